Context: an optimization exercise on an open-source flow, tuned for small area. The choices shown serve that exercise and are no tape-out recipe.
Function was checked by simulation only, so behaviour that the tests miss may differ from the original.
Runs are listed by start time; runs that overlapped did not see each other's results, and the first one shown may already differ from the original design.
Some runs may be left out. An edit can pass the tests and still lose a function that they never use.
The clock port is modelled as an ideal driver, which makes a skipped or thinned clock tree look cheaper than it is; a real chip needs a root buffer or a tree.

===== flow/config.mk =====
export PLATFORM = sky130hd
export DESIGN_NAME = test
export DESIGN_NICKNAME = test
export VERILOG_FILES = /design/flow/design.v
export SDC_FILE = /design/flow/constraint.sdc
export NUM_CORES = 4
export LEC_CHECK = 0
export CAP_MARGIN = 20
export CORE_MARGIN = 2
export CORE_UTILIZATION = 40
export SLEW_MARGIN = 20

===== flow/run.sh =====
#!/bin/bash
# synth_recipe.tcl (not shown) runs the flow's synth.tcl, then flattens the netlist and writes it again
# the make line also repeats each setting of config.mk as NAME=value (left out here)
make -C /OpenROAD-flow-scripts/flow DESIGN_CONFIG=/design/flow/config.mk WORK_HOME=/design/flow/orfs CLKGATE_MAP_FILE= SYNTH_SCRIPT=/design/flow/synth_recipe.tcl finish

===== flow/design.v =====
module Custom_font_ROM(addr, out_data);
	input 	[5:0] addr; 
	output 	[7:0] out_data;
	wire 	[7:0] data[63:0];
	assign out_data = data[addr];
	assign data[00] = 8'b000_01100;
	assign data[01] = 8'b000_01100;
	assign data[02] = 8'b000_00000;
	assign data[03] = 8'b000_00001;
	assign data[04] = 8'b000_10000;
	assign data[05] = 8'b000_11000;
	assign data[06] = 8'b000_00110;
	assign data[07] = 8'b000_00011;
	assign data[08] = 8'b000_00110;
	assign data[09] = 8'b000_00110;
	assign data[10] = 8'b000_00000;
	assign data[11] = 8'b000_10000;
	assign data[12] = 8'b000_0001;
	assign data[13] = 8'b000_00011;
	assign data[14] = 8'b000_01100;
	assign data[15] = 8'b000_11000;
	assign data[16] = 8'b000_10000;
	assign data[17] = 8'b000_11000;
	assign data[18] = 8'b000_00110;
	assign data[19] = 8'b000_00001;
	assign data[20] = 8'b000_00000;
	assign data[21] = 8'b000_00000;
	assign data[22] = 8'b000_00000;
	assign data[23] = 8'b000_00000;
	assign data[24] = 8'b000_00001;
	assign data[25] = 8'b000_00011;
	assign data[26] = 8'b000_01100;
	assign data[27] = 8'b000_10000;
	assign data[28] = 8'b000_00000;
	assign data[29] = 8'b000_00000;
	assign data[30] = 8'b000_00000;
	assign data[31] = 8'b000_00000;
	assign data[32] = 8'b000_00000;
	assign data[33] = 8'b000_00000;
	assign data[34] = 8'b000_00000;
	assign data[35] = 8'b000_00000;
	assign data[36] = 8'b000_00000;
	assign data[37] = 8'b000_00000;
	assign data[38] = 8'b000_00000;
	assign data[39] = 8'b000_00000;
	assign data[40] = 8'b000_00000;
	assign data[41] = 8'b000_00000;
	assign data[42] = 8'b000_00000;
	assign data[43] = 8'b000_00000;
	assign data[44] = 8'b000_00000;
	assign data[45] = 8'b000_00000;
	assign data[46] = 8'b000_00000;
	assign data[47] = 8'b000_00000;
	assign data[48] = 8'b000_00000;
	assign data[49] = 8'b000_00000;
	assign data[50] = 8'b000_00000;
	assign data[51] = 8'b000_00000;
	assign data[52] = 8'b000_00000;
	assign data[53] = 8'b000_00000;
	assign data[54] = 8'b000_00000;
	assign data[55] = 8'b000_00000;
	assign data[56] = 8'b000_00000;
	assign data[57] = 8'b000_00000;
	assign data[58] = 8'b000_00000;
	assign data[59] = 8'b000_00000;
	assign data[60] = 8'b000_00000;
	assign data[61] = 8'b000_00000;
	assign data[62] = 8'b000_00000;
	assign data[63] = 8'b000_00000;
endmodule
module LCD_display_string(clk, rst, ID_data, index, out);
	input 			  	clk, rst;
	input 		[4:0]	index;
	input 		[255:0] ID_data;
	output reg 	[7:0]	out;	
	reg [7:0] displayreg [31:0];
	always@(posedge clk)begin
		displayreg[0] 	<= ID_data[127:120];
		displayreg[1] 	<= ID_data[119:112];
		displayreg[2] 	<= ID_data[111:104]; 
		displayreg[3] 	<= ID_data[103: 96];
		displayreg[4] 	<= ID_data[ 95: 88];
		displayreg[5] 	<= ID_data[ 87: 80];
		displayreg[6] 	<= ID_data[ 79: 72];
		displayreg[7] 	<= ID_data[ 71: 64];
		displayreg[8] 	<= ID_data[ 63: 56];
		displayreg[9] 	<= ID_data[ 55: 48];
		displayreg[10] 	<= ID_data[ 47: 40];
		displayreg[11] 	<= ID_data[ 39: 32]; 
		displayreg[12] 	<= ID_data[ 31: 24];
		displayreg[13] 	<= ID_data[ 23: 16];
		displayreg[14] 	<= ID_data[ 15:  8];
		displayreg[15] 	<= ID_data[  7:  0];
		displayreg[16] 	<= ID_data[255:248];	
		displayreg[17] 	<= ID_data[247:240];
		displayreg[18] 	<= ID_data[239:232]; 
		displayreg[19] 	<= ID_data[231:224];
		displayreg[20] 	<= ID_data[223:216];
		displayreg[21] 	<= ID_data[215:208];
		displayreg[22] 	<= ID_data[207:200];
		displayreg[23] 	<= ID_data[199:192];
		displayreg[24] 	<= ID_data[191:184];
		displayreg[25] 	<= ID_data[183:176];
		displayreg[26] 	<= ID_data[175:168];
		displayreg[27] 	<= ID_data[167:160]; 
		displayreg[28] 	<= ID_data[159:152];
		displayreg[29] 	<= ID_data[151:144];
		displayreg[30] 	<= ID_data[143:136];
		displayreg[31] 	<= ID_data[135:128];			
	end
	always@(*)begin
		out = displayreg[index];
	end
endmodule
module IR_RECEIVE(iCLK,iRST_n,iIRDA,oDATA_READY,oDATA);
input 				iCLK;         
input 				iRST_n;       
input 				iIRDA;        
output 				oDATA_READY;  
output	reg	[31:0]	oDATA;  
parameter IDLE = 2'b00;    
parameter GUIDANCE = 2'b01;    
parameter DATAREAD = 2'b10;    
parameter IDLE_DUR = 230000;   
parameter GUIDANCE_DUR = 210000;   
parameter DATAREAD_DUR = 262143;   
parameter DATA_HIGH_DUR = 41500;	  
parameter BIT_AVAILABLE_DUR = 20000;    
reg [17:0] 	idle_count;           
reg 		idle_count_flag;       
reg [17:0] 	guidance_count;           
reg			guidance_count_flag;      
reg [17:0] 	data_count;            
reg 		data_count_flag;    
reg [5:0] 	bitcount;  
reg [1:0] 	state;    
reg [31:0] 	data;    
reg [31:0] 	data_buf;  
reg 		data_ready;  
assign oDATA_READY = data_ready;
always @(posedge iCLK or negedge iRST_n)begin 
	if (!iRST_n) begin	     
	    state <= IDLE;
	end
	else begin
		case (state)
 		    IDLE     	: if (idle_count > IDLE_DUR)  
		  	              	state <= GUIDANCE; 
		    GUIDANCE 	: if (guidance_count > GUIDANCE_DUR)
		  	              	state <= DATAREAD;
		    DATAREAD 	: if ((data_count >= DATAREAD_DUR) || (bitcount >= 33))
		  					state <= IDLE;
	    default  		: state <= IDLE; 
		endcase
	end
end
always @(posedge iCLK or negedge iRST_n)begin	
	if (!iRST_n)
		idle_count_flag <= 1'b0;
	else if ((state == IDLE) && !iIRDA)
		idle_count_flag <= 1'b1;
	else                           
		idle_count_flag <= 1'b0;		     		 	
 end  		  
always @(posedge iCLK or negedge iRST_n)begin	
	if (!iRST_n)
		idle_count <= 0;
	else if (idle_count_flag)     
		idle_count <= idle_count + 1'b1;
	else  
		idle_count <= 0;	          
end
always @(posedge iCLK or negedge iRST_n)	begin
	if (!iRST_n)
		guidance_count_flag <= 1'b0;
	else if ((state == GUIDANCE) && iIRDA)
		guidance_count_flag <= 1'b1;
	else  
		guidance_count_flag <= 1'b0;     		 	
end
always @(posedge iCLK or negedge iRST_n)	begin
	if (!iRST_n)
		guidance_count <= 0;
	else if (guidance_count_flag)     
		guidance_count <= guidance_count + 1'b1;
	else  
		guidance_count <= 0;	         
end
always @(posedge iCLK or negedge iRST_n)begin
	if (!iRST_n) 
		data_count_flag <= 0;	
	else if ((state == DATAREAD) && iIRDA)
		data_count_flag <= 1'b1;  
	else
		data_count_flag <= 1'b0; 
end
always @(posedge iCLK or negedge iRST_n)begin
	if (!iRST_n)
		data_count <= 1'b0;
	else if(data_count_flag)       
		data_count <= data_count + 1'b1;
	else 
		data_count <= 1'b0;         
end
always @(posedge iCLK or negedge iRST_n) begin
    if (!iRST_n)
       	bitcount <= 6'b0;
	else if (state == DATAREAD) begin
		if (data_count == BIT_AVAILABLE_DUR)
			bitcount <= bitcount + 1'b1;  
	end   
	else
	    bitcount <= 6'b0;
end	  
always @(posedge iCLK or negedge iRST_n)begin
	if (!iRST_n) begin
		data <= 0;
	end
	else if (state == DATAREAD) begin
		if (data_count >= DATA_HIGH_DUR)  
			data[bitcount-1'b1] <= 1'b1;   
	end
	else begin
		data <= 0;	
	end
end		 
always @(posedge iCLK or negedge iRST_n) begin 
	if (!iRST_n) begin
	    data_ready <= 1'b0;
	end
    else if (bitcount == 32) begin
		if (data[31:24] == ~data[23:16]) begin		
			data_buf <= data;      
			data_ready <= 1'b1;    
		end	
		else begin
			data_ready <= 1'b0 ;   
		end
	end
	else begin
		data_ready <= 1'b0 ;
	end
end
always @(posedge iCLK or negedge iRST_n) begin
	  if (!iRST_n)
		   oDATA <= 32'b0000;
	else if (data_ready)
	    oDATA <= data_buf;   
end	  
endmodule
module div400(clk50M, rst, clk400, en400);
    input               clk50M, rst;
    output  reg         clk400;
    output              en400;
    parameter   [22:0]  DIV = 23'd62_500;
    reg         [22:0]  count;
    assign en400 = (count == DIV) & ~clk400;
    always @(posedge clk50M or negedge rst)begin
        if (!rst) begin
            count <= 23'd0;
            clk400 <= 1'd0;
        end
        else begin
            if (count == DIV)begin
                count <= 23'd0;
                clk400 <= ~clk400;
            end
            else begin
                count <= count + 1'd1;
            end
        end
    end
endmodule
module test(clk, rst, IRDA_RXD, LCD_DATA, LCD_EN, LCD_RW, LCD_RS, LED,KEY,SW);
    input               clk, rst;
    input               IRDA_RXD;
    output      [7:0]   LCD_DATA;
	 input 	     [2:0] KEY;
	 input [17:0]SW;
	 output  reg         LCD_EN, LCD_RS, LCD_RW;
    output  reg [17:0]   LED;
    wire            clk400;
    wire            en400;
    div400 	#(.DIV(23'd1953)) div_400HZ(.clk50M(clk), .rst(rst), .clk400(clk400), .en400(en400));
    wire            IR_READY;
    wire    [31:0]  IR_DATA;
    IR_RECEIVE #(.IDLE_DUR(7187), .GUIDANCE_DUR(6562), .DATAREAD_DUR(8191),
                 .DATA_HIGH_DUR(1297), .BIT_AVAILABLE_DUR(625))
               IR(  .iCLK(clk), .iRST_n(rst),
                    .iIRDA(IRDA_RXD), .oDATA_READY(IR_READY), .oDATA(IR_DATA));
    reg             IR_READY_q;
    wire            IR_FALL = IR_READY_q & ~IR_READY;
    always @(posedge clk or negedge rst)begin
        if (!rst)
            IR_READY_q <= 1'b0;
        else
            IR_READY_q <= IR_READY;
    end
    always @(posedge clk or negedge rst)begin
        if (!rst)begin
            LED <= 8'd1;
        end
        else if (IR_FALL) begin
            case(IR_DATA[23:16])
                8'h14 : LED <= (LED[7] == 1'd1) ? {{7{1'd0}}, 1'd1} : LED << 1;
                8'h18 : LED <= (LED[0] == 1'd1) ? {1'd1, {7{1'd0}}} : LED >> 1;
            endcase
        end
    end
    reg     [3:0]   	state, next_command;
    reg     [4:0]   	CHAR_COUNT;
    reg 		[7:0] 	DATA_BUS_VALUE;
    reg     [255:0] 	ID_data;
    reg     [127:0] 	num_Data;
    wire    [127:0] 	org_num;
    reg     [127:0] 	crypto_num;
    reg 		[5:0] 	font_addr;
    wire 	[7:0]		font_data;
    wire    [7:0]   	Next_Char;
    assign LCD_DATA = DATA_BUS_VALUE;
    Custom_font_ROM cr(.addr(font_addr), .out_data(font_data));
    LCD_display_string LCD( .clk(clk), .rst(rst), 
                            .index(CHAR_COUNT), .ID_data(ID_data), .out(Next_Char));
	parameter   space   =   8'h20,
					N       =   8'h4e,
					C       =   8'h43,
					L       =   8'h4c,
					A       =   8'h41,
					B       =   8'h42,
					zero    =   8'h30,
					one     =   8'h31,
					two     =   8'h32,
					three   =   8'h33,
					four    =   8'h34,
					eight   =   8'h38;
	always @(posedge clk or negedge rst)begin
		 if (!rst)begin
				ID_data[127:0] <= {16{space}}; 	  	
				ID_data[255:128] <= {16{space}};   	
 		 end														
		 else if (IR_FALL) begin
			  case (IR_DATA[23:16])
					8'h01 : begin
						 ID_data[127:0] <= {{5{space}}, N, C, L, A, B, space, 8'h00, 8'h01, {3{space}}};
						 ID_data[255:128] <= {16{space}};
					end
					8'h02 : begin
						 ID_data[127:0] <= {16{space}};
						 ID_data[255:128] <= {two, zero, two, four, space, one, one, space, two, eight, {6{space}}};
					end 
			  endcase
		 end
	end
    parameter  RESET 			= 4'd0,
	            DROP_LCD_E 		= 4'd1,
	            HOLD 				= 4'd2,
	            DISPLAY_CLEAR 	= 4'd3,
	            MODE_SET 		= 4'd4,
	            Print_String 	= 4'd5,
	            LINE2 			= 4'd6,
	            RETURN_HOME 	= 4'd7,
	            CG_RAM_HOME 	= 4'd8,
	            write_CG 		= 4'd9;
    reg     [3:0]   	state_nx;
    always @(posedge clk or negedge rst)begin
		if (!rst)
			state <= RESET;
		else if (en400)
			state <= state_nx;
	end
    always @(*)begin
		state_nx = state;
		case (state)
			RESET, DISPLAY_CLEAR, MODE_SET, Print_String,
			LINE2, RETURN_HOME, CG_RAM_HOME, write_CG : state_nx = DROP_LCD_E;
			DROP_LCD_E : state_nx = HOLD;
			HOLD       : state_nx = next_command;
			default    : state_nx = state;
		endcase
	end
    always @(posedge clk)begin
		if (en400) begin
			case (state)
				RESET : begin   
					LCD_EN 			<= 1'b1;
					LCD_RS 			<= 1'b0;
					LCD_RW 			<= 1'b0;
					DATA_BUS_VALUE 	<= 8'h38;
					next_command 	<= DISPLAY_CLEAR;
					CHAR_COUNT 		<= 5'b00000;
				end
				DISPLAY_CLEAR : begin
					LCD_EN 			<= 1'b1;
					LCD_RS 			<= 1'b0;
					LCD_RW 			<= 1'b0;
					DATA_BUS_VALUE 	<= 8'h01;
					next_command 	<= MODE_SET;
				end
				MODE_SET : begin
					LCD_EN 			<= 1'b1;
					LCD_RS 			<= 1'b0;
					LCD_RW 			<= 1'b0;
					DATA_BUS_VALUE 	<= 8'h06;
					next_command 	<= CG_RAM_HOME;
				end
				Print_String : begin
					LCD_EN 			<= 1'b1;
					LCD_RS 			<= 1'b1;
					LCD_RW 			<= 1'b0;
					DATA_BUS_VALUE 	<= Next_Char;
					if (CHAR_COUNT < 31)
						CHAR_COUNT <= CHAR_COUNT + 1'b1;
					else
						CHAR_COUNT <= 5'b00000; 
					if (CHAR_COUNT == 15)
						next_command <= LINE2;
					else if (CHAR_COUNT == 31)
						next_command <= RETURN_HOME;
					else
						next_command <= Print_String;
				end
				LINE2 : begin
					LCD_EN 			<= 1'b1;
					LCD_RS 			<= 1'b0;
					LCD_RW 			<= 1'b0;
					DATA_BUS_VALUE 	<= 8'hC0;  
					next_command 	<= Print_String;
				end
				RETURN_HOME : begin
					LCD_EN 			<= 1'b1;
					LCD_RS 			<= 1'b0;
					LCD_RW 			<= 1'b0;
					DATA_BUS_VALUE 	<= 8'h80;  
					next_command 	<= Print_String;
				end
				CG_RAM_HOME : begin
					LCD_EN 			<= 1'b1;
					LCD_RS 			<= 1'b0;
					LCD_RW 			<= 1'b0;
					DATA_BUS_VALUE 	<= 8'h40;  
					font_addr		<= 6'd0;
					next_command 	<= write_CG;
				end
				write_CG : begin
					LCD_EN 			<= 1'b1;
					LCD_RS 			<= 1'b1;
					LCD_RW 			<= 1'b0;
					DATA_BUS_VALUE 	<= font_data;
					if(font_addr == 6'b111111)begin
						next_command 	<= RETURN_HOME;
					end else begin
						font_addr		<= font_addr + 6'b1;
						next_command 	<= write_CG;
					end
				end
				DROP_LCD_E : begin
					LCD_EN 	<= 1'b0;
				end
				HOLD : begin
				end
			endcase
		end
	end
endmodule

===== flow/constraint.sdc =====
create_clock -name core_clock -period 10.0 [get_ports {clk}]
set_input_delay 2.0000 -clock core_clock [delete_from_list [all_inputs] [get_ports {clk}]]
set_output_delay 2.0000 -clock core_clock [all_outputs]
set_load 0.01 [all_outputs]

==> results.cfg, run 1 <==
[run_status]
status = complete, no violations

[critical_path]
slowest_delay_ps = 590
path_cells = clkdlybuf4s50_1
critPathRequiredTime_ps = 8000
crit_path_top_delay_cell = dfstp_2
start_kind = register
path_delay_family = flip-flops
path_buf_inv = 1
critPathKind = reg -> out
critPathMaxFanout = 6
r2r_slack_ps = 7190
cp-end-kind = output pin
worstPathArrival_ps = 1570

[die]
ioPinCount = 53
die_h_um = 154
dieArea_mm2 = 0.0238
initial_core_util_pct = 41.1
std_cell_rows = 54
core_area_mm2 = 0.0220
dieWidth_um = 154

[route]
wl_mm = 16.9
drtPass1Iterations = 5
drt_iter0_markers = 422
drcViolationCount = 0
vias = 6266
wire_per_inst_um = 14.2
via_per_inst = 5.26
ant_nets = 0

[timing]
hold_violations = 0
setup_ws_ps = 6430
finalSetupViolCount = 0
slew_viol_final = 0
timing.setup.tns_ps = 0
rsz0062_at_grt = no
period_share_pct = 35.7
worst_pin_slew_ps = 931
max_freq_ghz = 0.280
relSlewSlack_pct = 37.3
period_needed_ps = 3570
fin_skew_ps = 10.8

[clocking]
clock_latency_ps = 430
cts.path.max_buffers = 2
cts_made_buffers = 17
cts-resized-gates = 0
cts_root_buf = clkbuf_16
cts_tree = built
cts_setup_buffers = 0
cts.sinks = 176
cts_hold_buffers = 0
cts.clk_slew.worst_paths_ps = 70
htree_levels = 4

[global_routing]
grt_usage_pct = 15.3
grt_pass1_wl_mm = 30.2
overflow = 0
antenna_found_initial = 0
grt_pass1_vias = 6213
grt_max_degree = 73

[synthesis]
synth_edf_count = 33
ys_warn_count = 6
synth_largest_area_cell = dfrtp_1
ys_ff_latch = 176
syn_inst = 880
ys_seq_area_share_pct = 50.5
ys_types = 76
async_flop_share_pct = 79.5
avgSynthCellArea_um2 = 10.3
ys.flop_type = dfrtp_1
synthDominantCellAreaShare_pct = 38.3
ys_top_cells_by_area = dfrtp_1 (38%), edfxtp_1 (11%), xnor2_1 (4.9%)
syn_area_mm2 = 0.00903

[final_layout]
drive_gt1_share_pct = 6.03
multi_input_area_mm2 = 0.00422
nets = 947
area_delta_synth_final_pct = 12.3
register_area_mm2 = 0.00456
n_fill_cell = 2021
diodes = 0
fin_area_mm2 = 0.0101

[min_path]
hold_path_class = reg -> reg

[place]
dp_slack_ps = 6530
port_buffers = 30
hpwl_mm = 11.0
placed_area_mm2 = 0.00956
gp_congestion = 0.791

[job]
cap_viol_max_count = 0
## Yosys cell counts (5+ instances only)
library cell,n
or3_1,11
nor3_1,16
a21boi_1,5
nor4_1,12
o21ai_0,26
ha_1,24
nor2_1,76
nand3b_1,5
and4_1,5
and3_1,12
clkbuf_1,22
mux2_2,8
edfxtp_1,33
nand3_1,47
a21oi_1,23
o41ai_1,16
dfrtp_1,138
nand4_1,19
xnor2_1,50
buf_2,7
nor2b_1,36
nand2_1,64
nand2b_1,15
and2_1,45
a221o_1,13
inv_1,27
xor2_1,40
## layer usage
metal / track usage, % / wire (µm)
met1: 21.4 / 8430
met2: 24.2 / 7820
met3: 3.53 / 481
met4: 3.74 / 140
met5: 0 / 0
## layout by cell type, fill, tap and decap left out, drive strengths merged, types with 6 or more instances in the layout
cell	netlist	routed
a21oi	23	23
clkdlybuf4s50	0	29
edfxtp	33	33
nor4	13	13
xnor2	51	51
clkbuf	22	19
o21ai	29	29
nor3	16	16
o41ai	16	16
xor2	40	40
and3	12	12
a221o	13	13
a21boi	7	7
nand2	64	64
or3	11	11
nor2b	36	36
nand4	19	19
nand3	47	47
clkinv	0	6
dfrtp	138	138
and2	45	45
or2	8	8
nor2	76	76
nand2b	15	15
ha	24	24
mux2	9	9
inv	27	32
## cell families after synthesis
family	after synthesis	synth area share, %
simple gates	385	22.7
flops	176	50.5
compound gates	130	10.3
xor+xnor	91	8.91
buf+inv	61	2.80
fa+ha+maj	24	3.33
mux	12	1.46
other cells	1	0.0415
## metrics by stage
stage / hold slack, ps / cells / utilization [%]
2_1_floorplan: 347 / 880 / -
3_3_place_gp: 367 / 1160 / 43.5
3_5_place_dp: 366 / 1160 / 43.5
4_1_cts: 392 / 1192 / 46.2
5_1_grt: 405 / 1192 / 46.2
6_report: 388 / 1192 / 46.2
## registers in the layout, indices dropped and copies added (netlist names), 2 cells and up
name               flops
IR.bitcount            6
IR.idle_count         18
IR.oDATA               8
IR.data_count         18
font_addr              6
CHAR_COUNT             5
DATA_BUS_VALUE         8
div_400HZ.count       23
LCD.displayreg         3
IR.data_buf            8
ID_data                3
IR.guidance_count     18
next_command           4
state                  4
IR.data               16
IR.state               2
LED                   18
## final timing paths
path / startpoint / endpoint / cells past startpoint
max: LED[0]$_DFFE_PN1P_ / LED[0] / 1
min: ID_data[249]$_DFFE_PN0P_ / LCD.displayreg[16][1]$_DFF_P_ / 0
max reg2reg: div_400HZ.count[1]$_DFF_PN0_ / CHAR_COUNT[2]$_SDFFCE_PP0P_ / 6
min reg2reg: ID_data[249]$_DFFE_PN0P_ / LCD.displayreg[16][1]$_DFF_P_ / 0
max in group asynchronous: rst / IR.guidance_count[3]$_DFF_PN0_ / 2
min in group asynchronous: rst / IR.guidance_count[16]$_DFF_PN0_ / 1
## layout make-up
class | instances | share of cell area [%]
Multi-Input combinational cell | 643 | 41.6
Inverter | 27 | 0.999
Clock buffer | 19 | 4.49
Sequential cell | 176 | 44.9
Clock inverter | 13 | 1.25
Tap cell | 280 | 3.45
Timing Repair Buffer | 34 | 3.27
Power of run 1 is not shown: the default activity estimate is doubtful for this run.
==> inputs of run 2 (changes only) <==
==> flow/design.v (replaced) <==
module Custom_font_ROM(addr, out_data);
	input 	[5:0] addr;
	output reg [4:0] out_data;
	always @(*) begin
		case (addr)
			6'd0: out_data = 5'b01100;
			6'd1: out_data = 5'b01100;
			6'd3: out_data = 5'b00001;
			6'd4: out_data = 5'b10000;
			6'd5: out_data = 5'b11000;
			6'd6: out_data = 5'b00110;
			6'd7: out_data = 5'b00011;
			6'd8: out_data = 5'b00110;
			6'd9: out_data = 5'b00110;
			6'd11: out_data = 5'b10000;
			6'd12: out_data = 5'b00001;
			6'd13: out_data = 5'b00011;
			6'd14: out_data = 5'b01100;
			6'd15: out_data = 5'b11000;
			6'd16: out_data = 5'b10000;
			6'd17: out_data = 5'b11000;
			6'd18: out_data = 5'b00110;
			6'd19: out_data = 5'b00001;
			6'd24: out_data = 5'b00001;
			6'd25: out_data = 5'b00011;
			6'd26: out_data = 5'b01100;
			6'd27: out_data = 5'b10000;
			default: out_data = 5'b00000;
		endcase
	end
endmodule
module LCD_display_string(txt, index, out);
	input 		[1:0]	txt;
	input 		[4:0]	index;
	output reg 	[7:0]	out;
	always @(*) begin
		out = 8'h20;
		if (txt[0]) begin
			case (index)
				5'd5:  out = 8'h4e;
				5'd6:  out = 8'h43;
				5'd7:  out = 8'h4c;
				5'd8:  out = 8'h41;
				5'd9:  out = 8'h42;
				5'd11: out = 8'h00;
				5'd12: out = 8'h01;
				default: out = 8'h20;
			endcase
		end
		else if (txt[1]) begin
			case (index)
				5'd16: out = 8'h32;
				5'd17: out = 8'h30;
				5'd18: out = 8'h32;
				5'd19: out = 8'h34;
				5'd21: out = 8'h31;
				5'd22: out = 8'h31;
				5'd24: out = 8'h32;
				5'd25: out = 8'h38;
				default: out = 8'h20;
			endcase
		end
	end
endmodule
module IR_RECEIVE(iCLK, iRST_n, iIRDA, oDATA_READY, oCMD);
input               iCLK;
input               iRST_n;
input               iIRDA;
output              oDATA_READY;
output      [7:0]   oCMD;
localparam IDLE = 2'b00, GUIDANCE = 2'b01, DATAREAD = 2'b10;
reg     [1:0]   state, state_nx;
reg     [12:0]  cnt;
reg             flag;
reg     [5:0]   bitcount;
reg             T;           
reg     [7:0]   R;           
reg             M;           
reg             data_ready;
always @(*) begin
    case (state)
        IDLE:     state_nx = (cnt == 13'd7188) ? GUIDANCE : IDLE;
        GUIDANCE: state_nx = (cnt == 13'd6563) ? DATAREAD : GUIDANCE;
        DATAREAD: state_nx = ((cnt == 13'd8191) || (bitcount == 6'd33)) ? IDLE : DATAREAD;
        default:  state_nx = IDLE;
    endcase
end
wire chg  = (state_nx != state);
wire cond = (state == IDLE) ? ~iIRDA : iIRDA;
wire rd   = (state == DATAREAD);
wire sh   = rd && (cnt == 13'd625);
wire st1  = rd && (cnt == 13'd1297);
wire push = (bitcount <= 6'd24);
wire rot  = (bitcount >= 6'd25) && (bitcount <= 6'd31);
wire neq  = T ^ R[0];
always @(posedge iCLK or negedge iRST_n)
    if (!iRST_n) begin
        state    <= IDLE;
        flag     <= 1'b0;
        cnt      <= 13'd0;
        bitcount <= 6'd0;
        data_ready <= 1'b0;
    end
    else begin
        state <= state_nx;
        flag  <= cond & ~chg;
        cnt   <= (flag & ~chg) ? cnt + 13'd1 : 13'd0;
        if (rd) begin
            if (cnt == 13'd625) bitcount <= bitcount + 6'd1;
        end
        else
            bitcount <= 6'd0;
        data_ready <= (bitcount == 6'd32) && M && neq;
    end
always @(posedge iCLK) begin
    if (sh)       T <= 1'b0;
    else if (st1) T <= 1'b1;
    if (sh) begin
        if (push)     R <= {T, R[7:1]};
        else if (rot) R <= {R[0], R[7:1]};
    end
    if (!rd)
        M <= 1'b1;
    else if (sh && rot)
        M <= M & neq;
end
assign oDATA_READY = data_ready;
assign oCMD = {R[0], R[7:1]};
endmodule
module div400(clk, rst, en400);
    input               clk, rst;
    output              en400;
    parameter   [10:0]  DIV = 11'd1953;
    reg         [10:0]  count;
    reg                 half;
    wire        tc = (count == DIV);
    assign en400 = tc & ~half;
    always @(posedge clk or negedge rst)
        if (!rst) begin
            count <= 11'd0;
            half  <= 1'b0;
        end
        else if (tc) begin
            count <= 11'd0;
            half  <= ~half;
        end
        else
            count <= count + 11'd1;
endmodule
module test(clk, rst, IRDA_RXD, LCD_DATA, LCD_EN, LCD_RW, LCD_RS, LED, KEY, SW);
    input               clk, rst;
    input               IRDA_RXD;
    output      [7:0]   LCD_DATA;
    input       [2:0]   KEY;
    input       [17:0]  SW;
    output              LCD_EN, LCD_RS, LCD_RW;
    output      [17:0]  LED;
    wire            en400;
    div400 div_400HZ(.clk(clk), .rst(rst), .en400(en400));
    wire            IR_READY;
    wire    [7:0]   IR_CMD;
    IR_RECEIVE IR(.iCLK(clk), .iRST_n(rst), .iIRDA(IRDA_RXD),
                  .oDATA_READY(IR_READY), .oCMD(IR_CMD));
    reg             IR_READY_q;
    wire            IR_FALL = IR_READY_q & ~IR_READY;
    always @(posedge clk or negedge rst)
        if (!rst) IR_READY_q <= 1'b0;
        else      IR_READY_q <= IR_READY;
    reg     [2:0]   led_pos;
    always @(posedge clk or negedge rst)
        if (!rst)
            led_pos <= 3'd0;
        else if (IR_FALL) begin
            if (IR_CMD == 8'h14) led_pos <= led_pos + 3'd1;
            else if (IR_CMD == 8'h18) led_pos <= led_pos - 3'd1;
        end
    assign LED = {10'd0, 8'd1 << led_pos};
    reg     [1:0]   txt;
    always @(posedge clk or negedge rst)
        if (!rst)
            txt <= 2'b00;
        else if (IR_FALL) begin
            if (IR_CMD == 8'h01) txt <= 2'b01;
            else if (IR_CMD == 8'h02) txt <= 2'b10;
        end
    reg     [1:0]   txt_d, txt_w;
    always @(posedge clk) txt_d <= txt;
    localparam INIT = 3'b000, FONT = 3'b001, HOME = 3'b010, CHAR = 3'b011, L2 = 3'b100;
    reg     [1:0]   ph;
    reg     [2:0]   t;
    reg     [5:0]   k;
    always @(posedge clk or negedge rst)
        if (!rst) begin
            ph <= 2'd0;
            t  <= INIT;
            k  <= 6'd59;
        end
        else if (en400) begin
            case (ph)
                2'd0:    ph <= 2'd1;
                2'd1:    ph <= 2'd2;
                default: ph <= 2'd0;
            endcase
            if (ph == 2'd0) begin
                case (t)
                    INIT: begin
                        k <= k + 6'd1;
                        if (k == 6'd63) t <= FONT;
                    end
                    FONT: begin
                        if (k == 6'd63) t <= HOME;
                        else k <= k + 6'd1;
                    end
                    CHAR: begin
                        if (k[3:0] == 4'd15) t <= k[4] ? HOME : L2;
                        else k <= k + 6'd1;
                    end
                    default: begin  
                        t <= CHAR;
                        k <= k + 6'd1;
                    end
                endcase
            end
        end
    always @(posedge clk)
        if (en400 && ph == 2'd0) txt_w <= txt_d;
    wire    [4:0]   font_data;
    wire    [7:0]   char_data;
    Custom_font_ROM cr(.addr(k), .out_data(font_data));
    LCD_display_string LCD(.txt(txt_w), .index(k[4:0]), .out(char_data));
    reg     [7:0]   data;
    always @(*) begin
        case (t)
            INIT:    case (k[1:0])
                         2'd0: data = 8'h38;
                         2'd1: data = 8'h01;
                         2'd2: data = 8'h06;
                         default: data = 8'h40;
                     endcase
            FONT:    data = {3'b000, font_data};
            HOME:    data = 8'h80;
            CHAR:    data = char_data;
            default: data = 8'hC0;
        endcase
    end
    assign LCD_DATA = data;
    assign LCD_EN   = (ph == 2'd1);
    assign LCD_RS   = t[0];
    assign LCD_RW   = 1'b0;
endmodule
==> run 2 against run 1 <==
Against the previous run: routed wire length decreased by 54%; via count shrank 53%; register-to-register slack improved by 410 ps; still clean on timing, DRC and antenna; first-iteration DRC count decreased by 69%; worst setup slack worse by 1300 ps; global-route usage is 0.73 points higher; design area is 57% lower; utilization up 0.54 points; maximum frequency shrank 27%; synthesized cell count shrank 54%; sequential share of layout area is 6.2 points lower.
==> results.cfg, run 2 <==
[synthesis]
ys.flop_type = dfrtp_1
ys_seq_area_share_pct = 43.5
synth_edf_count = 10
syn_inst = 406
syn_area_mm2 = 0.00388
ys_warn_count = 5
ys_types = 61
avgSynthCellArea_um2 = 9.57
ys_top_cells_by_area = dfrtp_1 (30%), edfxtp_1 (7.7%), ha_1 (4.5%)
ys_ff_latch = 66
synth_common_cells = dfrtp_1 (47), nor3_1 (31), nor2_1 (29), nand2_1 (28)
synth_largest_area_cell = dfrtp_1
async_flop_share_pct = 78.8
synth_most_common_cell = dfrtp_1
synthDominantCellAreaShare_pct = 30.3

[final_layout]
final_common_cell = dfrtp_1
area_delta_synth_final_pct = 12.2
drive_gt1_share_pct = 8.00
largest-register = IR.cnt
nets = 459
diodes = 0
largest_reg_flops = 13
stdcell_count = 554
largest_registers = IR.cnt (13), div_400HZ.count (11), IR.R (8)
final_cell_mix = dfrtp_1 (47), nor3_1 (31), nor2_1 (29)

[clocking]
cts-resized-gates = 0
cts.clk_slew.worst_paths_ps = 70
cts.path.max_buffers = 2
cts_root_buf = clkbuf_8
htree_levels = 3
cts_made_buffers = 9
cts_setup_buffers = 0
cts.sinks = 66
clock_latency_ps = 340
cts_tree = built
cts_hold_buffers = 0

[global_routing]
met3_usage_pct = 2.24
grt_max_degree = 53
grt_usage_pct = 16.0
grt_use_met1_pct = 20.7
overflow = 0
antenna_found_initial = 0
grt_pass1_wl_mm = 13.6
top_usage_layer = met2
use_met2_pct = 27.5
grt_pass1_vias = 2923

[critical_path]
crit_top_cell = o21ai_0
slowest_delay_ps = 660
path_delay_family = compound AO/OA/AOI/OAI gates
path_cells = ha_1 > nor2_1 > o21ai_0 > o21ai_0 > o311ai_1 > clkdlybuf4s50_1
start_kind = register
worstPathArrival_ps = 2920
critPathKind = reg -> out
crit_path_top_delay_cell = dfstp_2
critPathMaxFanout = 12
path_buf_inv = 1
critPathRequiredTime_ps = 8000
cp-end-kind = output pin

[timing]
setup_ws_ps = 5080
relSlewSlack_pct = 44.3
rsz0062_at_grt = no
hold_violations = 0
period_share_pct = 49.2
max_freq_ghz = 0.203
period_needed_ps = 4920
worst_pin_slew_ps = 829
slew_viol_final = 0
fin_skew_ps = 5.74
timing.setup.tns_ps = 0
finalSetupViolCount = 0

[place]
hpwl_mm = 5.42
dp_cells = 538
port_buffers = 20
dp_slack_ps = 5460
gp_congestion = 0.867

[die]
initial_core_util_pct = 41.6
die_h_um = 103
dieArea_mm2 = 0.0105
dieWidth_um = 103
core_area_mm2 = 0.00933
ioPinCount = 53
std_cell_rows = 35

[route]
wire_per_inst_um = 13.9
ant_nets = 0
drcViolationCount = 0
drtPass1Iterations = 4
via_per_inst = 5.35
vias = 2965
wl_mm = 7.68
drt_iter0_markers = 131

[job]
cap_viol_max_count = 0

[min_path]
hold_path_class = reg -> reg

[run_status]
status = complete, no violations
run 2: cell count changes after synthesis, moves of 33 or more:
cell	previous run	this run
and2_1	45	3
dfrtp_1	138	47
nand2_1	64	28
nor2_1	76	29
nor2b_1	36	3
xnor2_1	50	12
run 2: final timing paths:
check	from	endpoint	slack [ps]	cells after the start
worst max-delay path	k[1]$_DFFE_PN1P_	LCD_DATA[0]	5080	6
worst min-delay path	txt[1]$_DFFE_PN0P_	txt_d[1]$_DFF_P_	380	0
worst max register to register	IR.cnt[11]$_DFF_PN0_	IR.R[5]$_DFFE_PP_	7600	3
worst min register to register	txt[1]$_DFFE_PN0P_	txt_d[1]$_DFF_P_	380	0
max in group asynchronous	rst	IR.cnt[8]$_DFF_PN0_	7800	2
min in group asynchronous	rst	IR.cnt[2]$_DFF_PN0_	1770	2
run 2: per-layer routing:
metal  up-vias  wire length [µm]
li1       1474                 -
met1      1437              3590
met2        47              3760
met3         7               225
met4         0                97
met5         -                 0
run 2: layout make-up:
type	instances	area, µm²
multi-input combinational	302	2010
clock inverter	4	47.5
clock buffer	12	166
sequential	66	1690
inverter	19	71.3
timing repair buffer	22	210
fill	915	4970
tap	129	161
run 2: kinds of logic after synthesis:
| group | synth area share (%) |
|---|---|
| AOI/OAI and AO/OA | 10.1 |
| DFF | 43.5 |
| xor gates and xnor gates | 6.99 |
| adders and majority gates | 5.03 |
| and+or+nand+nor | 24.9 |
| other | 0.0966 |
| muxes | 3.58 |
| buffers and inverters | 5.80 |
run 2: stage by stage:
stage	utilization, %	cell area (µm²)	hold WS (ps)
global placement	44.3	4130	349
floorplan	-	3920	344
CTS	46.7	4350	378
finish	46.7	4360	377
global route	46.7	4360	386
detailed placement	44.4	4140	363
Power of run 2 is not shown: the default activity estimate is doubtful for this run.
==> inputs of run 3 (changes only) <==
--- a/flow/design.v
+++ b/flow/design.v
@@ -71,2 +71,6 @@
 localparam IDLE = 2'b00, GUIDANCE = 2'b01, DATAREAD = 2'b10;
+localparam [12:0] B_IDLE = 13'b0100100000100,
+                  B_GUID = 13'b0101101100100,
+                  C625   = 13'b0101010010000,
+                  C1297  = 13'b0000110001011;
 reg     [1:0]   state, state_nx;
@@ -79,8 +83,20 @@
 reg             data_ready;
+wire        z      = (cnt[11:0] == 12'd0);
+wire        tc     = cnt[12] & z;
+wire        fb     = cnt[12] ^ cnt[7] ^ cnt[6] ^ cnt[5] ^ z;
+wire [12:0] cnt_nx = {cnt[11:0], fb};
 always @(*) begin
     case (state)
-        IDLE:     state_nx = (cnt == 13'd7188) ? GUIDANCE : IDLE;
-        GUIDANCE: state_nx = (cnt == 13'd6563) ? DATAREAD : GUIDANCE;
-        DATAREAD: state_nx = ((cnt == 13'd8191) || (bitcount == 6'd33)) ? IDLE : DATAREAD;
+        IDLE:     state_nx = tc ? GUIDANCE : IDLE;
+        GUIDANCE: state_nx = tc ? DATAREAD : GUIDANCE;
+        DATAREAD: state_nx = (tc || (bitcount == 6'd33)) ? IDLE : DATAREAD;
         default:  state_nx = IDLE;
+    endcase
+end
+reg [12:0] base;
+always @(*) begin
+    case (state)
+        IDLE:     base = B_IDLE;
+        GUIDANCE: base = B_GUID;
+        default:  base = 13'd0;
     endcase
@@ -90,4 +106,4 @@
 wire rd   = (state == DATAREAD);
-wire sh   = rd && (cnt == 13'd625);
-wire st1  = rd && (cnt == 13'd1297);
+wire sh   = rd && (cnt == C625);
+wire st1  = rd && (cnt == C1297);
 wire push = (bitcount <= 6'd24);
@@ -106,5 +122,5 @@
         flag  <= cond & ~chg;
-        cnt   <= (flag & ~chg) ? cnt + 13'd1 : 13'd0;
+        cnt   <= flag ? cnt_nx : base;
         if (rd) begin
-            if (cnt == 13'd625) bitcount <= bitcount + 6'd1;
+            if (sh) bitcount <= bitcount + 6'd1;
         end
@@ -132,6 +148,6 @@
     output              en400;
-    parameter   [10:0]  DIV = 11'd1953;
+    localparam  [10:0]  S0 = 11'd1547, TC = 11'd1797;
     reg         [10:0]  count;
     reg                 half;
-    wire        tc = (count == DIV);
+    wire        tc = (count == TC);
     assign en400 = tc & ~half;
@@ -139,11 +155,9 @@
         if (!rst) begin
-            count <= 11'd0;
+            count <= S0;
             half  <= 1'b0;
         end
-        else if (tc) begin
-            count <= 11'd0;
-            half  <= ~half;
-        end
-        else
-            count <= count + 11'd1;
+        else begin
+            count <= {count[9:0], count[10] ^ count[8] ^ tc};
+            if (tc) half <= ~half;
+        end
 endmodule
@@ -163,7 +177,14 @@
                   .oDATA_READY(IR_READY), .oCMD(IR_CMD));
-    reg             IR_READY_q;
-    wire            IR_FALL = IR_READY_q & ~IR_READY;
-    always @(posedge clk or negedge rst)
-        if (!rst) IR_READY_q <= 1'b0;
-        else      IR_READY_q <= IR_READY;
+    reg             IR_READY_q, IR_READY_q2;
+    wire            IR_FALL  = IR_READY_q & ~IR_READY;
+    wire            TXT_FALL = IR_READY_q2 & ~IR_READY_q;
+    always @(posedge clk or negedge rst)
+        if (!rst) begin
+            IR_READY_q  <= 1'b0;
+            IR_READY_q2 <= 1'b0;
+        end
+        else begin
+            IR_READY_q  <= IR_READY;
+            IR_READY_q2 <= IR_READY_q;
+        end
     reg     [2:0]   led_pos;
@@ -181,3 +202,3 @@
             txt <= 2'b00;
-        else if (IR_FALL) begin
+        else if (TXT_FALL) begin
             if (IR_CMD == 8'h01) txt <= 2'b01;
@@ -185,4 +206,3 @@
         end
-    reg     [1:0]   txt_d, txt_w;
-    always @(posedge clk) txt_d <= txt;
+    reg     [1:0]   txt_w;
     localparam INIT = 3'b000, FONT = 3'b001, HOME = 3'b010, CHAR = 3'b011, L2 = 3'b100;
@@ -225,3 +245,3 @@
     always @(posedge clk)
-        if (en400 && ph == 2'd0) txt_w <= txt_d;
+        if (en400 && ph == 2'd0) txt_w <= txt;
     wire    [4:0]   font_data;
==> run 3 against run 2 <==
Against the previous run: worst hold slack worse by 10 ps; synthesized cell count shrank 15%; still clean on timing, DRC and antenna; via count shrank 13%; die area is 9.2% lower; largest cell class is now flip-flops and latches; sequential cell count decreased by 1; register-to-register slack improved by 20 ps; clock-buffer cell count decreased by 1; non-clock buffer count is the same; area after synthesis decreased by 9.5%; global-route usage decreased by 0.71 points; highest routed layer unchanged; critical path depth grew 1; worst setup slack improved by 180 ps.
==> results.cfg, run 3 <==
[synthesis]
ys_types = 60
ys_ff_latch = 65
ys.flop_type = dfrtp_1
ys_top_cells_by_area = dfrtp_1 (31%), edfxtp_1 (8.5%), dfstp_2 (7.5%)
synthDominantCellAreaShare_pct = 30.6
syn_area_mm2 = 0.00351
synth_largest_area_cell = dfrtp_1
syn_inst = 346
ys_seq_area_share_pct = 47.8
async_flop_share_pct = 81.5
synth_most_common_cell = dfrtp_1
avgSynthCellArea_um2 = 10.2
ys_warn_count = 5
synth_common_cells = dfrtp_1 (43), a21oi_1 (22), inv_1 (19), clkbuf_1 (15), nor3_1 (15)
synth_edf_count = 10

[die]
dieArea_mm2 = 0.00955
dieWidth_um = 97.7
core_area_mm2 = 0.00864
ioPinCount = 53
initial_core_util_pct = 40.7
die_h_um = 97.7
std_cell_rows = 34

[clocking]
cts_hold_buffers = 0
cts.sinks = 65
cts-resized-gates = 0
cts_root_buf = clkbuf_8
cts_setup_buffers = 0
htree_levels = 3
cts.clk_slew.worst_paths_ps = 70
cts_tree = built
cts.path.max_buffers = 2
clock_latency_ps = 340
cts_made_buffers = 9

[global_routing]
grt_usage_pct = 15.3
antenna_found_initial = 0
use_met2_pct = 24.1
grt_use_met1_pct = 20.9
grt_pass1_wl_mm = 12.1
grt_max_degree = 54
overflow = 0
met3_usage_pct = 3.02
grt_pass1_vias = 2559
top_usage_layer = met2

[timing]
finalSetupViolCount = 0
hold_ws_ps = 367
worst_pin_slew_ps = 714
rsz0062_at_grt = no
period_share_pct = 47.4
hold_violations = 0
timing.setup.tns_ps = 0
fin_skew_ps = 12.8
relSlewSlack_pct = 52.1
max_freq_ghz = 0.211
period_needed_ps = 4740
slew_viol_final = 0

[route]
wire_per_inst_um = 14.8
drt_iter0_markers = 115
ant_nets = 0
drtPass1Iterations = 4
vias = 2592
drcViolationCount = 0
via_per_inst = 5.46
wl_mm = 7.01

[critical_path]
start_kind = register
slowest_delay_ps = 640
crit_path_top_delay_cell = dfstp_2
critPathMaxFanout = 10
worstPathArrival_ps = 2740
cp-end-kind = output pin
critPathKind = reg -> out
crit_top_cell = a22o_1
path_cells = inv_1 > ha_1 > or2_2 > a22o_1 > o21ai_0 > a22o_1 > clkdlybuf4s50_1
critPathRequiredTime_ps = 8000

[final_layout]
nets = 397
final_common_cell = dfrtp_1
largest_registers = IR.cnt (13), div_400HZ.count (11), IR.R (8)
n_fill_cell = 847
stdcell_count = 475
drive_gt1_share_pct = 11.2
diodes = 0
largest-register = IR.cnt
fin_area_mm2 = 0.00397
largest_reg_flops = 13
area_delta_synth_final_pct = 12.9
final_cell_mix = dfrtp_1 (43), a21oi_1 (22), inv_1 (19), clkdlybuf4s50_1 (19), nor3_1 (15)

[place]
dp_cells = 459
port_buffers = 20
hpwl_mm = 4.91
placed_area_mm2 = 0.00375
gp_congestion = 0.830

[run_status]
status = complete, no violations

[min_path]
hold_path_class = reg -> reg

[job]
cap_viol_max_count = 0
[run 3: cell types whose count changed after synthesis, sizes merged, moves of 6 or more]
cell,before,now
a21oi,14,22
nand2,28,12
nor2b,3,13
nor3,32,15
xor2,19,8
a21o,1,7
o21ai,15,6
nor2,30,13
[run 3: path summary, 6_finish.rpt]
kind	cells after the start	startpoint	slack, ps	end
setup / recovery	7	k[1]$_DFFE_PN1P_	5260	LCD_DATA[5]
hold / removal	0	div_400HZ.count[9]$_DFF_PN1_	370	div_400HZ.count[10]$_DFF_PN1_
setup reg to reg	5	k[1]$_DFFE_PN1P_	7620	k[1]$_DFFE_PN1P_
hold reg to reg	0	div_400HZ.count[9]$_DFF_PN1_	370	div_400HZ.count[10]$_DFF_PN1_
max in group asynchronous	2	rst	7780	IR.cnt[5]$_DFF_PN0_
min in group asynchronous	2	rst	1780	ph[1]$_DFFE_PN0N_
[run 3: layout make-up]
type | instances | area, µm² | share of cell area [%]
multi-input cells | 244 | 1650 | 41.7
flip-flops and latches | 65 | 1680 | 42.3
inverters | 20 | 75.1 | 1.89
clock inverters | 5 | 61.3 | 1.55
clock buffers | 11 | 153 | 3.85
repair buffers | 22 | 210 | 5.30
well taps | 108 | 135 | 3.41
[run 3: kinds of logic (layout without fill, tap and decap cells)]
kind of cell	count (synthesis)	in the layout	synth area share, %
and+or+nand+nor	126	126	21.4
other	1	11	0.107
AOI/OAI and AO/OA	72	72	13.9
buffers and inverters	47	58	6.23
muxes	7	7	2.14
adders and majority gates	11	11	4.13
DFF	65	65	47.8
xor gates and xnor gates	17	17	4.24
[run 3: layer usage]
layer	routed length, µm	vias to the layer above
met5	0	-
met4	180	0
met3	223	19
met2	3340	52
met1	3270	1245
li1	-	1276
[run 3: critical path, delay by kind of cell (launching register included)]
family                   cells  cell delay, ps
adder cells (fa/ha/maj)      1             300
AND/OR/NAND/NOR              1             310
AO/OA/AOI/OAI                3             540
buffers and inverters        2             620
flip-flops                   1             640
[run 3: per-stage QoR]
stage,setup WS (ps),util (%)
floorplan,6030,-
global placement,5690,43.5
detailed placement,5640,43.5
CTS,5260,45.9
global route,5090,45.9
finish,5260,45.9
Power of run 3 is not shown: the default activity estimate is doubtful for this run.
==> inputs of run 4 (changes only) <==
==> flow/flow/run.sh (new file) <==
#!/bin/bash
# The standard layout (standard.sh) with two changes:
#  - synthesis runs ABC with an area-oriented script (flow/abc_area.script);
#  - the port buffers are sky130_fd_sc_hd__buf_1.
set -euo pipefail
W=$PWD
sed "s#SYNTH_SCRIPT=[^ ]*#SYNTH_SCRIPT=$W/flow/my_synth.tcl#" standard.sh > my_standard.sh
echo 'export BUFFER_PORTS_ARGS = -buffer_cell sky130_fd_sc_hd__buf_1' >> config.mk
export MY_ABC_SCRIPT=$W/flow/abc_area.script
export FLOW_SYNTH=$W/synth_recipe.tcl
bash my_standard.sh > flow.log 2>&1
==> flow/flow/abc_area.script (new file) <==
&get -n
&st
&deepsyn -T 20 -S 1
&st
&dch -f
&nf -R 1000 -a
&put
==> flow/flow/my_synth.tcl (new file) <==
# The standard synthesis (synth_recipe.tcl), with ABC's mapping script
# replaced by abc_area.script; registers are mapped before ABC and are untouched.
proc abc {args} {
  set i [lsearch -exact $args -script]
  if {$i >= 0} { lset args [expr {$i + 1}] $::env(MY_ABC_SCRIPT) }
  yosys abc {*}$args
}
source $::env(FLOW_SYNTH)
==> flow/standard.sh (new file) <==
#!/bin/bash
# synth_recipe.tcl (not shown) runs the flow's synth.tcl, then flattens the netlist and writes it again
# the make line also repeats each setting of config.mk as NAME=value (left out here)
make -C /OpenROAD-flow-scripts/flow DESIGN_CONFIG=/design/flow/config.mk WORK_HOME=/design/flow/orfs CLKGATE_MAP_FILE= SYNTH_SCRIPT=/design/flow/synth_recipe.tcl "${@:-finish}"
--- a/flow/config.mk
+++ b/flow/config.mk
@@ -11 +11,2 @@
 export SLEW_MARGIN = 20
+export BUFFER_PORTS_ARGS = -buffer_cell sky130_fd_sc_hd__buf_1
removed: flow/run.sh
==> run 4 against run 3 <==
Against the previous run: maximum frequency increased by 12%; synthesized cell count fell by 13%; clock-buffer cell count grew 1; critical path depth unchanged; register-to-register slack got worse by 520 ps; cell count fell by 7.4%; die area shrank 10%; clock skew is 0.99 ps lower; sequential share of layout area increased by 6.0 points; critical path type unchanged; non-clock buffer count fell by 1; via count decreased by 14%; highest routed layer unchanged; worst hold slack got worse by 14 ps.
==> results.cfg, run 4 <==
[clocking]
cts_tree = built
cts_root_buf = clkbuf_8
htree_levels = 3
cts_hold_buffers = 0
cts.sinks = 65
cts-resized-gates = 0
cts.path.max_buffers = 2
cts_made_buffers = 9
cts.clk_slew.worst_paths_ps = 70
clock_latency_ps = 340
cts_setup_buffers = 0

[final_layout]
area_delta_synth_final_pct = 10.3
largest_reg_flops = 13
fin_area_mm2 = 0.00347
nets = 368
largest_registers = IR.cnt (13), div_400HZ.count (11), IR.R (8)
largest-register = IR.cnt
final_cell_mix = dfrtp_1 (43), nor2_1 (25), nand2_1 (25)
diodes = 0
drive_gt1_share_pct = 7.10
final_common_cell = dfrtp_1
n_fill_cell = 770

[route]
ant_nets = 0
vias = 2222
via_per_inst = 5.05
drcViolationCount = 0
drt_iter0_markers = 143
wl_mm = 5.46
drtPass1Iterations = 4
wire_per_inst_um = 12.4

[global_routing]
grt_usage_pct = 14.1
grt_max_degree = 54
grt_pass1_vias = 2054
antenna_found_initial = 0
grt_pass1_wl_mm = 9.57
overflow = 0

[synthesis]
synth_largest_area_cell = dfrtp_1
ys_top_cells_by_area = dfrtp_1 (34%), edfxtp_1 (9.5%), dfstp_2 (8.3%)
async_flop_share_pct = 81.5
synthDominantCellAreaShare_pct = 34.2
syn_area_mm2 = 0.00315
synth_common_cells = dfrtp_1 (43), nand2_1 (25), nor2_1 (25), a21oi_1 (22), clkinv_1 (15)
ys_types = 48
ys_warn_count = 5
avgSynthCellArea_um2 = 10.4
synth_edf_count = 10
ys_seq_area_share_pct = 53.3
ys.flop_type = dfrtp_1
syn_inst = 302
ys_ff_latch = 65
synth_most_common_cell = dfrtp_1

[timing]
worst_pin_slew_ps = 921
max_freq_ghz = 0.237
finalSetupViolCount = 0
relSlewSlack_pct = 38.0
setup_ws_ps = 5790
rsz0062_at_grt = no
hold_violations = 0
period_share_pct = 42.1
timing.setup.tns_ps = 0
slew_viol_final = 0
period_needed_ps = 4210
fin_skew_ps = 11.8
hold_ws_ps = 353

[place]
dp_slack_ps = 6180
gp_congestion = 0.836
placed_area_mm2 = 0.00332
hpwl_mm = 3.85
port_buffers = 20

[critical_path]
critPathRequiredTime_ps = 8000
critPathKind = reg -> out
cp-end-kind = output pin
start_kind = register
worstPathArrival_ps = 2210
critPathMaxFanout = 5

[die]
die_h_um = 92.7
ioPinCount = 53
dieArea_mm2 = 0.00860
dieWidth_um = 92.7
initial_core_util_pct = 41.0
std_cell_rows = 32
core_area_mm2 = 0.00769

[min_path]
hold_path_class = reg -> reg

[run_status]
status = complete, no violations

[job]
cap_viol_max_count = 0
## run 4: critical path, cell delays in order (launching register included)
cell	delay, ps
dfstp_2	560
clkinv_1	120
ha_1	280
nor2b_1	160
a21o_1	190
a221oi_1	290
o211ai_1	140
buf_1	150
## run 4: worst paths after layout
path / from / endpoint / slack (ps) / cells past startpoint
worst max register to register: div_400HZ.count[9]$_DFF_PN1_ / t[1]$_DFFE_PN0P_ / 7100 / 9
worst min-delay path: div_400HZ.count[9]$_DFF_PN1_ / div_400HZ.count[10]$_DFF_PN1_ / 350 / 0
min in group asynchronous: rst / IR_READY_q$_DFF_PN0_ / 1770 / 2
max in group asynchronous: rst / IR.cnt[8]$_DFF_PN0_ / 7790 / 2
worst min register to register: div_400HZ.count[9]$_DFF_PN1_ / div_400HZ.count[10]$_DFF_PN1_ / 350 / 0
worst max-delay path: k[0]$_DFFE_PN1P_ / LCD_DATA[0] / 5790 / 7
## run 4: cells by family after synthesis
group	count (synthesis)	synth area share [%]
DFF	65	53.3
xor gates and xnor gates	13	3.62
adders and majority gates	11	4.61
other	1	0.119
AOI/OAI and AO/OA	47	8.86
and+or+nand+nor	132	22.6
buffers and inverters	26	4.41
muxes	7	2.42
## run 4: final cells by class
cell class	count	area [µm²]	area share (%)
flip-flops and latches	65	1680	48.4
multi-input cells	221	1370	39.4
clock buffers	12	135	3.89
well taps	102	128	3.68
repair buffers	21	83.8	2.41
inverters	15	56.3	1.62
clock inverters	4	21.3	0.613
## run 4: routing by layer
layer | share of wire [%] | global-route usage (%) | vias to the layer above
met1 | 47 | 19.1 | 1038
met4 | 1.4 | 4.04 | 0
met2 | 45 | 21.4 | 64
li1 | - | - | 1113
met5 | 0 | 0 | -
met3 | 5.8 | 5.13 | 7
## run 4: stage by stage
step | util (%) | cells
after floorplan | - | 312
after global placement | 43.1 | 424
after detailed placement | 43.1 | 424
after CTS | 45.2 | 440
after global routing | 45.2 | 440
final | 45.2 | 440
Power of run 4 is not shown: the default activity estimate is doubtful for this run.
==> inputs of run 5 (changes only) <==
--- a/flow/flow/run.sh
+++ b/flow/flow/run.sh
@@ -3,3 +3,4 @@
 #  - synthesis runs ABC with an area-oriented script (flow/abc_area.script);
-#  - the port buffers are sky130_fd_sc_hd__buf_1.
+#  - the port buffers are sky130_fd_sc_hd__buf_1;
+#  - CTS adds no dummy loads to the clock tree.
 set -euo pipefail
@@ -8,2 +9,3 @@
 echo 'export BUFFER_PORTS_ARGS = -buffer_cell sky130_fd_sc_hd__buf_1' >> config.mk
+echo 'export CTS_ARGS = -sink_clustering_enable -repair_clock_nets -dont_use_dummy_load' >> config.mk
 export MY_ABC_SCRIPT=$W/flow/abc_area.script
--- a/flow/config.mk
+++ b/flow/config.mk
@@ -12 +12,2 @@
 export BUFFER_PORTS_ARGS = -buffer_cell sky130_fd_sc_hd__buf_1
+export CTS_ARGS = -sink_clustering_enable -repair_clock_nets -dont_use_dummy_load
==> run 5 against run 4 <==
Against the previous run: still clean on timing, DRC and antenna; first-iteration DRC count decreased by 48%; clock skew increased by 12 ps; register-to-register slack got worse by 70 ps; highest routed layer unchanged.
==> results.cfg, run 5 <==
[synthesis]
synth_edf_count = 10
synth_common_cells = dfrtp_1 (43), nand2_1 (34), nor2_1 (22), a21oi_1 (20), o21ai_0 (19)
syn_area_mm2 = 0.00315
synth_most_common_cell = dfrtp_1
ys_seq_area_share_pct = 53.3
ys.flop_type = dfrtp_1
synthDominantCellAreaShare_pct = 34.2
ys_top_cells_by_area = dfrtp_1 (34%), edfxtp_1 (9.5%), dfstp_2 (8.3%)
ys_ff_latch = 65
ys_warn_count = 5
avgSynthCellArea_um2 = 10.4
synth_largest_area_cell = dfrtp_1
syn_inst = 302
async_flop_share_pct = 81.5
ys_types = 44

[die]
ioPinCount = 53
dieWidth_um = 92.7
dieArea_mm2 = 0.00860
initial_core_util_pct = 41.0
std_cell_rows = 32
die_h_um = 92.7
core_area_mm2 = 0.00769

[clocking]
cts-resized-gates = 0
htree_levels = 3
cts_tree = built
clock_latency_ps = 340
cts_root_buf = clkbuf_8
cts_hold_buffers = 0
cts.path.max_buffers = 2
cts_setup_buffers = 0
cts.clk_slew.worst_paths_ps = 70
cts_made_buffers = 9
cts.sinks = 65

[global_routing]
grt_pass1_vias = 2128
grt_max_degree = 54
overflow = 0
grt_usage_pct = 14.6
grt_pass1_wl_mm = 9.87
antenna_found_initial = 0

[timing]
timing.setup.tns_ps = 0
relSlewSlack_pct = 43.6
fin_skew_ps = 23.7
period_needed_ps = 4140
max_freq_ghz = 0.242
rsz0062_at_grt = no
worst_pin_slew_ps = 847
slew_viol_final = 0
period_share_pct = 41.4
hold_violations = 0
finalSetupViolCount = 0

[critical_path]
worstPathArrival_ps = 2140
critPathRequiredTime_ps = 8000
crit_path_top_delay_cell = dfstp_2
slowest_delay_ps = 630
path_delay_family = simple AND/OR/NAND/NOR gates
path_buf_inv = 1
reg2reg_from = div_400HZ.count[9]$_DFF_PN1_
critPathMaxFanout = 10
path_cells = o21ai_0 > nor2_1 > nand3_1 > a21oi_1 > nand2_1 > or2_0 > nand4_1 > buf_1
start_kind = register
cp-end-kind = output pin
critPathKind = reg -> out
cp-startpoint = k[3]$_DFFE_PN1P_

[min_path]
hold_path_class = reg -> reg
min_from = div_400HZ.count[9]$_DFF_PN1_

[job]
cap_viol_max_count = 0

[route]
drtPass1Iterations = 7
drcViolationCount = 0
drt_iter0_markers = 75
via_per_inst = 5.07
vias = 2197
wl_mm = 5.58
wire_per_inst_um = 12.9
ant_nets = 0

[final_layout]
largest_registers = IR.cnt (13), div_400HZ.count (11), IR.R (8)
area_delta_synth_final_pct = 9.22
final_common_cell = dfrtp_1
largest_reg_flops = 13
stdcell_count = 433
final_cell_mix = dfrtp_1 (43), nand2_1 (34), nor2_1 (22)
largest-register = IR.cnt
nets = 368
diodes = 0
drive_gt1_share_pct = 6.34

[place]
hpwl_mm = 3.99
port_buffers = 20
gp_congestion = 0.880
dp_cells = 424

[run_status]
status = complete, no violations
==> run 5: changes by cell type in the layout (fill, tap and decap cells not counted), sizes merged, moves of 4 or more <==
cell and delta:
o21ai +10, nor3 -4, nand2 +9, clkinv -10
==> run 5: routing by layer <==
layer,up-vias,global-route usage [%],part of all wire [%]
met5,-,0,0
met4,0,6.50,2.2
met3,11,3.91,4.4
met2,50,23.1,46
met1,1027,18.8,47
li1,1109,-,-
==> run 5: worst paths after layout <==
| path | end | slack [ps] | depth (start not counted) |
|---|---|---|---|
| min | div_400HZ.count[10]$_DFF_PN1_ | 360 | 0 |
| max in group asynchronous | IR.cnt[8]$_DFF_PN0_ | 7770 | 2 |
| min in group asynchronous | IR_READY_q$_DFF_PN0_ | 1760 | 2 |
| max | LCD_DATA[3] | 5860 | 8 |
| max reg2reg | k[5]$_DFFE_PN1P_ | 7030 | 9 |
| min reg2reg | div_400HZ.count[10]$_DFF_PN1_ | 360 | 0 |
==> run 5: kinds of logic (layout without fill, tap and decap cells) <==
group	count (synthesis)	count (layout)	share of synthesized area, %
mux	6	6	2.07
xor+xnor	12	12	3.34
fa+ha+maj	11	11	4.61
flops	65	65	53.3
buf+inv	19	38	3.58
compound gates	52	52	9.58
simple gates	136	136	23.4
other cells	1	11	0.119
==> run 5: layout make-up <==
class	instances	area, µm²
clock buffer	9	124
fill	747	4250
inverter	8	30.0
multi-input combinational	228	1390
sequential	65	1680
tap	102	128
timing repair buffer	21	83.8
==> run 5: through the flow <==
stage	util [%]	area [µm²]	hold WS, ps	setup slack [ps]
2_1_floorplan	-	3190	345	6430
3_3_place_gp	43.1	3310	354	6230
3_5_place_dp	43.1	3310	353	6210
4_1_cts	44.7	3440	356	5840
5_1_grt	44.7	3440	358	5620
6_report	44.7	3440	356	5860
Power of run 5 is not shown: the default activity estimate is doubtful for this run.
==> inputs of run 6 (changes only) <==
--- a/flow/flow/run.sh
+++ b/flow/flow/run.sh
@@ -4,3 +4,5 @@
 #  - the port buffers are sky130_fd_sc_hd__buf_1;
-#  - CTS adds no dummy loads to the clock tree.
+#  - CTS adds no dummy loads to the clock tree and builds it from
+#    sky130_fd_sc_hd__clkbuf_4; flow/post_cts.tcl then makes the root and
+#    the leaves with 10 or more sinks sky130_fd_sc_hd__clkbuf_8.
 set -euo pipefail
@@ -9,3 +11,4 @@
 echo 'export BUFFER_PORTS_ARGS = -buffer_cell sky130_fd_sc_hd__buf_1' >> config.mk
-echo 'export CTS_ARGS = -sink_clustering_enable -repair_clock_nets -dont_use_dummy_load' >> config.mk
+echo 'export CTS_ARGS = -sink_clustering_enable -repair_clock_nets -dont_use_dummy_load -buf_list sky130_fd_sc_hd__clkbuf_4' >> config.mk
+echo "export POST_CTS_TCL = $W/flow/post_cts.tcl" >> config.mk
 export MY_ABC_SCRIPT=$W/flow/abc_area.script
==> flow/flow/post_cts.tcl (new file) <==
# Upsize the clock tree's root and its heavily loaded leaf buffers.
set changed 0
foreach inst [get_cells clkbuf_*] {
  set out [get_pins -of_objects $inst -filter "direction==output"]
  set fo [llength [get_pins -of_objects [get_nets -of_objects $out] -filter "direction==input"]]
  if { [get_property $inst name] == "clkbuf_0_clk" || $fo >= 10 } {
    puts "post_cts: [get_property $inst name] fanout $fo -> clkbuf_8"
    replace_cell $inst sky130_fd_sc_hd__clkbuf_8
    incr changed
  }
}
if { $changed } {
  detailed_placement
  check_placement -verbose
  estimate_parasitics -placement
}
--- a/flow/config.mk
+++ b/flow/config.mk
@@ -12,2 +12,3 @@
 export BUFFER_PORTS_ARGS = -buffer_cell sky130_fd_sc_hd__buf_1
-export CTS_ARGS = -sink_clustering_enable -repair_clock_nets -dont_use_dummy_load
+export CTS_ARGS = -sink_clustering_enable -repair_clock_nets -dont_use_dummy_load -buf_list sky130_fd_sc_hd__clkbuf_4
+export POST_CTS_TCL = /design/flow/flow/post_cts.tcl
==> run 6 against run 5 <==
Against the previous run: still clean; sequential cell count unchanged; critical path depth unchanged; die area unchanged; synthesized cell count unchanged; area after synthesis did not move; global-route usage rose by 0.052 points; register-to-register slack worse by 40 ps; worst hold slack barely moved; routed wire length shrank 0.61%; design area down 1.1%; critical path type unchanged; critical endpoint unchanged.
==> results.cfg, run 6 <==
[run_status]
status = complete, no violations

[die]
ioPinCount = 53
dieWidth_um = 92.7
core_area_mm2 = 0.00769
dieArea_mm2 = 0.00860
die_h_um = 92.7
initial_core_util_pct = 41.0
std_cell_rows = 32

[synthesis]
syn_area_mm2 = 0.00315
avgSynthCellArea_um2 = 10.4
synth_most_common_cell = dfrtp_1
ys_ff_latch = 65
ys_warn_count = 5
ys.flop_type = dfrtp_1
synth_common_cells = dfrtp_1 (43), nand2_1 (34), nor2_1 (22), a21oi_1 (20), o21ai_0 (19)
ys_types = 44
syn_inst = 302
ys_top_cells_by_area = dfrtp_1 (34%), edfxtp_1 (9.5%), dfstp_2 (8.3%)
synth_largest_area_cell = dfrtp_1
synthDominantCellAreaShare_pct = 34.2
synth_edf_count = 10
async_flop_share_pct = 81.5
ys_seq_area_share_pct = 53.3

[final_layout]
final_common_cell = dfrtp_1
final_cell_mix = dfrtp_1 (43), nand2_1 (34), nor2_1 (22)
nets = 368
diodes = 0
largest_reg_flops = 13
largest_registers = IR.cnt (13), div_400HZ.count (11), IR.R (8)
fin_area_mm2 = 0.00340
largest-register = IR.cnt
n_fill_cell = 753
drive_gt1_share_pct = 6.34
area_delta_synth_final_pct = 8.03

[route]
wl_mm = 5.54
wire_per_inst_um = 12.8
drcViolationCount = 0
vias = 2210
via_per_inst = 5.10
ant_nets = 0
drt_iter0_markers = 73
drtPass1Iterations = 6

[critical_path]
start_kind = register
worstPathArrival_ps = 2120
critPathRequiredTime_ps = 8000
critPathKind = reg -> out
critPathMaxFanout = 10
cp-end-kind = output pin

[job]
cap_viol_max_count = 0

[timing]
relSlewSlack_pct = 44.1
timing.setup.tns_ps = 0
hold_ws_ps = 356
finalSetupViolCount = 0
fin_skew_ps = 30.2
slew_viol_final = 0
rsz0062_at_grt = no
period_share_pct = 41.2
setup_ws_ps = 5880
period_needed_ps = 4120
worst_pin_slew_ps = 839
max_freq_ghz = 0.242
hold_violations = 0

[place]
hpwl_mm = 3.99
placed_area_mm2 = 0.00331
port_buffers = 20
gp_congestion = 0.880
dp_slack_ps = 6210

[global_routing]
grt_pass1_wl_mm = 9.85
grt_usage_pct = 14.6
grt_pass1_vias = 2120
overflow = 0
antenna_found_initial = 0
grt_max_degree = 54

[clocking]
cts.sinks = 65
cts_tree = built
cts.clk_slew.worst_paths_ps = 100
clock_latency_ps = 340

[min_path]
hold_path_class = reg -> reg
[run 6: cell counts after synthesis]
Identical to the previous run, type by type.
[run 6: per-stage QoR]
step                utilization [%]  cells
floorplan                         -    312
finish                         44.2    433
global placement               43.1    424
global route                   44.2    433
detailed placement             43.1    424
[run 6: path summary, 6_finish.rpt]
check,from,end,slack [ps],depth (start not counted)
max,k[3]$_DFFE_PN1P_,LCD_DATA[3],5880,8
min reg2reg,div_400HZ.count[9]$_DFF_PN1_,div_400HZ.count[10]$_DFF_PN1_,360,0
max reg2reg,div_400HZ.count[9]$_DFF_PN1_,k[5]$_DFFE_PN1P_,6990,9
min,div_400HZ.count[9]$_DFF_PN1_,div_400HZ.count[10]$_DFF_PN1_,360,0
max in group asynchronous,rst,IR.cnt[8]$_DFF_PN0_,7770,2
min in group asynchronous,rst,txt[1]$_DFFE_PN0P_,1770,2
[run 6: worst max-delay path: stages, from the launching register on]
cell,delay (ps)
dfstp_2,640
o21ai_0,110
nor2_1,170
nand3_1,100
a21oi_1,220
nand2_1,90
or2_0,240
nand4_1,90
buf_1,150
[run 6: cell type report]
class,count,area [µm²],area share [%]
flip-flops and latches,65,1680,49.4
repair buffers,21,83.8,2.47
clock buffers,9,86.3,2.54
well taps,102,128,3.75
inverters,8,30.0,0.883
multi-input cells,228,1390,41.0
[run 6: metal layers]
layer / vias to the layer above / share of wire, % / track usage, %
li1: 1114 / - / -
met1: 1036 / 47 / 18.9
met2: 52 / 47 / 22.9
met3: 8 / 4.5 / 4.88
met4: 0 / 1.6 / 5.39
met5: - / 0 / 0
[run 6: cell families (layout without fill, tap and decap cells)]
group / Yosys count / in the layout / synth area share [%]
muxes: 6 / 6 / 2.07
DFF: 65 / 65 / 53.3
xor gates and xnor gates: 12 / 12 / 3.34
and+or+nand+nor: 136 / 136 / 23.4
AOI/OAI and AO/OA: 52 / 52 / 9.58
adders and majority gates: 11 / 11 / 4.61
other: 1 / 11 / 0.119
buffers and inverters: 19 / 38 / 3.58
Power of run 6 is not shown: the default activity estimate is doubtful for this run.
==> inputs of run 7 (changes only) <==
--- a/flow/design.v
+++ b/flow/design.v
@@ -111,8 +111,9 @@
 wire neq  = T ^ R[0];
+wire [5:0] bitcount_nx = !rd ? 6'd0 : sh ? bitcount + 6'd1 : bitcount;
 always @(posedge iCLK or negedge iRST_n)
     if (!iRST_n) begin
-        state    <= IDLE;
-        flag     <= 1'b0;
-        cnt      <= 13'd0;
-        bitcount <= 6'd0;
+        state      <= IDLE;
+        flag       <= 1'b0;
+        cnt[12]    <= 1'b0;
+        bitcount[5] <= 1'b0;
         data_ready <= 1'b0;
@@ -120,12 +121,12 @@
     else begin
-        state <= state_nx;
-        flag  <= cond & ~chg;
-        cnt   <= flag ? cnt_nx : base;
-        if (rd) begin
-            if (sh) bitcount <= bitcount + 6'd1;
-        end
-        else
-            bitcount <= 6'd0;
+        state      <= state_nx;
+        flag       <= cond & ~chg;
+        cnt[12]    <= flag ? cnt_nx[12] : base[12];
+        bitcount[5] <= bitcount_nx[5];
         data_ready <= (bitcount == 6'd32) && M && neq;
     end
+always @(posedge iCLK) begin
+    cnt[11:0]      <= flag ? cnt_nx[11:0] : base[11:0];
+    bitcount[4:0]  <= bitcount_nx[4:0];
+end
 always @(posedge iCLK) begin
--- a/flow/flow/run.sh
+++ b/flow/flow/run.sh
@@ -4,2 +4,3 @@
 #  - the port buffers are sky130_fd_sc_hd__buf_1;
+#  - constant outputs share one tie cell (no tie fan-out repair);
 #  - CTS adds no dummy loads to the clock tree and builds it from
@@ -12,2 +13,3 @@
 echo 'export CTS_ARGS = -sink_clustering_enable -repair_clock_nets -dont_use_dummy_load -buf_list sky130_fd_sc_hd__clkbuf_4' >> config.mk
+echo 'export SKIP_REPAIR_TIE_FANOUT = 1' >> config.mk
 echo "export POST_CTS_TCL = $W/flow/post_cts.tcl" >> config.mk
--- a/flow/config.mk
+++ b/flow/config.mk
@@ -13,2 +13,3 @@
 export CTS_ARGS = -sink_clustering_enable -repair_clock_nets -dont_use_dummy_load -buf_list sky130_fd_sc_hd__clkbuf_4
+export SKIP_REPAIR_TIE_FANOUT = 1
 export POST_CTS_TCL = /design/flow/flow/post_cts.tcl
==> run 7 against run 6 <==
Against the previous run: global-route usage down 1.1 points; register-to-register slack lost 250 ps; critical path depth shrank 1; clock-buffer cell count is the same; routed wire length shrank 4.6%; worst hold slack better by 12 ps; sequential share of layout area grew 0.18 points; utilization decreased by 0.12 points; non-clock buffer count decreased by 1; first-iteration DRC count increased by 81%; via count is 5.0% lower; worst setup slack lost 140 ps; largest cell class unchanged.
==> results.cfg, run 7 <==
[route]
wire_per_inst_um = 12.9
wl_mm = 5.28
drtPass1Iterations = 4
vias = 2099
drt_iter0_markers = 132
drcViolationCount = 0
via_per_inst = 5.13
ant_nets = 0

[synthesis]
ys_types = 50
avgSynthCellArea_um2 = 10.3
ys_warn_count = 5
syn_area_mm2 = 0.00301
ys_seq_area_share_pct = 52.9
synth_largest_area_cell = dfrtp_1
ys_top_cells_by_area = dfrtp_1 (22%), dfxtp_1 (13%), edfxtp_1 (10%)
synthDominantCellAreaShare_pct = 21.6
synth_edf_count = 10
syn_inst = 292
async_flop_share_pct = 55.4
ys.flop_type = dfrtp_1
ys_ff_latch = 65
synth_common_cells = dfrtp_1 (26), nand2_1 (26), nor2_1 (21)

[timing]
worst_pin_slew_ps = 909
timing.setup.tns_ps = 0
rsz0062_at_grt = no
hold_violations = 0
period_needed_ps = 4260
max_freq_ghz = 0.235
relSlewSlack_pct = 39.4
finalSetupViolCount = 0
period_share_pct = 42.6
fin_skew_ps = 35.3
slew_viol_final = 0

[place]
port_buffers = 20
dp_cells = 400
gp_congestion = 0.845
hpwl_mm = 3.75

[critical_path]
crit_top_cell = o21ai_0
worstPathArrival_ps = 2260
path_buf_inv = 1
crit_path_top_delay_cell = dfrtp_1
start_kind = register
critPathKind = reg -> out
slowest_delay_ps = 620
critPathRequiredTime_ps = 8000
path_cells = o21ai_0 > a211oi_1 > o21a_1 > nand3_1 > o21ai_0 > a211o_1 > buf_1
path_delay_family = compound AO/OA/AOI/OAI gates
critPathMaxFanout = 14
cp-end-kind = output pin

[die]
dieArea_mm2 = 0.00824
core_area_mm2 = 0.00729
initial_core_util_pct = 41.3
ioPinCount = 53
die_h_um = 90.8
std_cell_rows = 31
dieWidth_um = 90.8

[final_layout]
area_delta_synth_final_pct = 6.77
diodes = 0
stdcell_count = 409
largest_reg_flops = 13
nets = 347
final_util_pct = 44.1
largest_registers = IR.cnt (13), div_400HZ.count (11), IR.R (8)
largest-register = IR.cnt
final_cell_mix = dfrtp_1 (26), nand2_1 (26), nor2_1 (21)
drive_gt1_share_pct = 6.45

[job]
cap_viol_max_count = 0

[global_routing]
top_usage_layer = met2
grt_max_degree = 37
grt_use_met1_pct = 18.1
met3_usage_pct = 3.76
use_met2_pct = 20.6
overflow = 0
antenna_found_initial = 0
grt_usage_pct = 13.5
grt_pass1_wl_mm = 9.00
grt_pass1_vias = 1937

[clocking]
cts_tree = built
clock_latency_ps = 330
cts.sinks = 65
cts.clk_slew.worst_paths_ps = 90

[min_path]
hold_path_class = reg -> reg

[run_status]
status = complete, no violations
[run 7: cell types whose count changed after synthesis, moves of 4 or more]
cell and delta:
nor4_1 -4, nor2b_1 -5, nand2_1 -8, clkinv_1 +5, dfrtp_1 -17, dfxtp_1 +17
[run 7: metrics by stage]
| stage | hold slack, ps | cell area, µm² | worst slack, ps |
|---|---|---|---|
| floorplan | 345 | 3010 | 6350 |
| global placement | 356 | 3130 | 6100 |
| detailed placement | 358 | 3130 | 6120 |
| global route | 379 | 3220 | 5530 |
| finish | 368 | 3220 | 5740 |
[run 7: final cells by class]
class / count / area [µm²]
Timing Repair Buffer: 20 / 76.3
Sequential cell: 65 / 1590
Multi-Input combinational cell: 203 / 1290
Clock buffer: 9 / 86.3
Inverter: 13 / 48.8
Tap cell: 99 / 124
Fill cell: 727 / 4080
[run 7: final timing paths]
path,from,end,slack (ps),cells after the start
max reg2reg,div_400HZ.count[10]$_DFF_PN1_,t[2]$_DFFE_PN0P_,6740,12
min in group asynchronous,rst,IR.flag$_DFF_PN0_,1780,1
min reg2reg,div_400HZ.count[0]$_DFF_PN1_,div_400HZ.count[1]$_DFF_PN1_,370,0
max,k[2]$_DFFE_PN0P_,LCD_DATA[6],5740,7
min,div_400HZ.count[0]$_DFF_PN1_,div_400HZ.count[1]$_DFF_PN1_,370,0
max in group asynchronous,rst,IR_READY_q2$_DFF_PN0_,7620,1
[run 7: logic make-up after synthesis]
logic type | count (synthesis) | share of synthesized area, %
xor+xnor | 11 | 3.20
mux | 7 | 2.49
buf+inv | 24 | 4.36
fa+ha+maj | 11 | 4.82
flops | 65 | 52.9
simple gates | 114 | 20.1
other cells | 1 | 0.124
compound gates | 59 | 12.0
[run 7: per-layer routing]
| layer | part of all wire [%] | vias to the layer above | routed length [µm] |
|---|---|---|---|
| met2 | 45 | 37 | 2360 |
| met1 | 51 | 985 | 2670 |
| met3 | 4.1 | 4 | 219 |
| met5 | 0 | - | 0 |
| met4 | 0.68 | 0 | 36 |
| li1 | - | 1073 | - |
Power of run 7 is not shown: the default activity estimate is doubtful for this run.
==> inputs of run 8 (changes only) <==
--- a/flow/flow/run.sh
+++ b/flow/flow/run.sh
@@ -4,3 +4,2 @@
 #  - the port buffers are sky130_fd_sc_hd__buf_1;
-#  - constant outputs share one tie cell (no tie fan-out repair);
 #  - CTS adds no dummy loads to the clock tree and builds it from
@@ -13,3 +12,2 @@
 echo 'export CTS_ARGS = -sink_clustering_enable -repair_clock_nets -dont_use_dummy_load -buf_list sky130_fd_sc_hd__clkbuf_4' >> config.mk
-echo 'export SKIP_REPAIR_TIE_FANOUT = 1' >> config.mk
 echo "export POST_CTS_TCL = $W/flow/post_cts.tcl" >> config.mk
--- a/flow/config.mk
+++ b/flow/config.mk
@@ -13,3 +13,2 @@
 export CTS_ARGS = -sink_clustering_enable -repair_clock_nets -dont_use_dummy_load -buf_list sky130_fd_sc_hd__clkbuf_4
-export SKIP_REPAIR_TIE_FANOUT = 1
 export POST_CTS_TCL = /design/flow/flow/post_cts.tcl
==> run 8 against run 7 <==
Against the previous run: clock skew decreased by 9.4 ps; register-to-register slack improved by 20 ps; first-iteration DRC count decreased by 31%; clock-buffer cell count unchanged; non-clock buffer count unchanged; via count increased by 1.8%; worst setup slack got worse by 8.8 ps; critical path type unchanged; largest cell class unchanged.
==> results.cfg, run 8 <==
[die]
die_h_um = 90.8
initial_core_util_pct = 41.3
ioPinCount = 53
dieArea_mm2 = 0.00824
dieWidth_um = 90.8
core_area_mm2 = 0.00729
std_cell_rows = 31

[timing]
finalSetupViolCount = 0
period_share_pct = 42.7
max_freq_ghz = 0.234
fin_skew_ps = 25.9
period_needed_ps = 4270
timing.setup.tns_ps = 0
relSlewSlack_pct = 39.7
rsz0062_at_grt = no
slew_viol_final = 0
setup_ws_ps = 5730
hold_violations = 0
worst_pin_slew_ps = 904

[route]
vias = 2137
wire_per_inst_um = 12.5
wl_mm = 5.22
ant_nets = 0
drcViolationCount = 0
via_per_inst = 5.10
drt_iter0_markers = 91
drtPass1Iterations = 4

[final_layout]
nets = 357
largest_registers = IR.cnt (13), div_400HZ.count (11), IR.R (8)
largest-register = IR.cnt
final_cell_mix = dfrtp_1 (26), nand2_1 (26), nor2_1 (21)
diodes = 0
largest_reg_flops = 13
drive_gt1_share_pct = 6.25
area_delta_synth_final_pct = 7.81
n_fill_cell = 747

[global_routing]
grt_pass1_wl_mm = 9.01
grt_max_degree = 37
overflow = 0
antenna_found_initial = 0
grt_pass1_vias = 2040
grt_usage_pct = 13.6

[place]
gp_congestion = 0.940
dp_slack_ps = 6120
hpwl_mm = 3.70
port_buffers = 20

[synthesis]
ys_warn_count = 5
synth_largest_area_cell = dfrtp_1
ys_types = 50
async_flop_share_pct = 55.4
synth_common_cells = dfrtp_1 (26), nand2_1 (26), nor2_1 (21)
synth_edf_count = 10
syn_area_mm2 = 0.00301
ys_seq_area_share_pct = 52.9
ys_ff_latch = 65
avgSynthCellArea_um2 = 10.3
syn_inst = 292
ys_top_cells_by_area = dfrtp_1 (22%), dfxtp_1 (13%), edfxtp_1 (10%)
synthDominantCellAreaShare_pct = 21.6
ys.flop_type = dfrtp_1

[job]
cap_viol_max_count = 0

[critical_path]
slowest_delay_ps = 590
path_cells = ha_1 > nor2b_1 > a21oi_1 > nor3_1 > nand2_1 > o21ai_0 > a211o_1 > buf_1
crit_path_top_delay_cell = dfstp_2
cp-end-kind = output pin
critPathRequiredTime_ps = 8000
critPathMaxFanout = 6
critPathKind = reg -> out
worstPathArrival_ps = 2270
start_kind = register

[clocking]
cts.sinks = 65
cts_tree = built
cts.clk_slew.worst_paths_ps = 90
clock_latency_ps = 340

[min_path]
hold_path_class = reg -> reg

[run_status]
status = complete, no violations
## run 8: final timing paths
path / from / end / slack [ps] / depth (start not counted)
setup / recovery: k[1]$_DFFE_PN1P_ / LCD_DATA[6] / 5730 / 8
hold / removal: div_400HZ.count[4]$_DFF_PN0_ / div_400HZ.count[5]$_DFF_PN0_ / 360 / 0
setup reg to reg: div_400HZ.count[10]$_DFF_PN1_ / t[2]$_DFFE_PN0P_ / 6760 / 12
hold reg to reg: div_400HZ.count[4]$_DFF_PN0_ / div_400HZ.count[5]$_DFF_PN0_ / 360 / 0
max in group asynchronous: rst / IR.cnt[12]$_DFF_PN0_ / 7640 / 1
min in group asynchronous: rst / IR.state[0]$_DFF_PN0_ / 1780 / 1
## run 8: metal layers
layer	track usage, %	vias to the layer above	routed length, µm
li1	-	1083	-
met1	17.1	998	2500
met2	21.1	47	2380
met3	3.34	9	240
met4	8.08	0	97
met5	0	-	0
## run 8: cells by family (layout without fill, tap and decap cells)
group,count (synthesis),in the layout,synth area share (%)
AND/OR/NAND/NOR,114,114,20.1
other,1,11,0.124
flip-flops,65,65,52.9
AO/OA/AOI/OAI,59,59,12.0
multiplexers,7,7,2.49
adder cells (fa/ha/maj),11,11,4.82
buffers and inverters,24,42,4.36
XOR/XNOR,11,11,3.20
## run 8: worst max-delay path: cells and delay by family (launching register included)
kind / cells / cell delay, ps
buffers and inverters: 1 / 150
AO/OA/AOI/OAI: 3 / 360
AND/OR/NAND/NOR: 3 / 580
flip-flops: 1 / 590
adder cells (fa/ha/maj): 1 / 240
## run 8: through the flow
stage | instances | utilization (%) | hold WS [ps] | cell area (µm²)
2_1_floorplan | 302 | - | 345 | 3050
3_3_place_gp | 410 | 43.4 | 355 | 3170
3_5_place_dp | 410 | 43.4 | 356 | 3170
5_1_grt | 419 | 44.5 | 374 | 3250
6_report | 419 | 44.5 | 365 | 3250
## run 8: area by class of cell
cell class,count,area [µm²],share of cell area (%)
Clock buffer,9,80.1,2.47
Inverter,13,48.8,1.50
Tap cell,99,124,3.81
Timing Repair Buffer,20,76.3,2.35
Multi-Input combinational cell,213,1330,40.8
Sequential cell,65,1590,49.1
Power of run 8 is not shown: the default activity estimate is doubtful for this run.
==> inputs of run 9 (changes only) <==
--- a/flow/flow/run.sh
+++ b/flow/flow/run.sh
@@ -4,2 +4,3 @@
 #  - the port buffers are sky130_fd_sc_hd__buf_1;
+#  - constant outputs share one tie cell (no tie fan-out repair);
 #  - CTS adds no dummy loads to the clock tree and builds it from
@@ -12,2 +13,3 @@
 echo 'export CTS_ARGS = -sink_clustering_enable -repair_clock_nets -dont_use_dummy_load -buf_list sky130_fd_sc_hd__clkbuf_4' >> config.mk
+echo 'export SKIP_REPAIR_TIE_FANOUT = 1' >> config.mk
 echo "export POST_CTS_TCL = $W/flow/post_cts.tcl" >> config.mk
==> flow/flow/abc_area.script (replaced) <==
&get -n
&st
&deepsyn -I 1 -J 50 -S 1 -T 120
&st
&dch -f
&nf -R 1000 -a
&put
--- a/flow/config.mk
+++ b/flow/config.mk
@@ -13,2 +13,3 @@
 export CTS_ARGS = -sink_clustering_enable -repair_clock_nets -dont_use_dummy_load -buf_list sky130_fd_sc_hd__clkbuf_4
+export SKIP_REPAIR_TIE_FANOUT = 1
 export POST_CTS_TCL = /design/flow/flow/post_cts.tcl
==> run 9 against run 8 <==
Against the previous run: still clean on timing, DRC and antenna; largest cell class unchanged; critical path depth shrank 1; sequential cell count is the same; register-to-register slack got worse by 20 ps.
==> results.cfg, run 9 <==
[run_status]
status = complete, no violations

[critical_path]
crit_path_top_delay_cell = dfrtp_1
critPathMaxFanout = 14
crit_top_cell = o21ai_0
cp-end-kind = output pin
r2r_slack_ps = 6740
worstPathArrival_ps = 2260
slowest_delay_ps = 620
critPathRequiredTime_ps = 8000
path_cells = o21ai_0 > a211oi_1 > o21a_1 > nand3_1 > o21ai_0 > a211o_1 > buf_1
critPathKind = reg -> out
start_kind = register

[global_routing]
grt_pass1_vias = 1937
antenna_found_initial = 0
grt_usage_pct = 13.5
overflow = 0
grt_pass1_wl_mm = 9.00
grt_max_degree = 37

[route]
drt_iter0_markers = 132
ant_nets = 0
vias = 2099
wl_mm = 5.28
drtPass1Iterations = 4
wire_per_inst_um = 12.9
via_per_inst = 5.13
drcViolationCount = 0

[final_layout]
largest_registers = IR.cnt (13), div_400HZ.count (11), IR.R (8)
n_fill_cell = 727
register_area_mm2 = 0.00159
drive_gt1_share_pct = 6.45
largest-register = IR.cnt
multi_input_area_mm2 = 0.00129
area_delta_synth_final_pct = 6.77
nets = 347
largest_reg_flops = 13
final_cell_mix = dfrtp_1 (26), nand2_1 (26), nor2_1 (21)
diodes = 0
fin_area_mm2 = 0.00322
stdcell_count = 409

[clocking]
cts.sinks = 65
cts.clk_slew.worst_paths_ps = 90
clock_latency_ps = 330
cts_tree = built

[die]
dieArea_mm2 = 0.00824
dieWidth_um = 90.8
std_cell_rows = 31
initial_core_util_pct = 41.3
die_h_um = 90.8
ioPinCount = 53
core_area_mm2 = 0.00729

[synthesis]
synth_edf_count = 10
ys.flop_type = dfrtp_1
syn_area_mm2 = 0.00301
ys_warn_count = 5
ys_ff_latch = 65
syn_inst = 292
synth_common_cells = dfrtp_1 (26), nand2_1 (26), nor2_1 (21)
ys_types = 50
ys_top_cells_by_area = dfrtp_1 (22%), dfxtp_1 (13%), edfxtp_1 (10%)
ys_seq_area_share_pct = 52.9
synthDominantCellAreaShare_pct = 21.6
avgSynthCellArea_um2 = 10.3
async_flop_share_pct = 55.4
synth_largest_area_cell = dfrtp_1

[place]
placed_area_mm2 = 0.00313
port_buffers = 20
dp_cells = 400
hpwl_mm = 3.75
gp_congestion = 0.845

[min_path]
hold_path_class = reg -> reg

[timing]
slew_viol_final = 0
max_freq_ghz = 0.235
rsz0062_at_grt = no
fin_skew_ps = 35.3
relSlewSlack_pct = 39.4
finalSetupViolCount = 0
timing.setup.tns_ps = 0
hold_violations = 0
worst_pin_slew_ps = 909
period_share_pct = 42.6
period_needed_ps = 4260

[job]
cap_viol_max_count = 0
run 9: cell counts after synthesis:
Identical to the previous run, type by type.
run 9: worst paths after layout:
check / start / endpoint / depth (start not counted)
worst max register to register: div_400HZ.count[10]$_DFF_PN1_ / t[2]$_DFFE_PN0P_ / 12
min in group asynchronous: rst / IR.flag$_DFF_PN0_ / 1
worst min-delay path: div_400HZ.count[0]$_DFF_PN1_ / div_400HZ.count[1]$_DFF_PN1_ / 0
worst min register to register: div_400HZ.count[0]$_DFF_PN1_ / div_400HZ.count[1]$_DFF_PN1_ / 0
worst max-delay path: k[2]$_DFFE_PN0P_ / LCD_DATA[6] / 7
max in group asynchronous: rst / IR_READY_q2$_DFF_PN0_ / 1
run 9: critical path: cells and delay by family (launching register included):
| kind | cells | cell delay (ps) |
|---|---|---|
| AOI/OAI and AO/OA | 5 | 1040 |
| buffers and inverters | 1 | 140 |
| DFF | 1 | 620 |
| and+or+nand+nor | 1 | 130 |
run 9: final cells by class:
class	instances	share of cell area, %
Sequential cell	65	49.6
Clock buffer	9	2.68
Timing Repair Buffer	20	2.37
Multi-Input combinational cell	203	40.0
Tap cell	99	3.85
Inverter	13	1.52
run 9: cell families after synthesis:
logic type               after synthesis  synth area share [%]
multiplexers                           7                  2.49
buffers and inverters                 24                  4.36
XOR/XNOR                              11                  3.20
adder cells (fa/ha/maj)               11                  4.82
other                                  1                 0.124
AND/OR/NAND/NOR                      114                  20.1
flip-flops                            65                  52.9
AO/OA/AOI/OAI                         59                  12.0
run 9: layer usage:
metal,share of wire [%],GRT usage [%],up-vias
met5,0,0,-
met4,0.68,5.30,0
met3,4.1,3.76,4
met2,45,20.6,37
met1,51,18.1,985
li1,-,-,1073
run 9: per-stage QoR:
step           worst slack [ps]  util [%]  hold WS, ps
2_1_floorplan              6350         -          345
6_report                   5740      44.1          368
3_5_place_dp               6120      42.9          358
3_3_place_gp               6100      42.9          356
5_1_grt                    5530      44.1          379
Power of run 9 is not shown: the default activity estimate is doubtful for this run.
==> inputs of run 10 (changes only) <==
--- a/flow/flow/run.sh
+++ b/flow/flow/run.sh
@@ -1,4 +1,6 @@
 #!/bin/bash
-# The standard layout (standard.sh) with two changes:
-#  - synthesis runs ABC with an area-oriented script (flow/abc_area.script);
+# The standard layout (standard.sh) with these changes:
+#  - synthesis runs ABC with an area-oriented script (flow/abc_area.script,
+#    deepsyn then area mapping); the synthesis is tried with six deepsyn
+#    seeds and the layout is made from the seed whose netlist is smallest;
 #  - the port buffers are sky130_fd_sc_hd__buf_1;
@@ -10,3 +12,2 @@
 W=$PWD
-sed "s#SYNTH_SCRIPT=[^ ]*#SYNTH_SCRIPT=$W/flow/my_synth.tcl#" standard.sh > my_standard.sh
 echo 'export BUFFER_PORTS_ARGS = -buffer_cell sky130_fd_sc_hd__buf_1' >> config.mk
@@ -15,4 +16,22 @@
 echo "export POST_CTS_TCL = $W/flow/post_cts.tcl" >> config.mk
-export MY_ABC_SCRIPT=$W/flow/abc_area.script
 export FLOW_SYNTH=$W/synth_recipe.tcl
-bash my_standard.sh > flow.log 2>&1
+
+# synthesis with each seed, each in a work folder of its own
+for S in 1 2 3 4 5 6; do
+  sed "s/-S 1 /-S $S /" flow/abc_area.script > abc_s$S.script
+  sed "s#WORK_HOME=[^ ]*#WORK_HOME=$W/try_s$S#; s#SYNTH_SCRIPT=[^ ]*#SYNTH_SCRIPT=$W/flow/my_synth.tcl#" standard.sh > try_s$S.sh
+  ( MY_ABC_SCRIPT=$W/abc_s$S.script bash try_s$S.sh synth > try_s$S.log 2>&1 || true ) &
+done
+wait
+BEST=1; BESTA=1e12
+for S in 1 2 3 4 5 6; do
+  f=$W/try_s$S/reports/sky130hd/test/base/synth_stat.txt
+  [[ -f $f ]] || continue
+  A=$(grep -m1 "Chip area for module" $f | awk '{print $NF}')
+  echo "seed $S synth area $A" | tee -a seeds.log
+  if awk "BEGIN{exit !($A < $BESTA)}"; then BEST=$S; BESTA=$A; fi
+done
+echo "best seed $BEST ($BESTA)" | tee -a seeds.log
+
+sed "s#SYNTH_SCRIPT=[^ ]*#SYNTH_SCRIPT=$W/flow/my_synth.tcl#" standard.sh > my_standard.sh
+MY_ABC_SCRIPT=$W/abc_s$BEST.script bash my_standard.sh > flow.log 2>&1
==> run 10 against run 9 <==
Against the previous run: synthesized cell count down 0.68%; clock skew down 9.1 ps; sequential cell count unchanged; critical endpoint is now LCD_DATA[0]; largest cell class unchanged; highest routed layer unchanged.
==> results.cfg, run 10 <==
[timing]
slew_viol_final = 0
finalSetupViolCount = 0
timing.setup.tns_ps = 0
rsz0062_at_grt = no
period_needed_ps = 4400
fin_skew_ps = 26.2
max_freq_ghz = 0.227
period_share_pct = 44.0
worst_pin_slew_ps = 864
relSlewSlack_pct = 42.4
hold_violations = 0

[synthesis]
synthMuxAreaShare_pct = 2.51
synth_largest_area_cell = dfrtp_1
ys_seq_area_share_pct = 53.3
syn_area_mm2 = 0.00299
ys_top_cells_by_area = dfrtp_1 (22%), dfxtp_1 (13%), edfxtp_1 (10%)
synth_edf_count = 10
synthDominantCellAreaShare_pct = 21.7
synth_most_common_cell = nand2_1
ys.flop_type = dfrtp_1
synthAdderAreaFrac_pct = 4.85
ys_types = 49
ys_ff_latch = 65
synth_top_family_by_area = simple AND/OR/NAND/NOR gates
synth_common_cells = nand2_1 (29), nor2_1 (27), dfrtp_1 (26), o21ai_0 (21), dfxtp_1 (19)
synth-compound-area-share_pct = 12.4
async_flop_share_pct = 55.4
synthSimpleGateAreaFrac_pct = 19.7
ys_warn_count = 5
synth-xor-area-share_pct = 3.22
syn_inst = 290
avgSynthCellArea_um2 = 10.3

[final_layout]
final_common_cell = nand2_1
register_area_mm2 = 0.00159
largest_reg_flops = 13
largest-register = IR.cnt
n_fill_cell = 693
final_util_pct = 44.0
drive_gt1_share_pct = 6.49
largest_registers = IR.cnt (13), div_400HZ.count (11), IR.R (8)
multi_input_area_mm2 = 0.00128
final_cell_mix = nand2_1 (29), nor2_1 (27), dfrtp_1 (26)
area_delta_synth_final_pct = 6.61
diodes = 0
nets = 345

[critical_path]
start_kind = register
rr_worst_depth = 12
cp-end-kind = output pin
critPathMaxFanout = 5
critPathKind = reg -> out
r2r_slack_ps = 6760
critPathRequiredTime_ps = 8000
reg2reg_from = div_400HZ.count[10]$_DFF_PN1_
worstPathArrival_ps = 2400
r2r_end = t[2]$_DFFE_PN0P_

[run_status]
status = complete, no violations

[place]
gp_congestion = 0.914
hpwl_mm = 3.67
port_buffers = 20

[min_path]
hold_depth = 0
min_from = div_400HZ.count[9]$_DFF_PN1_
min_to = div_400HZ.count[10]$_DFF_PN1_
hold_path_class = reg -> reg

[route]
drtPass1Iterations = 4
ant_nets = 0
vias = 2117
drt_iter0_markers = 83
wl_mm = 5.18
via_per_inst = 5.20
wire_per_inst_um = 12.7
drcViolationCount = 0

[die]
initial_core_util_pct = 41.3
dieWidth_um = 90.5
ioPinCount = 53
die_h_um = 90.5
std_cell_rows = 31
core_area_mm2 = 0.00725
dieArea_mm2 = 0.00819

[global_routing]
grt_pass1_wl_mm = 9.07
grt_max_degree = 37
grt_usage_pct = 13.7
antenna_found_initial = 0
overflow = 0
grt_pass1_vias = 2025

[job]
cap_viol_max_count = 0

[clocking]
clock_latency_ps = 330
cts.sinks = 65
cts_tree = built
cts.clk_slew.worst_paths_ps = 90
-- run 10: changes by cell type in the layout (fill, tap and decap cells not counted), sizes merged, moves of 2 or more --
cell	delta
nor3	-3
a21oi	-5
nor2	+6
a221oi	-2
nand2	+3
nor4	+2
o21bai	+2
clkinv	-4
and4	-2
o21ai	+2
-- run 10: metal layers --
metal  wire, µm  vias up  track usage [%]  share of wire [%]
met1       2370      996             15.3                 46
li1           -     1061                -                  -
met3        253       11             5.76                4.9
met2       2480       49             23.9                 48
met4         69        0             3.85                1.3
met5          0        -                0                  0
-- run 10: final cells by class --
cell class	instances	share of cell area [%]
Multi-Input combinational cell	205	40.2
Sequential cell	65	50.0
Clock buffer	9	2.51
Inverter	9	1.06
Tap cell	99	3.88
Timing Repair Buffer	20	2.39
-- run 10: cell families after synthesis --
group / Yosys count
buf+inv: 20
flops: 65
mux: 7
other cells: 1
simple gates: 116
compound gates: 59
fa+ha+maj: 11
xor+xnor: 11
-- run 10: through the flow --
step | instance area [µm²] | cells | setup slack (ps) | hold slack (ps)
6_report | 3190 | 407 | 5600 | 355
5_1_grt | 3190 | 407 | 5480 | 355
3_5_place_dp | 3110 | 398 | 5990 | 354
3_3_place_gp | 3110 | 398 | 5950 | 357
2_1_floorplan | 2990 | 290 | 6260 | 345
-- run 10: worst max-delay path by stage --
stage,depth (start not counted),start,slack [ps],endpoint
2_1_floorplan,8,k[0]$_DFFE_PN1P_,6260,LCD_DATA[0]
3_3_place_gp,7,t[2]$_DFFE_PN0P_,5950,LCD_DATA[3]
3_5_place_dp,7,t[2]$_DFFE_PN0P_,5990,LCD_DATA[3]
5_1_grt,9,k[0]$_DFFE_PN1P_,5480,LCD_DATA[0]
6_report,9,k[0]$_DFFE_PN1P_,5600,LCD_DATA[0]
-- run 10: critical path: stages (launching register included) --
cell and delay (ps):
dfstp_2 570, clkinv_1 120, ha_1 270, nor2b_1 170
a21oi_1 180, nor2_1 80, a221o_1 280, a31oi_1 160
o31ai_1 110, buf_1 130
Power of run 10 is not shown: the default activity estimate is doubtful for this run.
==> inputs of run 11 (changes only) <==
--- a/flow/config.mk
+++ b/flow/config.mk
@@ -9,3 +9,4 @@
 export CORE_MARGIN = 2
-export CORE_UTILIZATION = 40
+export CORE_UTILIZATION = 75
+export PLACE_DENSITY = 0.85
 export SLEW_MARGIN = 20
==> run 11 against run 10 <==
Against the previous run: still clean on timing, DRC and antenna; design area fell by 1.8%; first-iteration DRC count rose by 150%; non-clock buffer count did not move; clock skew rose by 0.53 ps; area after synthesis did not move; critical path type unchanged.
==> results.cfg, run 11 <==
[run_status]
status = complete, no violations

[route]
wire_per_inst_um = 15.6
ant_nets = 0
drtPass1Iterations = 4
wl_mm = 5.56
via_per_inst = 6.14
vias = 2185
drcViolationCount = 0
drt_iter0_markers = 205

[timing]
timing.setup.tns_ps = 0
period_share_pct = 44.1
rsz0062_at_grt = no
fin_skew_ps = 26.7
finalSetupViolCount = 0
hold_violations = 0
slew_viol_final = 0
relSlewSlack_pct = 41.3
worst_pin_slew_ps = 880
max_freq_ghz = 0.227
period_needed_ps = 4410

[clocking]
cts_tree = built
cts.sinks = 65
cts.clk_slew.worst_paths_ps = 70
clock_latency_ps = 330

[synthesis]
ys_warn_count = 5
syn_inst = 290
avgSynthCellArea_um2 = 10.3
async_flop_share_pct = 55.4
synth_edf_count = 10
synthDominantCellAreaShare_pct = 21.7
ys.flop_type = dfrtp_1
ys_ff_latch = 65
synth_most_common_cell = nand2_1
synth_common_cells = nand2_1 (29), nor2_1 (27), dfrtp_1 (26), o21ai_0 (21), dfxtp_1 (19)
ys_top_cells_by_area = dfrtp_1 (22%), dfxtp_1 (13%), edfxtp_1 (10%)
ys_seq_area_share_pct = 53.3
synth_largest_area_cell = dfrtp_1
syn_area_mm2 = 0.00299
ys_types = 49

[final_layout]
drive_gt1_share_pct = 6.49
nets = 345
diodes = 0
largest-register = IR.cnt
n_fill_cell = 216
multi_input_area_mm2 = 0.00128
largest_reg_flops = 13
final_cell_mix = nand2_1 (29), nor2_1 (27), dfrtp_1 (26)
largest_registers = IR.cnt (13), div_400HZ.count (11), IR.R (8)
register_area_mm2 = 0.00159
area_delta_synth_final_pct = 4.68
final_common_cell = nand2_1

[critical_path]
cp-end-kind = output pin
critPathKind = reg -> out
critPathRequiredTime_ps = 8000
critPathMaxFanout = 5
worstPathArrival_ps = 2410
start_kind = register

[job]
cap_viol_max_count = 0

[global_routing]
overflow = 0
grt_pass1_vias = 2042
grt_usage_pct = 27.6
antenna_found_initial = 0
grt_max_degree = 37
grt_pass1_wl_mm = 9.18

[die]
die_h_um = 67.2
ioPinCount = 53
dieArea_mm2 = 0.00451
std_cell_rows = 22
dieWidth_um = 67.2
core_area_mm2 = 0.00374
initial_core_util_pct = 79.9

[place]
gp_congestion = 0.914
port_buffers = 20
hpwl_mm = 3.89

[min_path]
hold_path_class = reg -> reg
## run 11: final timing paths
check | startpoint | endpoint | slack [ps] | depth (start not counted)
max in group asynchronous | rst | t[2]$_DFFE_PN0P_ | 7660 | 1
hold reg to reg | div_400HZ.count[9]$_DFF_PN1_ | div_400HZ.count[10]$_DFF_PN1_ | 370 | 0
setup reg to reg | div_400HZ.count[10]$_DFF_PN1_ | t[2]$_DFFE_PN0P_ | 6670 | 12
min in group asynchronous | rst | t[1]$_DFFE_PN0P_ | 1770 | 1
hold / removal | div_400HZ.count[9]$_DFF_PN1_ | div_400HZ.count[10]$_DFF_PN1_ | 370 | 0
setup / recovery | k[0]$_DFFE_PN1P_ | LCD_DATA[0] | 5590 | 9
## run 11: layout make-up
type	count	area share, %
clock buffers	9	2.76
inverters	9	1.08
multi-input cells	205	40.9
flip-flops and latches	65	50.9
well taps	48	1.92
repair buffers	20	2.44
## run 11: metal layers
layer	up-vias	part of all wire (%)	track usage (%)	wire, µm
met1	1040	46	36.4	2550
met5	-	0	0	0
li1	1064	-	-	-
met3	14	4.4	7.00	242
met4	0	1.5	11.5	86
met2	67	48	43.8	2680
## run 11: logic make-up (layout without fill, tap and decap cells)
| family | after synthesis | after routing | share of synthesized area, % |
|---|---|---|---|
| multiplexers | 7 | 7 | 2.51 |
| other | 1 | 1 | 0.125 |
| buffers and inverters | 20 | 38 | 3.89 |
| flip-flops | 65 | 65 | 53.3 |
| XOR/XNOR | 11 | 11 | 3.22 |
| AO/OA/AOI/OAI | 59 | 59 | 12.4 |
| AND/OR/NAND/NOR | 116 | 116 | 19.7 |
| adder cells (fa/ha/maj) | 11 | 11 | 4.85 |
## run 11: critical path: stages (launching register included)
cell	delay, ps
dfstp_2	570
clkinv_1	130
ha_1	280
nor2b_1	170
a21oi_1	220
nor2_1	100
a221o_1	270
a31oi_1	140
o31ai_1	100
buf_1	130
## run 11: per-stage QoR
stage / hold slack, ps / setup slack [ps] / utilization [%] / std cells / instance area (µm²)
5_1_grt: 374 / 5430 / 83.7 / 356 / 3130
6_report: 367 / 5590 / 83.7 / 356 / 3130
2_1_floorplan: 345 / 6260 / - / 290 / 2990
3_5_place_dp: 357 / 5970 / 81.4 / 347 / 3050
3_3_place_gp: 357 / 6030 / 81.4 / 347 / 3050
Power of run 11 is not shown: the default activity estimate is doubtful for this run.
==> inputs of run 12 (changes only) <==
--- a/flow/config.mk
+++ b/flow/config.mk
@@ -9,4 +9,4 @@
 export CORE_MARGIN = 2
-export CORE_UTILIZATION = 75
-export PLACE_DENSITY = 0.85
+export CORE_UTILIZATION = 60
+export PLACE_DENSITY = 0.75
 export SLEW_MARGIN = 20
==> run 12 against run 11 <==
Against the previous run: routed wire length decreased by 8.5%; largest cell class unchanged; critical endpoint unchanged; first-iteration DRC count decreased by 63%; maximum frequency grew 0.43%; critical path type unchanged; clock-buffer cell count unchanged; sequential share of layout area fell by 0.28 points; still clean on timing, DRC and antenna; die area is 23% higher; non-clock buffer count unchanged; global-route usage shrank 6.5 points; via count down 1.4%.
==> results.cfg, run 12 <==
[run_status]
status = complete, no violations

[min_path]
hold_depth = 0
hold_path_class = reg -> reg
min_to = div_400HZ.count[10]$_DFF_PN1_
min_from = div_400HZ.count[9]$_DFF_PN1_

[timing]
hold_violations = 0
relSlewSlack_pct = 39.8
timing.setup.tns_ps = 0
finalSetupViolCount = 0
slew_viol_final = 0
hold_ws_ps = 371
fin_skew_ps = 23.0
worst_pin_slew_ps = 904
max_freq_ghz = 0.228
rsz0062_at_grt = no
period_needed_ps = 4390
period_share_pct = 43.9

[die]
ioPinCount = 53
core_area_mm2 = 0.00475
die_h_um = 74.6
dieWidth_um = 74.6
dieArea_mm2 = 0.00557
std_cell_rows = 25
initial_core_util_pct = 62.9

[synthesis]
avgSynthCellArea_um2 = 10.3
syn_area_mm2 = 0.00299
ys_seq_area_share_pct = 53.3
ys_ff_latch = 65
ys_warn_count = 5
synth_edf_count = 10
syn_inst = 290
async_flop_share_pct = 55.4
synthDominantCellAreaShare_pct = 21.7
ys.flop_type = dfrtp_1
synth_largest_area_cell = dfrtp_1
ys_top_cells_by_area = dfrtp_1 (22%), dfxtp_1 (13%), edfxtp_1 (10%)
ys_types = 49
synth_most_common_cell = nand2_1
synth_common_cells = nand2_1 (29), nor2_1 (27), dfrtp_1 (26), o21ai_0 (21), dfxtp_1 (19)

[route]
via_per_inst = 5.74
drt_iter0_markers = 75
ant_nets = 0
wl_mm = 5.09
vias = 2154
drcViolationCount = 0
drtPass1Iterations = 4
wire_per_inst_um = 13.6

[final_layout]
drive_gt1_share_pct = 6.49
largest-register = IR.cnt
multi_input_area_mm2 = 0.00128
largest_registers = IR.cnt (13), div_400HZ.count (11), IR.R (8)
area_delta_synth_final_pct = 5.27
diodes = 0
final_cell_mix = nand2_1 (29), nor2_1 (27), dfrtp_1 (26)
final_util_pct = 66.3
stdcell_count = 375
register_area_mm2 = 0.00159
nets = 345
n_fill_cell = 415
final_common_cell = nand2_1
largest_reg_flops = 13

[critical_path]
path_cells = clkinv_1 > ha_1 > nor2b_1 > a21oi_1 > nor2_1 > a221o_1 > a31oi_1 > o31ai_1 > buf_1
critPathMaxFanout = 5
r2r_slack_ps = 6820
rr_worst_depth = 12
r2r_end = t[2]$_DFFE_PN0P_
cp-end-kind = output pin
slowest_delay_ps = 570
critPathRequiredTime_ps = 8000
crit_path_top_delay_cell = dfstp_2
reg2reg_from = div_400HZ.count[10]$_DFF_PN1_
critPathKind = reg -> out
start_kind = register
worstPathArrival_ps = 2390

[global_routing]
grt_usage_pct = 21.1
grt_pass1_vias = 2013
grt_max_degree = 37
antenna_found_initial = 0
grt_pass1_wl_mm = 8.76
overflow = 0

[clocking]
cts_tree = built
cts.sinks = 65
clock_latency_ps = 330
cts.clk_slew.worst_paths_ps = 90

[place]
hpwl_mm = 3.54
dp_cells = 366
port_buffers = 20
gp_congestion = 0.965

[job]
cap_viol_max_count = 0
==> run 12: cell counts after synthesis <==
Identical to the previous run, type by type.
==> run 12: per-layer routing <==
layer  track usage (%)  routed length (µm)
met1              27.3                2420
met3              6.16                 239
met2              33.3                2390
met4              9.33                  46
met5                 0                   0
==> run 12: worst max path at each step <==
stage / start / endpoint / cells after the start
detailed placement: k[0]$_DFFE_PN1P_ / LCD_DATA[0] / 9
global route: k[0]$_DFFE_PN1P_ / LCD_DATA[0] / 9
floorplan: k[0]$_DFFE_PN1P_ / LCD_DATA[0] / 8
global placement: t[2]$_DFFE_PN0P_ / LCD_DATA[3] / 7
finish: k[0]$_DFFE_PN1P_ / LCD_DATA[0] / 9
==> run 12: area by class of cell <==
type / count / area share (%)
clock buffers: 9 / 2.54
inverters: 9 / 1.07
multi-input cells: 205 / 40.7
flip-flops and latches: 65 / 50.6
well taps: 67 / 2.66
repair buffers: 20 / 2.42
==> run 12: metrics by stage <==
| stage | cell area (µm²) | setup slack, ps |
|---|---|---|
| after detailed placement | 3070 | 5990 |
| after floorplan | 2990 | 6260 |
| after global placement | 3070 | 5980 |
| final | 3150 | 5610 |
| after global routing | 3150 | 5410 |
==> run 12: kinds of logic (layout without fill, tap and decap cells) <==
group                    count (synthesis)  in the layout  synth area share [%]
AND/OR/NAND/NOR                        116            116                  19.7
flip-flops                              65             65                  53.3
AO/OA/AOI/OAI                           59             59                  12.4
buffers and inverters                   20             38                  3.89
adder cells (fa/ha/maj)                 11             11                  4.85
XOR/XNOR                                11             11                  3.22
multiplexers                             7              7                  2.51
other                                    1              1                 0.125
==> run 12: worst max-delay path, delay by kind of cell (launching register included) <==
| kind | cells | cell delay (ps) |
|---|---|---|
| compound gates | 4 | 700 |
| fa+ha+maj | 1 | 280 |
| buf+inv | 2 | 260 |
| flops | 1 | 570 |
| simple gates | 2 | 250 |
Power of run 12 is not shown: the default activity estimate is doubtful for this run.
==> inputs of run 13 (changes only) <==
--- a/flow/flow/run.sh
+++ b/flow/flow/run.sh
@@ -5,2 +5,3 @@
 #    seeds and the layout is made from the seed whose netlist is smallest;
+#  - adders are left to ABC (no ADDER_MAP_FILE), like the rest of the logic;
 #  - the port buffers are sky130_fd_sc_hd__buf_1;
@@ -12,2 +13,3 @@
 W=$PWD
+echo 'export ADDER_MAP_FILE =' >> config.mk
 echo 'export BUFFER_PORTS_ARGS = -buffer_cell sky130_fd_sc_hd__buf_1' >> config.mk
--- a/flow/config.mk
+++ b/flow/config.mk
@@ -9,5 +9,5 @@
 export CORE_MARGIN = 2
-export CORE_UTILIZATION = 60
-export PLACE_DENSITY = 0.75
+export CORE_UTILIZATION = 40
 export SLEW_MARGIN = 20
+export ADDER_MAP_FILE =
 export BUFFER_PORTS_ARGS = -buffer_cell sky130_fd_sc_hd__buf_1
==> run 13 against run 12 <==
Against the previous run: cell count rose by 4.3%; synthesized cell count fell by 4.5%; global-route usage fell by 7.5 points; design area fell by 3.1%; register-to-register slack improved by 400 ps; critical path depth did not move; critical path type unchanged; largest cell class unchanged.
==> results.cfg, run 13 <==
[run_status]
status = complete, no violations

[final_layout]
final_cell_mix = nor2_1 (27), nand2_1 (27), dfrtp_1 (26)
largest_registers = IR.cnt (13), div_400HZ.count (11), IR.R (8)
nets = 321
diodes = 0
drive_gt1_share_pct = 6.78
largest_reg_flops = 13
area_delta_synth_final_pct = 7.02
largest-register = IR.cnt
n_fill_cell = 694

[clocking]
cts.clk_slew.worst_paths_ps = 70
clock_latency_ps = 330
cts.sinks = 65
cts_tree = built

[synthesis]
syn_inst = 277
ys_top_cells_by_area = dfrtp_1 (23%), dfxtp_1 (13%), edfxtp_1 (11%)
synth_edf_count = 10
synth_largest_area_cell = dfrtp_1
avgSynthCellArea_um2 = 10.3
synthDominantCellAreaShare_pct = 22.8
ys_seq_area_share_pct = 55.9
ys_ff_latch = 65
synth_common_cells = nand2_1 (27), nor2_1 (27), dfrtp_1 (26), dfxtp_1 (19), a21oi_1 (17)
ys_types = 47
async_flop_share_pct = 55.4
syn_area_mm2 = 0.00285
ys.flop_type = dfrtp_1
ys_warn_count = 5

[route]
drtPass1Iterations = 4
wl_mm = 4.86
ant_nets = 0
vias = 2052
wire_per_inst_um = 12.4
via_per_inst = 5.25
drt_iter0_markers = 68
drcViolationCount = 0

[timing]
fin_skew_ps = 22.3
relSlewSlack_pct = 40.2
rsz0062_at_grt = no
slew_viol_final = 0
finalSetupViolCount = 0
timing.setup.tns_ps = 0
period_needed_ps = 4990
hold_violations = 0
max_freq_ghz = 0.201
worst_pin_slew_ps = 897
period_share_pct = 49.9

[critical_path]
reg2reg_from = div_400HZ.count[0]$_DFF_PN1_
path_cells = nor2b_1 > nor3b_1 > a21boi_0 > o21ai_0 > nor2b_1 > o21ai_0 > a22oi_1 > nand2_1 > buf_1
start_kind = register
critPathRequiredTime_ps = 8000
slowest_delay_ps = 540
critPathKind = reg -> out
path_buf_inv = 1
worstPathArrival_ps = 2990
r2r_end = k[5]$_DFFE_PN1P_
cp-startpoint = t[0]$_DFFE_PN0P_
cp-end-kind = output pin
crit_path_end = LCD_DATA[2]
path_delay_family = simple AND/OR/NAND/NOR gates
rr_worst_depth = 9
critPathMaxFanout = 8
path_depth = 9
r2r_slack_ps = 7220
crit_path_top_delay_cell = a21boi_0

[place]
port_buffers = 20
hpwl_mm = 3.40
gp_congestion = 0.887

[die]
die_h_um = 88.4
initial_core_util_pct = 41.7
core_area_mm2 = 0.00683
std_cell_rows = 30
dieArea_mm2 = 0.00782
dieWidth_um = 88.4
ioPinCount = 53

[min_path]
hold_path_class = reg -> reg
min_from = div_400HZ.count[9]$_DFF_PN1_

[global_routing]
grt_usage_pct = 13.6
antenna_found_initial = 0
grt_pass1_wl_mm = 8.22
grt_pass1_vias = 1840
grt_max_degree = 37
overflow = 0

[job]
cap_viol_max_count = 0
[run 13: cell families after synthesis]
| logic type | after synthesis | share of synthesized area, % |
|---|---|---|
| XOR/XNOR | 10 | 3.07 |
| multiplexers | 5 | 1.84 |
| buffers and inverters | 13 | 3.16 |
| flip-flops | 65 | 55.9 |
| AO/OA/AOI/OAI | 55 | 12.0 |
| AND/OR/NAND/NOR | 128 | 23.9 |
| other | 1 | 0.132 |
[run 13: metal layers]
layer	track usage, %	vias up	wire length (µm)
met5	0	-	0
met4	6.75	0	48
met3	4.01	5	200
met2	20.3	33	2230
met1	18.0	982	2380
li1	-	1032	-
[run 13: worst register-to-register path, stage by stage, from the launching register on]
cell      delay (ps)
dfstp_2          530
nor2b_1          160
and3_1           170
nand3_1           80
nor4_1           520
clkinv_1         190
a211oi_1         540
and3_1           320
and3_1           170
nor2_1            40
[run 13: worst min path at each step]
stage,to,slack [ps],depth (start not counted)
2_1_floorplan,div_400HZ.count[10]$_DFF_PN1_,350,0
3_3_place_gp,div_400HZ.count[10]$_DFF_PN1_,350,0
3_5_place_dp,div_400HZ.count[1]$_DFF_PN1_,350,0
5_1_grt,div_400HZ.count[10]$_DFF_PN1_,370,0
6_report,div_400HZ.count[10]$_DFF_PN1_,370,0
[run 13: cell type report]
class	count	area (µm²)	area share, %
tap	96	120	3.94
multi-input combinational	199	1170	38.3
clock buffer	9	86.3	2.83
sequential	65	1590	52.2
timing repair buffer	20	76.3	2.50
inverter	2	7.51	0.246
[run 13: through the flow]
| step | area, µm² | cells | utilization (%) | hold slack (ps) | worst slack [ps] |
|---|---|---|---|---|---|
| global placement | 2970 | 382 | 43.4 | 354 | 5380 |
| finish | 3050 | 391 | 44.7 | 366 | 5010 |
| detailed placement | 2970 | 382 | 43.4 | 353 | 5370 |
| floorplan | 2850 | 277 | - | 351 | 5940 |
| global route | 3050 | 391 | 44.7 | 372 | 4620 |
Power of run 13 is not shown: the default activity estimate is doubtful for this run.
==> inputs of run 14 (changes only) <==
--- a/flow/design.v
+++ b/flow/design.v
@@ -31,4 +31,4 @@
 endmodule
-module LCD_display_string(txt, index, out);
-	input 		[1:0]	txt;
+module LCD_display_string(on, index, out);
+	input 			on;	 
 	input 		[4:0]	index;
@@ -37,3 +37,3 @@
 		out = 8'h20;
-		if (txt[0]) begin
+		if (on)
 			case (index)
@@ -46,7 +46,2 @@
 				5'd12: out = 8'h01;
-				default: out = 8'h20;
-			endcase
-		end
-		else if (txt[1]) begin
-			case (index)
 				5'd16: out = 8'h32;
@@ -61,3 +56,2 @@
 			endcase
-		end
 	end
@@ -207,6 +201,4 @@
         end
-    reg     [1:0]   txt_w;
-    localparam INIT = 3'b000, FONT = 3'b001, HOME = 3'b010, CHAR = 3'b011, L2 = 3'b100;
     reg     [1:0]   ph;
-    reg     [2:0]   t;
+    reg             fnt;
     reg     [5:0]   k;
@@ -214,5 +206,5 @@
         if (!rst) begin
-            ph <= 2'd0;
-            t  <= INIT;
-            k  <= 6'd59;
+            ph  <= 2'd0;
+            fnt <= 1'b0;
+            k   <= 6'b110011;
         end
@@ -225,24 +217,24 @@
             if (ph == 2'd0) begin
-                case (t)
-                    INIT: begin
-                        k <= k + 6'd1;
-                        if (k == 6'd63) t <= FONT;
-                    end
-                    FONT: begin
-                        if (k == 6'd63) t <= HOME;
-                        else k <= k + 6'd1;
-                    end
-                    CHAR: begin
-                        if (k[3:0] == 4'd15) t <= k[4] ? HOME : L2;
-                        else k <= k + 6'd1;
-                    end
-                    default: begin  
-                        t <= CHAR;
-                        k <= k + 6'd1;
-                    end
-                endcase
+                if (fnt) begin
+                    if (k == 6'd63) fnt <= 1'b0;           
+                    else            k <= k + 6'd1;
+                end
+                else if (!k[5]) begin
+                    if (k[3:0] == 4'd15) k[5] <= 1'b1;     
+                    else                 k <= k + 6'd1;
+                end
+                else if (k[3:0] == 4'd15)
+                    k <= {1'b0, k[4:0] + 5'd1};            
+                else if (k[3:0] == 4'd7) begin
+                    fnt <= 1'b1;                           
+                    k   <= 6'd0;
+                end
+                else
+                    k <= k + 6'd1;
             end
         end
+    reg             txt_w;
     always @(posedge clk)
-        if (en400 && ph == 2'd0) txt_w <= txt;
+        if (en400 && ph == 2'd0)
+            txt_w <= (k[5] ^ k[4]) ? txt[1] : txt[0];
     wire    [4:0]   font_data;
@@ -250,17 +242,18 @@
     Custom_font_ROM cr(.addr(k), .out_data(font_data));
-    LCD_display_string LCD(.txt(txt_w), .index(k[4:0]), .out(char_data));
+    LCD_display_string LCD(.on(txt_w), .index(k[4:0]), .out(char_data));
     reg     [7:0]   data;
     always @(*) begin
-        case (t)
-            INIT:    case (k[1:0])
-                         2'd0: data = 8'h38;
-                         2'd1: data = 8'h01;
-                         2'd2: data = 8'h06;
-                         default: data = 8'h40;
-                     endcase
-            FONT:    data = {3'b000, font_data};
-            HOME:    data = 8'h80;
-            CHAR:    data = char_data;
-            default: data = 8'hC0;
-        endcase
+        if (fnt)
+            data = {3'b000, font_data};
+        else if (!k[5])
+            data = char_data;
+        else
+            case (k[4:0])
+                5'b01111: data = 8'hC0;
+                5'b10100: data = 8'h38;
+                5'b10101: data = 8'h01;
+                5'b10110: data = 8'h06;
+                5'b10111: data = 8'h40;
+                default:  data = 8'h80;
+            endcase
     end
@@ -268,3 +261,3 @@
     assign LCD_EN   = (ph == 2'd1);
-    assign LCD_RS   = t[0];
+    assign LCD_RS   = fnt | ~k[5];
     assign LCD_RW   = 1'b0;
==> run 14 against run 13 <==
Against the previous run: still clean; register-to-register slack is essentially flat; die area decreased by 3.7%; critical path depth shrank 2; first-iteration DRC count grew 50%; sequential share of layout area decreased by 0.44 points; worst setup slack better by 440 ps; clock skew up 6.5 ps; maximum frequency is 9.7% higher; routed wire length shrank 0.43%; largest cell class unchanged; highest routed layer unchanged.
==> results.cfg, run 14 <==
[die]
std_cell_rows = 30
dieWidth_um = 86.8
initial_core_util_pct = 40.8
ioPinCount = 53
core_area_mm2 = 0.00672
dieArea_mm2 = 0.00753
die_h_um = 86.8

[run_status]
status = complete, no violations

[critical_path]
rr_worst_depth = 7
reg2reg_from = div_400HZ.count[3]$_DFF_PN1_
path_cells = nand2_1 > nand2b_1 > a21oi_1 > a2111oi_0 > nand2_1 > o21ai_0 > buf_1
crit_top_cell = nand2_1
critPathMaxFanout = 11
r2r_slack_ps = 7230
start_kind = register
worstPathArrival_ps = 2540
critPathKind = reg -> out
crit_path_top_delay_cell = dfstp_2
critPathRequiredTime_ps = 8000
cp-end-kind = output pin
slowest_delay_ps = 660
r2r_end = k[4]$_DFFE_PN1P_

[synthesis]
syn_inst = 277
avgSynthCellArea_um2 = 9.89
ys_warn_count = 5
ys_seq_area_share_pct = 55.2
synth_edf_count = 9
ys_ff_latch = 62
ys.flop_type = dfrtp_1
syn_area_mm2 = 0.00274
ys_types = 43
synth_most_common_cell = nor2_1
synth_common_cells = nor2_1 (29), dfrtp_1 (25), a21oi_1 (23), nand2_1 (23), o21ai_0 (21)
synthDominantCellAreaShare_pct = 22.8
async_flop_share_pct = 54.8
synth_largest_area_cell = dfrtp_1
ys_top_cells_by_area = dfrtp_1 (23%), dfxtp_1 (14%), edfxtp_1 (9.9%)

[final_layout]
diodes = 0
n_fill_cell = 651
register_area_mm2 = 0.00151
nets = 321
drive_gt1_share_pct = 6.44
final_util_pct = 43.5
area_delta_synth_final_pct = 6.58
final_common_cell = nor2_1
largest_reg_flops = 13
multi_input_area_mm2 = 0.00110
final_cell_mix = nor2_1 (29), dfrtp_1 (25), nand2_1 (23), a21oi_1 (23), o21ai_0 (21)
largest-register = IR.cnt
largest_registers = IR.cnt (13), div_400HZ.count (11), IR.R (8)

[min_path]
min_from = div_400HZ.count[6]$_DFF_PN0_
min_to = div_400HZ.count[7]$_DFF_PN0_
hold_depth = 0
hold_path_class = reg -> reg

[route]
wl_mm = 4.84
via_per_inst = 5.29
drcViolationCount = 0
ant_nets = 0
wire_per_inst_um = 12.9
drtPass1Iterations = 4
vias = 1983
drt_iter0_markers = 102

[place]
hpwl_mm = 3.37
gp_congestion = 0.875
port_buffers = 20

[timing]
period_share_pct = 45.4
period_needed_ps = 4540
hold_violations = 0
rsz0062_at_grt = no
slew_viol_final = 0
hold_ws_ps = 371
finalSetupViolCount = 0
timing.setup.tns_ps = 0
max_freq_ghz = 0.220
relSlewSlack_pct = 42.9
fin_skew_ps = 28.8
worst_pin_slew_ps = 856

[global_routing]
grt_pass1_wl_mm = 8.51
antenna_found_initial = 0
grt_usage_pct = 14.5
overflow = 0
grt_pass1_vias = 1860
grt_max_degree = 35

[clocking]
cts_tree = built
clock_latency_ps = 340
cts.sinks = 62
cts.clk_slew.worst_paths_ps = 100

[job]
cap_viol_max_count = 0
run 14: layout make-up:
class / count / share of cell area, %
well taps: 80 / 3.43
inverters: 11 / 1.41
clock buffers: 9 / 2.96
repair buffers: 20 / 2.61
flip-flops and latches: 62 / 51.8
multi-input cells: 193 / 37.8
run 14: worst max-delay path: cells and delay by family, from the launching register on:
family                 cells  cell delay [ps]
AO/OA/AOI/OAI              3              910
AND/OR/NAND/NOR            3              480
flip-flops                 1              660
buffers and inverters      1              170
run 14: per-stage QoR:
stage / cell area (µm²) / cells / setup slack (ps)
after detailed placement: 2830 / 366 / 5860
after floorplan: 2740 / 277 / 6250
after global placement: 2830 / 366 / 5820
final: 2920 / 375 / 5460
after global routing: 2920 / 375 / 5140
run 14: metal layers:
metal / vias up / GRT usage (%) / share of wire [%]
met2: 38 / 21.7 / 44
met1: 923 / 19.6 / 51
met3: 3 / 4.67 / 4.4
li1: 1019 / - / -
met4: 0 / 5.54 / 0.48
met5: - / 0 / 0
run 14: how the worst max path moves through the flow:
stage          depth (start not counted)  slack (ps)           to        startpoint
2_1_floorplan                          6        6250  LCD_DATA[1]  k[0]$_DFFE_PN1P_
3_3_place_gp                           7        5820  LCD_DATA[1]  k[0]$_DFFE_PN1P_
3_5_place_dp                           7        5860  LCD_DATA[1]  k[0]$_DFFE_PN1P_
5_1_grt                                7        5140  LCD_DATA[1]  k[0]$_DFFE_PN1P_
6_report                               7        5460  LCD_DATA[1]  k[0]$_DFFE_PN1P_
run 14: cell families (layout without fill, tap and decap cells):
kind of cell / count (synthesis) / in the layout / synth area share, %
multiplexers: 4 / 4 / 1.64
AO/OA/AOI/OAI: 64 / 64 / 13.9
flip-flops: 62 / 62 / 55.2
AND/OR/NAND/NOR: 114 / 114 / 21.4
other: 1 / 1 / 0.137
buffers and inverters: 22 / 40 / 4.52
XOR/XNOR: 10 / 10 / 3.20
Power of run 14 is not shown: the default activity estimate is doubtful for this run.
==> inputs of run 15 (changes only) <==
--- a/flow/design.v
+++ b/flow/design.v
@@ -176,10 +176,5 @@
     always @(posedge clk or negedge rst)
-        if (!rst) begin
-            IR_READY_q  <= 1'b0;
-            IR_READY_q2 <= 1'b0;
-        end
-        else begin
-            IR_READY_q  <= IR_READY;
-            IR_READY_q2 <= IR_READY_q;
-        end
+        if (!rst) IR_READY_q <= 1'b0;
+        else      IR_READY_q <= IR_READY;
+    always @(posedge clk) IR_READY_q2 <= IR_READY_q;
     reg     [2:0]   led_pos;
@@ -194,4 +189,5 @@
     reg     [1:0]   txt;
-    always @(posedge clk or negedge rst)
-        if (!rst)
+    wire            pre;
+    always @(posedge clk)
+        if (pre)
             txt <= 2'b00;
@@ -204,2 +200,3 @@
     reg     [5:0]   k;
+    assign pre = !fnt && (k == 6'b110011);
     always @(posedge clk or negedge rst)
==> run 15 against run 14 <==
Against the previous run: worst hold slack got worse by 2.9 ps; sequential cell count unchanged; cell count decreased by 2.7%; clock skew decreased by 8.1 ps; maximum frequency increased by 10%; utilization decreased by 0.26 points; via count decreased by 2.9%; die area decreased by 0.95%; sequential share of layout area increased by 0.086 points; register-to-register slack got worse by 80 ps; design area decreased by 1.2%; routed wire length increased by 2.3%; critical endpoint is now LCD_DATA[3]; highest routed layer unchanged.
==> results.cfg, run 15 <==
[timing]
timing.setup.tns_ps = 0
setup_ws_ps = 5880
slew_viol_final = 0
hold_violations = 0
rsz0062_at_grt = no
max_freq_ghz = 0.243
period_needed_ps = 4120
period_share_pct = 41.2
worst_pin_slew_ps = 797
fin_skew_ps = 20.8
finalSetupViolCount = 0
relSlewSlack_pct = 46.8

[global_routing]
grt_pass1_vias = 1837
grt_pass1_wl_mm = 8.20
grt_usage_pct = 14.2
overflow = 0
grt_max_degree = 32
antenna_found_initial = 0

[clocking]
cts.sinks = 62
cts_tree = built
clock_latency_ps = 320
cts.clk_slew.worst_paths_ps = 80

[final_layout]
diodes = 0
final_common_cell = nor2_1
largest_reg_flops = 13
largest_registers = IR.cnt (13), div_400HZ.count (11), IR.R (8)
area_delta_synth_final_pct = 6.41
stdcell_count = 365
drive_gt1_share_pct = 6.67
largest-register = IR.cnt
final_cell_mix = nor2_1 (28), nand2_1 (25), dfxtp_1 (22), dfrtp_1 (22), buf_1 (19)
nets = 311

[job]
cap_viol_max_count = 0

[min_path]
hold_depth = 0
min_to = div_400HZ.count[10]$_DFF_PN1_
hold_path_class = reg -> reg
min_from = div_400HZ.count[9]$_DFF_PN1_

[synthesis]
syn_area_mm2 = 0.00271
ys_seq_area_share_pct = 55.2
synth_most_common_cell = nor2_1
synth_common_cells = nor2_1 (28), nand2_1 (25), dfrtp_1 (22), dfxtp_1 (22), a21oi_1 (18)
ys.flop_type = dfxtp_1
synth_edf_count = 9
ys_ff_latch = 62
avgSynthCellArea_um2 = 10.2
synthDominantCellAreaShare_pct = 20.3
ys_types = 43
async_flop_share_pct = 50.0
synth_largest_area_cell = dfrtp_1
ys_warn_count = 5
syn_inst = 267
ys_top_cells_by_area = dfrtp_1 (20%), dfxtp_1 (16%), edfxtp_1 (10%)

[critical_path]
reg2reg_from = div_400HZ.count[10]$_DFF_PN1_
start_kind = register
worstPathArrival_ps = 2120
r2r_end = k[4]$_DFFE_PN1P_
critPathMaxFanout = 12
critPathKind = reg -> out
cp-end-kind = output pin
critPathRequiredTime_ps = 8000
rr_worst_depth = 9
r2r_slack_ps = 7150

[die]
initial_core_util_pct = 40.6
core_area_mm2 = 0.00668
ioPinCount = 53
std_cell_rows = 30
die_h_um = 86.4
dieArea_mm2 = 0.00746
dieWidth_um = 86.4

[run_status]
status = complete, no violations

[place]
dp_cells = 356
hpwl_mm = 3.50
dp_slack_ps = 6220
port_buffers = 20
gp_congestion = 0.879

[route]
drcViolationCount = 0
wl_mm = 4.95
drtPass1Iterations = 5
wire_per_inst_um = 13.6
drt_iter0_markers = 73
vias = 1926
via_per_inst = 5.28
ant_nets = 0
[run 15: changes by cell type after synthesis, moves of 4 or more]
cell	delta
clkinv_1	-7
a21oi_1	-5
nand3_1	-9
o21ai_0	-8
nor4_1	-4
nor3_1	+8
[run 15: cells by family after synthesis]
logic type             Yosys count  share of synthesized area [%]
other                            1                          0.138
buffers and inverters           15                           3.60
flip-flops                      62                           55.2
AND/OR/NAND/NOR                121                           23.5
XOR/XNOR                        13                           4.20
AO/OA/AOI/OAI                   51                           11.7
multiplexers                     4                           1.66
[run 15: metrics by stage]
stage                     utilization, %  hold WS [ps]  area, µm²
after global placement              42.0           358       2810
after global routing                43.2           379       2890
after detailed placement            42.0           359       2810
final                               43.2           368       2890
after floorplan                        -           345       2710
[run 15: layout make-up]
class,instances,area (µm²)
timing repair buffer,20,76.3
multi-input combinational,190,1120
inverter,4,15.0
tap,80,100
sequential,62,1500
fill,701,3790
clock buffer,9,80.1
[run 15: worst max-delay path: stages, from the launching register on]
cell and delay [ps]:
dfrtp_1 510, xnor2_1 380, nor2_1 130, a21oi_1 220, a21oi_1 110, o311ai_0 280, buf_1 190
[run 15: per-layer routing]
metal | vias to the layer above | GRT usage [%] | wire [µm]
li1 | 979 | - | -
met1 | 892 | 17.7 | 2420
met2 | 41 | 22.2 | 2200
met3 | 14 | 3.24 | 171
met4 | 0 | 8.81 | 163
met5 | - | 0 | 0
[run 15: worst max-delay path by stage]
stage	endpoint	slack [ps]	startpoint	cells past startpoint
final	LCD_DATA[3]	5880	k[3]$_DFFE_PN0P_	6
after floorplan	LCD_DATA[3]	6330	k[1]$_DFFE_PN1P_	5
after global placement	LCD_DATA[3]	6140	k[3]$_DFFE_PN0P_	6
after detailed placement	LCD_DATA[3]	6220	k[3]$_DFFE_PN0P_	6
after global routing	LCD_DATA[1]	5630	fnt$_DFFE_PN0P_	7
Power of run 15 is not shown: the default activity estimate is doubtful for this run.
==> inputs of run 16 (changes only) <==
--- a/flow/flow/run.sh
+++ b/flow/flow/run.sh
@@ -9,4 +9,4 @@
 #  - CTS adds no dummy loads to the clock tree and builds it from
-#    sky130_fd_sc_hd__clkbuf_4; flow/post_cts.tcl then makes the root and
-#    the leaves with 10 or more sinks sky130_fd_sc_hd__clkbuf_8.
+#    sky130_fd_sc_hd__clkbuf_4; flow/post_cts.tcl then merges its 8 leaf
+#    buffers in sibling pairs into 4 sky130_fd_sc_hd__clkbuf_8.
 set -euo pipefail
==> flow/flow/post_cts.tcl (replaced) <==
# Rework the clock tree that CTS built from clkbuf_4 (a root, clkbuf_0_clk,
# and, with 8 leaves, clkbuf_3_<i>__f_clk):
#  - with 8 leaves, the sinks of leaf 2i+1 move to its sibling leaf 2i and
#    leaf 2i+1 is deleted; the 4 remaining leaves become clkbuf_8 and the
#    root, which then drives 4 leaves, stays clkbuf_4;
#  - otherwise the root and the leaves with 10 or more sinks become clkbuf_8.
proc out_net { inst } {
  return [get_nets -of_objects [get_pins -of_objects $inst -filter "direction==output"]]
}
set leaves [get_cells -quiet clkbuf_3_*__f_clk]
if { [llength $leaves] == 8 && [get_cells -quiet clkbuf_0_clk] != "" } {
  for {set i 0} {$i < 8} {incr i 2} {
    set keep [get_cells clkbuf_3_${i}__f_clk]
    set drop [get_cells clkbuf_3_[expr {$i + 1}]__f_clk]
    set knet [out_net $keep]
    set dnet [out_net $drop]
    set inpin [get_pins -of_objects $drop -filter "direction==input"]
    set sinks [get_pins -of_objects $dnet -filter "direction==input"]
    disconnect_pin [get_nets -of_objects $inpin] $inpin
    foreach s $sinks {
      disconnect_pin $dnet $s
      connect_pin $knet $s
    }
    delete_instance $drop
    delete_net $dnet
    replace_cell $keep sky130_fd_sc_hd__clkbuf_8
    puts "post_cts: clkbuf_3_[expr {$i + 1}]__f_clk merged into clkbuf_3_${i}__f_clk ([llength $sinks] sinks moved)"
  }
} else {
  foreach inst [get_cells clkbuf_*] {
    set fo [llength [get_pins -of_objects [out_net $inst] -filter "direction==input"]]
    if { [get_property $inst name] == "clkbuf_0_clk" || $fo >= 10 } {
      puts "post_cts: [get_property $inst name] fanout $fo -> clkbuf_8"
      replace_cell $inst sky130_fd_sc_hd__clkbuf_8
    }
  }
}
detailed_placement
check_placement -verbose
estimate_parasitics -placement
==> run 16 against run 15 <==
Against the previous run: clock-buffer cell count down 4; worst hold slack worse by 5.3 ps; critical path type unchanged; highest routed layer unchanged; synthesized cell count stayed put; still clean; routed wire length fell by 1.6%.
==> results.cfg, run 16 <==
[critical_path]
cp-end-kind = output pin
path_delay_family = flip-flops
critPathMaxFanout = 9
start_kind = register
critPathRequiredTime_ps = 8000
path_buf_inv = 1
crit_path_top_delay_cell = dfstp_2
slowest_delay_ps = 610
critPathKind = reg -> out
worstPathArrival_ps = 2160
path_cells = nand2b_1 > nor3_1 > a21oi_1 > o311ai_0 > buf_1

[synthesis]
ys_seq_area_share_pct = 55.2
ys_top_cells_by_area = dfrtp_1 (20%), dfxtp_1 (16%), edfxtp_1 (10%)
syn_area_mm2 = 0.00271
ys.flop_type = dfxtp_1
avgSynthCellArea_um2 = 10.2
synth_edf_count = 9
synthDominantCellAreaShare_pct = 20.3
ys_warn_count = 5
synth_most_common_cell = nor2_1
ys_types = 43
async_flop_share_pct = 50.0
synth_common_cells = nor2_1 (28), nand2_1 (25), dfrtp_1 (22), dfxtp_1 (22), a21oi_1 (18)
syn_inst = 267
synth_largest_area_cell = dfrtp_1
ys_ff_latch = 62

[place]
port_buffers = 20
dp_cells = 356
hpwl_mm = 3.50
dp_slack_ps = 6220
gp_congestion = 0.879

[die]
std_cell_rows = 30
initial_core_util_pct = 40.6
core_area_mm2 = 0.00668
dieArea_mm2 = 0.00746
dieWidth_um = 86.4
ioPinCount = 53
die_h_um = 86.4

[timing]
hold_violations = 0
period_share_pct = 41.6
period_needed_ps = 4160
max_freq_ghz = 0.240
rsz0062_at_grt = no
setup_ws_ps = 5840
timing.setup.tns_ps = 0
slew_viol_final = 0
worst_pin_slew_ps = 790
fin_skew_ps = 28.3
relSlewSlack_pct = 47.4
finalSetupViolCount = 0

[final_layout]
largest_reg_flops = 13
diodes = 0
area_delta_synth_final_pct = 5.77
n_fill_cell = 695
drive_gt1_share_pct = 5.34
nets = 307
final_cell_mix = nor2_1 (28), nand2_1 (25), dfxtp_1 (22), dfrtp_1 (22), buf_1 (19)
stdcell_count = 361
largest-register = IR.cnt
final_common_cell = nor2_1
largest_registers = IR.cnt (13), div_400HZ.count (11), IR.R (8)

[job]
cap_viol_max_count = 0

[global_routing]
grt_pass1_vias = 1796
overflow = 0
grt_usage_pct = 13.8
grt_pass1_wl_mm = 8.13
antenna_found_initial = 0
grt_max_degree = 32

[route]
via_per_inst = 5.25
drcViolationCount = 0
vias = 1897
drt_iter0_markers = 86
wl_mm = 4.87
wire_per_inst_um = 13.5
ant_nets = 0
drtPass1Iterations = 4

[min_path]
hold_path_class = reg -> reg

[clocking]
clock_latency_ps = 360
cts.sinks = 62
cts.clk_slew.worst_paths_ps = 110

[run_status]
status = complete, no violations
-- run 16: cell families (layout without fill, tap and decap cells) --
kind of cell           count (synthesis)  after routing  share of synthesized area (%)
buffers and inverters                 15             29                           3.60
XOR/XNOR                              13             13                           4.20
other                                  1              1                          0.138
multiplexers                           4              4                           1.66
AO/OA/AOI/OAI                         51             51                           11.7
flip-flops                            62             62                           55.2
AND/OR/NAND/NOR                      121            121                           23.5
-- run 16: layer usage --
layer	global-route usage, %	vias up	part of all wire [%]
met5	0	-	0
met4	5.40	0	2.5
met3	3.81	10	3.3
met2	22.2	38	45
met1	17.7	881	49
li1	-	968	-
-- run 16: worst register-to-register path, stage by stage, from the launching register on --
cell      delay (ps)
dfstp_2          550
nand4b_1          90
nor4b_1          290
nand2_1          130
or2_0            300
nor4_1           470
and2_0           310
nand2_1           80
o22ai_1          200
mux2_1           340
-- run 16: layout make-up --
class	count	area (µm²)	share of cell area [%]
Timing Repair Buffer	20	76.3	2.66
Tap cell	80	100	3.49
Clock buffer	5	62.6	2.18
Multi-Input combinational cell	190	1120	38.9
Inverter	4	15.0	0.523
Sequential cell	62	1500	52.2
-- run 16: per-stage QoR --
| step | util [%] | hold slack (ps) | instance area (µm²) |
|---|---|---|---|
| after global placement | 42.0 | 358 | 2810 |
| after floorplan | - | 345 | 2710 |
| after global routing | 42.9 | 380 | 2870 |
| final | 42.9 | 363 | 2870 |
| after detailed placement | 42.0 | 359 | 2810 |
-- run 16: final timing paths --
path	endpoint	cells after the start	start	slack [ps]
max in group asynchronous	IR.cnt[12]$_DFF_PN0_	1	rst	7780
worst max register to register	k[4]$_DFFE_PN1P_	9	div_400HZ.count[10]$_DFF_PN1_	7160
worst min register to register	IR_READY_q$_DFF_PN0_	0	IR.data_ready$_DFF_PN0_	360
worst min-delay path	IR_READY_q$_DFF_PN0_	0	IR.data_ready$_DFF_PN0_	360
min in group asynchronous	fnt$_DFFE_PN0P_	1	rst	1700
worst max-delay path	LCD_DATA[3]	5	k[5]$_DFFE_PN1P_	5840
Power of run 16 is not shown: the default activity estimate is doubtful for this run.

separate check: timing with driven ports:
How much do the figures lean on ideal ports? The routed layouts below were timed once more, with nothing changed but the port constraints.
Step 1 assumes that a clkbuf_16 drives the clock port and a buf_2 every other input.
Step 2 moves the port delays by t, midway between the first and last clock arrival at a register: inputs arrive t later, outputs are due t later. That takes back most of the time a late clock gives input paths.
Three values: ideal, step 1, step 2; two values: the first two.
run	shift t [ns]	setup WS [ns]	hold slack, ns	clock arrival spread, ns	worst slew at a driven data input, ns
run 1	0.474	6.430 / 6.384 / 6.638	0.388 / 0.388 / 0.388	0.012 / 0.012	0.04
run 2	0.365	5.081 / 5.051 / 5.416	0.377 / 0.377 / 0.377	0.006 / 0.006	0.03
run 3	0.365	5.260 / 5.232 / 5.597	0.367 / 0.367 / 0.367	0.014 / 0.013	0.03
run 4	0.358	5.786 / 5.757 / 6.115	0.353 / 0.353 / 0.353	0.012 / 0.012	0.03
run 5	0.358	5.861 / 5.831 / 6.189	0.356 / 0.356 / 0.356	0.023 / 0.024	0.03
run 6	0.353	5.876 / 5.846 / 6.199	0.356 / 0.356 / 0.356	0.030 / 0.030	0.03
run 7	0.341	5.739 / 5.712 / 6.053	0.368 / 0.368 / 0.368	0.035 / 0.036	0.03
run 8	0.356	5.730 / 5.701 / 6.057	0.365 / 0.365 / 0.365	0.026 / 0.026	0.03
run 9	0.341	5.739 / 5.712 / 6.053	0.368 / 0.368 / 0.368	0.035 / 0.036	0.03
run 10	0.349	5.597 / 5.569 / 5.918	0.355 / 0.355 / 0.355	0.032 / 0.032	0.03
run 11	0.343	5.588 / 5.566 / 5.908	0.367 / 0.367 / 0.367	0.027 / 0.027	0.03
run 12	0.347	5.607 / 5.580 / 5.927	0.371 / 0.371 / 0.371	0.023 / 0.023	0.03
run 13	0.346	5.015 / 4.986 / 5.331	0.366 / 0.366 / 0.366	0.023 / 0.023	0.03
run 14	0.348	5.455 / 5.431 / 5.779	0.371 / 0.371 / 0.371	0.029 / 0.030	0.03
run 15	0.340	5.877 / 5.849 / 6.189	0.368 / 0.368 / 0.368	0.023 / 0.022	0.03
run 16	0.372	5.839 / 5.815 / 6.187	0.363 / 0.363 / 0.363	0.028 / 0.028	0.03
After both steps setup and hold are still met in every run listed.
